Background: an optimization exercise with open tools, aiming at small area. Do not read the settings as production practice.
Function was checked by simulation only, so behaviour that the tests miss may differ from the original.
Order is by start time. A run may have started before the one above it ended, and the first run may already hold edits.
The series may have gaps, and a smaller design here may also do less where the tests do not look.
No driver is modelled on the clock port, so clocking that relies on it looks cheaper here than on a real chip.
Power and IR drop assume default switching activity.

==> flow/config.mk <==
export PLATFORM = sky130hd
export DESIGN_NAME = sstv
export DESIGN_NICKNAME = sstv
export VERILOG_FILES = /design/flow/design.v
export SDC_FILE = /design/flow/constraint.sdc
export NUM_CORES = 4
export LEC_CHECK = 0
export CAP_MARGIN = 20
export CORE_MARGIN = 2
export CORE_UTILIZATION = 40
export SLEW_MARGIN = 20
==> flow/constraint.sdc <==
create_clock -name core_clock -period 10.0 [get_ports {clk}]
set_input_delay 2.0000 -clock core_clock [delete_from_list [all_inputs] [get_ports {clk}]]
set_output_delay 2.0000 -clock core_clock [all_outputs]
set_load 0.01 [all_outputs]
==> flow/design.v <==
module sstv_pixel (
    input   reset,
    input   [11:0]  freq,
    output  reg [1:0] color
);
    localparam PIXEL_BLACK     = 2'b00;
    localparam PIXEL_DARKGRAY  = 2'b01;
    localparam PIXEL_LIGHTGRAY = 2'b10;
    localparam PIXEL_WHITE     = 2'b11;
    localparam FREQ_BLACK_LOWER = 12'd1500;
    localparam FREQ_BLACK_UPPER = 12'd1700;
    localparam FREQ_GRAY_MIDDLE = 12'd1900;
    localparam FREQ_WHITE_LOWER = 12'd2100;
    localparam FREQ_WHITE_UPPER = 12'd2300;
    always @(*)
        if (reset)
            color = 0;
        else begin
            if ((freq > FREQ_WHITE_LOWER) &&
                (freq <= FREQ_WHITE_UPPER))
                    color = PIXEL_WHITE;
            else
            if ((freq > FREQ_GRAY_MIDDLE) &&
                (freq <= FREQ_WHITE_LOWER))
                    color = PIXEL_LIGHTGRAY;
            else
            if ((freq > FREQ_BLACK_UPPER) &&
                (freq <= FREQ_GRAY_MIDDLE))
                    color = PIXEL_DARKGRAY;
            else
                color = PIXEL_BLACK;
        end
endmodule
module sstv_cal #(
    parameter simulate = 0
)   (
    input   clk,
    input   reset,
    input   frame_active,
    input   [11:0] freq,
    output  reg cal_active,
    output  reg cal_ok
);
    reg [31:0] cal_counter;
    reg [3:0] cal_state;
    reg [3:0] next_cal_state;
    localparam  CLK_TICKS_10MS  = simulate ? 32'd1_000  : 32'd1_000_000;
    localparam  CLK_TICKS_300MS = simulate ? 32'd30_000 : 32'd30_000_000;
    localparam  FREQ_1900HZ = 12'd1900;
    localparam  FREQ_1200HZ = 12'd1200;
    localparam SSTV_CAL_IDLE        = 4'b0001;
    localparam SSTV_CAL_LEADER_A    = 4'b0010;
    localparam SSTV_CAL_BREAK       = 4'b0100;
    localparam SSTV_CAL_LEADER_B    = 4'b1000;
    always @(posedge clk)
        if (reset)
            cal_state <= SSTV_CAL_IDLE;
        else
            cal_state <= next_cal_state;
    always @(*) begin
        next_cal_state = SSTV_CAL_IDLE;
        case(cal_state)
            SSTV_CAL_IDLE: begin
                if ((FREQ_1900HZ == freq) &&
                    !frame_active)
                    next_cal_state = SSTV_CAL_LEADER_A;
                else
                    next_cal_state = SSTV_CAL_IDLE;
            end
            SSTV_CAL_LEADER_A: begin
                if (FREQ_1900HZ == freq)
                    next_cal_state = SSTV_CAL_LEADER_A;
                else if (FREQ_1200HZ == freq)
                    if (cal_counter >= CLK_TICKS_300MS)
                        next_cal_state = SSTV_CAL_BREAK;
                    else
                        next_cal_state = SSTV_CAL_IDLE;
                else
                    next_cal_state = SSTV_CAL_IDLE;
            end
            SSTV_CAL_BREAK: begin
                if (FREQ_1200HZ == freq)
                    next_cal_state = SSTV_CAL_BREAK;
                else if (FREQ_1900HZ == freq)
                    if (cal_counter >= CLK_TICKS_10MS)
                        next_cal_state = SSTV_CAL_LEADER_B;
                    else
                        next_cal_state = SSTV_CAL_IDLE;
                else
                    next_cal_state = SSTV_CAL_IDLE;
            end
            SSTV_CAL_LEADER_B: begin
                if (FREQ_1900HZ == freq)
                    next_cal_state = SSTV_CAL_LEADER_B;
                else
                    next_cal_state = SSTV_CAL_IDLE;
            end
            default:
                next_cal_state = SSTV_CAL_IDLE;
        endcase
    end
    always @(posedge clk)
        if (reset) begin
            cal_active   <= 0;
            cal_ok       <= 0;
        end
        else
            case (cal_state)
                SSTV_CAL_IDLE: begin
                    cal_active  <= 0;
                    cal_counter <= 32'd1;
                end
                SSTV_CAL_LEADER_A: begin
                    cal_active  <= 1;
                    cal_ok      <= 0;
                    if (FREQ_1900HZ == freq)
                        cal_counter <= cal_counter + 32'd1;
                    else
                        cal_counter <= 32'd1;
                end
                SSTV_CAL_BREAK: begin
                    if (FREQ_1200HZ == freq)
                        cal_counter <= cal_counter + 32'd1;
                    else
                        cal_counter <= 32'd1;
                end
                SSTV_CAL_LEADER_B: begin
                    if (FREQ_1900HZ == freq)
                        cal_counter <= cal_counter + 32'd1;
                    else begin
                        if (cal_counter >= CLK_TICKS_300MS)
                            cal_ok <= 1;
                        else
                            cal_ok <= 0;
                    end
                end
            endcase
endmodule
module sstv_vis #(
    parameter simulate = 0
)   (
    input   clk,
    input   reset,
    input   [11:0]  freq,
    input   cal_ok,
    output  reg [6:0] vis_code,
    output  reg valid
);
    reg [8:0] data_recv;
    reg [4:0]   vis_state;
    reg [4:0]   next_vis_state;
    reg [3:0]   bit_num;
    reg [31:0]  delay_counter;
    localparam  CLK_TICKS_30MS  =   simulate ? 32'd3_000 : 32'd3_000_000;
    localparam  FREQ_1100HZ = 12'd1100;
    localparam  FREQ_1200HZ = 12'd1200;
    localparam  FREQ_1300HZ = 12'd1300;
    localparam  SSTV_VIS_LENGTH      = 4'd8;
    localparam  SSTV_VIS_IDLE    =   'b00001;
    localparam  SSTV_VIS_BEGIN   =   'b00010;
    localparam  SSTV_VIS_RECV    =   'b00100;
    localparam  SSTV_VIS_END     =   'b01000;
    localparam  SSTV_VIS_PARITY  =   'b10000;
    always @(posedge clk)
        if (reset)
            vis_state <= SSTV_VIS_IDLE;
        else
            vis_state <= next_vis_state;
    always @(*) begin
        next_vis_state = SSTV_VIS_IDLE;
        case (vis_state)
            SSTV_VIS_IDLE:
                if (cal_ok && (freq == FREQ_1200HZ))
                    next_vis_state = SSTV_VIS_BEGIN;
                else
                    next_vis_state = SSTV_VIS_IDLE;
            SSTV_VIS_BEGIN:
                    if (CLK_TICKS_30MS == delay_counter)
                        next_vis_state = SSTV_VIS_RECV;
                    else if (((CLK_TICKS_30MS / 2) == delay_counter) &&
                            (FREQ_1200HZ != freq))
                        next_vis_state = SSTV_VIS_IDLE;
                    else
                        next_vis_state = SSTV_VIS_BEGIN;
            SSTV_VIS_RECV:
                if ((CLK_TICKS_30MS / 2) == delay_counter)
                    if ((FREQ_1100HZ != freq) &&
                        (FREQ_1300HZ != freq))
                        next_vis_state = SSTV_VIS_IDLE;
                    else
                        next_vis_state = SSTV_VIS_RECV;
                else if ((bit_num == SSTV_VIS_LENGTH) &&
                        (CLK_TICKS_30MS == delay_counter))
                    next_vis_state = SSTV_VIS_END;
                else
                    next_vis_state = SSTV_VIS_RECV;
            SSTV_VIS_END:
                if (CLK_TICKS_30MS == delay_counter)
                    next_vis_state = SSTV_VIS_PARITY;
                else if (((CLK_TICKS_30MS / 2) == delay_counter) &&
                         (FREQ_1200HZ != freq))
                    next_vis_state = SSTV_VIS_IDLE;
                else
                    next_vis_state = SSTV_VIS_END;
            SSTV_VIS_PARITY:
                if (0 == cal_ok)
                    next_vis_state = SSTV_VIS_IDLE;
                else
                    next_vis_state = SSTV_VIS_PARITY;
            default:
                next_vis_state = SSTV_VIS_IDLE;
        endcase
    end
    always @(posedge clk)
        if (reset) begin
            data_recv       <= 10'b0;
            vis_code        <= 7'b0;
            valid           <= 1'b0;
            delay_counter   <= 32'b1;
            bit_num         <= 4'd0;
        end
        else
            case (vis_state)
                SSTV_VIS_IDLE: begin
                    data_recv   <= 10'b0;
                    bit_num     <= 4'd0;
                    if (FREQ_1200HZ == freq)
                        delay_counter <= delay_counter + 32'b1;
                    else
                        delay_counter <= 32'b1;
                end
                SSTV_VIS_BEGIN: begin
                    valid    <= 1'b0;
                    if (CLK_TICKS_30MS == delay_counter)
                        delay_counter <= 32'b1;
                    else
                        delay_counter <= delay_counter + 32'b1;
                end
                SSTV_VIS_RECV:
                    if (CLK_TICKS_30MS == delay_counter) begin
                        delay_counter <= 32'b1;
                        data_recv <= data_recv >> 9'b1;
                    end
                    else begin
                        delay_counter <= delay_counter + 32'b1;
                        if ((CLK_TICKS_30MS / 2) == delay_counter) begin
                            bit_num <= bit_num + 4'd1;
                            if (FREQ_1300HZ == freq)
                                data_recv[8] <= 1'b0;
                            else
                                data_recv[8] <= 1'b1;
                        end
                    end
                SSTV_VIS_END:
                    if (CLK_TICKS_30MS == delay_counter)
                        delay_counter <= 32'b1;
                    else
                        delay_counter <= delay_counter + 32'b1;
                SSTV_VIS_PARITY:
                    if (^data_recv[7:0] == data_recv[8]) begin
                        vis_code <= data_recv[7:0];
                        valid    <= 1'b1;
                    end
            endcase
endmodule
module sstv #(
    parameter simulate = 1
)   (
    input clk,
    input reset,
    input [11:0] freq,
    output  reg vid_write,
    output  reg [14:0]  vid_addr,
    output  reg [1:0]   vid_pixel,
    output  [6:0]   vis_code,
    output  vis_valid
);
    wire cal_active;
    wire cal_ok;
    reg [8:0]   sstv_state;
    reg [8:0]   next_sstv_state;
    reg [31:0]  delay_counter;
    reg [6:0]   sstv_row;
    reg [7:0]   sstv_col;
    wire [1:0]  pixel_data;
    localparam  CLK_TICKS_30MS  =   simulate ? 32'd3_000 : 32'd3_000_000;
    localparam  CLK_TICKS_5MS   =   simulate ? 32'd500   : 32'd500_000;
    localparam  CLK_TICKS_350US =   simulate ? 32'd35    : 32'd35_000;
    localparam  HORIZ_MAX = 8'd160;
    localparam  VERT_MAX  = 7'd120;
    localparam  FREQ_HSYNC  = 12'd1200;
    localparam  FREQ_BLACK  = 12'd1500;
    localparam  FREQ_WHITE  = 12'd2300;
    localparam  SSTV_IDLE   = 'b00000001;
    localparam  SSTV_CAL    = 'b00000010;
    localparam  SSTV_VIS    = 'b00000100;
    localparam  SSTV_FRAME  = 'b00001000;
    always @(posedge clk)
        if (reset)
            sstv_state <= SSTV_IDLE;
        else
            sstv_state <= next_sstv_state;
    always @(*)
        if(reset)
            next_sstv_state = SSTV_IDLE;
        else
            case (sstv_state)
                SSTV_IDLE: begin
                    if (cal_active)
                        next_sstv_state = SSTV_CAL;
                    else
                        next_sstv_state = SSTV_IDLE;
                end
                SSTV_CAL: begin
                    if (!cal_active && cal_ok)
                        next_sstv_state = SSTV_VIS;
                    else if (cal_active)
                        next_sstv_state = SSTV_CAL;
                    else
                        next_sstv_state = SSTV_IDLE;
                end
                SSTV_VIS: begin
                    if (vis_valid)
                        next_sstv_state = SSTV_FRAME;
                    else if (!cal_ok && !vis_valid)
                        next_sstv_state = SSTV_IDLE;
                    else
                        next_sstv_state = SSTV_VIS;
                end
                SSTV_FRAME: begin
                    if (!cal_active && !cal_ok)
                        next_sstv_state = SSTV_IDLE;
                    else
                    if (sstv_row == VERT_MAX)
                        next_sstv_state = SSTV_IDLE;
                    else
                        next_sstv_state = SSTV_FRAME;
                end
                default:
                        next_sstv_state = SSTV_IDLE;
            endcase
    always @(posedge clk)
        if(reset) begin
            sstv_row   <= 0;
            sstv_col   <= 0;
            vid_write  <= 0;
            vid_addr   <= 0;
        end
        else
            case (sstv_state)
                SSTV_IDLE: begin
                    sstv_row    <= 0;
                    sstv_col    <= 0;
                    vid_write   <= 0;
                    vid_addr    <= 0;
                    delay_counter <= 1;
                end
                SSTV_CAL: begin
                end
                SSTV_VIS: begin
                end
                SSTV_FRAME: begin
                    vid_addr <= (sstv_row * 8'd160) + sstv_col;
                    if (FREQ_HSYNC == freq) begin
                        sstv_col    <= 0;
                        delay_counter <= 1;
                    end
                    else
                    if ((freq >= FREQ_BLACK) &&
                        (freq <= FREQ_WHITE)) begin
                            if (delay_counter == (CLK_TICKS_350US / 2)) begin
                                delay_counter <= delay_counter + 1;
                                vid_pixel <= pixel_data;
                                vid_write <= 1;
                            end
                            else
                            if (delay_counter < CLK_TICKS_350US) begin
                                delay_counter <= delay_counter + 1'b1;
                                vid_write <= 0;
                            end
                            else begin
                                delay_counter <= 1;
                                vid_write <= 0;
                                if (sstv_col == 8'd159) begin
                                    sstv_col <= 0;
                                    sstv_row <= sstv_row + 1'b1;
                                end
                                else
                                    sstv_col <= sstv_col + 1'b1;
                            end
                        end
                end
            endcase
    sstv_cal #(
        .simulate(simulate)
    ) CAL (
        .clk(clk),
        .reset(reset),
        .frame_active(sstv_state == SSTV_FRAME),
        .freq(freq),
        .cal_active(cal_active),
        .cal_ok(cal_ok)
    );
    sstv_vis #(
        .simulate(simulate)
    ) VIS (
        .clk(clk),
        .reset(reset),
        .freq(freq),
        .cal_ok(cal_ok),
        .vis_code(vis_code),
        .valid(vis_valid)
    );
    sstv_pixel PIX (
        .reset(reset),
        .freq(freq),
        .color(pixel_data)
    );
endmodule
==> flow/run.sh <==
#!/bin/bash
# synth_recipe.tcl (not shown) runs the flow's synth.tcl, then flattens the netlist and writes it again
# the make line also repeats each setting of config.mk as NAME=value (left out here)
make -C /OpenROAD-flow-scripts/flow DESIGN_CONFIG=/design/flow/config.mk WORK_HOME=/design/flow/orfs CLKGATE_MAP_FILE= SYNTH_SCRIPT=/design/flow/synth_recipe.tcl finish
==> flow_metrics.tcl, run 1 <==
set metrics [dict create \
    crit_path_end_kind "flop" \
    fin_crit_ns 4.67 \
    synth-seq-cells 165 \
    clockBufferDepth 2 \
    dp.cells 1238 \
    cts_tree "built" \
    track_usage 0.161 \
    async_reset_ff_frac 0 \
    yosysMostFrequentCell "nor2_1" \
    hold_violations 0 \
    relSlewSlack 0.270 \
    synthTopCellsByArea "dfxtp_1 (23%), edfxtp_1 (23%), nor2_1 (6.6%), xor2_1 (4.9%), ha_1 (3.5%)" \
    hold_buffers 0 \
    fillCellCount 2043 \
    status "timing/DRC/antenna clean" \
    synth_top_area_cell "dfxtp_1" \
    yosysSeqAreaShare 0.461 \
    p_per_area_mw_per_mm2 141 \
    period_share 0.467 \
    syn_area_per_cell_um2 9.33 \
    post-cts-setup-buffers 0 \
    ir_worst_vdd_uv 117 \
    io-pin-count 40 \
    fp-row-count 53 \
    cts_buffers 17 \
    numPortBuffers 39 \
    seqPwrFrac 0.511 \
    cp_data_required_time_ns 10.09 \
    grt_pass1_wl_um 29400 \
    drtPass1Iterations 5 \
    cts_root_buffer "clkbuf_16" \
    cts_resized 0 \
    die-area_mm2 0.0227 \
    start_util 0.408 \
    gp_congestion 0.864 \
    path_max_fanout 32 \
    crit_slowest_cell "or4_1" \
    multi_input_area_mm2 0.00453 \
    grt_pass1_vias 6121 \
    p_leak_uw 0.00343 \
    internal_power_uw 1080 \
    syn_to_final_growth_pct 15.7 \
    clkTransAtPathRegs_ns 0.07 \
    clock_power_share 0.463 \
    power_frac_comb 0.026 \
    clock-sinks 165 \
    hpwlAfterDp_um 12100 \
    antenna_found_initial 0 \
    tightest_slew_ns 1.09 \
    worstSetupPathType "in -> reg" \
    num_vias 6678 \
    die_x_um 151 \
    stdcell_count 1270 \
    post_drt_wl_per_cell_um 13.9 \
    fmax_mhz 214 \
    synth_ff_type "dfxtp_1" \
    rsz0062_at_grt "false" \
    insertion_delay_ns 0.44 \
    nets 1022 \
    synth_cells 922 \
    setup_tns_ns 0 \
    initialDrtViolationCount 407 \
    ant_nets 0 \
    yosys-top-cells-count "nor2_1 (152), dfxtp_1 (99), edfxtp_1 (66), nand2_1 (65), a21oi_1 (50)" \
    grt_max_degree 59 \
    setup_viol 0 \
    synth_edf_count 66 \
    core_area_mm2 0.0211 \
    antenna_cells 0 \
    htree_levels 4 \
    seq_area_mm2 0.00396 \
    p_switching_uw 327 \
    drc_errors 0 \
    critPathMaxStageDelay_ns 0.91 \
    yosys_warnings 4 \
    netlist_area_mm2 0.00860 \
    ys_types 72 \
    die_h_um 151 \
    cp-start-kind "input port" \
    hp-class "reg -> reg" \
    grt-ovfl-total 0 \
    switching_share 0.233 \
    drt_wl_total_um 17600 \
    viasPerCell 5.26 \
    final-max-slew-violation-count 0 \
    yosysTopAreaCellShare 0.230 \
    clock_skew_ns 0.0107 \
    crit_chain "clkdlybuf4s50_1 > or4b_4 > or4_1 > a311oi_4 > buf_4" \
    cap_violations 0 \
    layout-drive-gt1-share 0.0633 \
    crit_arrival_ns 4.76 \
]
## registers in the layout (all words and copies together), names as in the netlist
register and flops:
sstv_state 4, delay_counter 32, VIS.bit_num 4, sstv_col 8
VIS.delay_counter 32, sstv_row 7, vid_addr 15, VIS.valid 1
CAL.cal_state 4, vid_write 1, vid_pixel 2, CAL.cal_ok 1
VIS.data_recv 9, VIS.vis_state 5, VIS.vis_code 7, CAL.cal_counter 32
CAL.cal_active 1
## cells in the final DEF, fill, tap and decap left out, types with 9 or more instances in the layout
cell type,instances
a21o_1,9
a21oi_1,49
a22oi_1,14
and3_1,22
clkbuf_16,17
clkdlybuf4s50_1,38
conb_1,26
dfxtp_1,99
edfxtp_1,66
ha_1,24
inv_1,25
mux2i_1,12
nand2_1,65
nand2b_1,11
nand3_1,45
nand3b_1,11
nand4_1,31
nor2_1,151
nor3_1,28
nor4_1,19
o21ai_0,14
xnor2_1,34
xor2_1,48
## stage by stage
step / total power (uW) / setup WS (ns) / area (um^2) / utilization / hold WS, ns
floorplan: 754 / 3.59 / 8700 / - / 0.461
global placement: 769 / 4.95 / 9370 / 0.444 / 0.470
detailed placement: 769 / 4.92 / 9370 / 0.444 / 0.479
CTS: 1420 / 5.38 / 9950 / 0.472 / 0.487
global route: 1450 / 5.26 / 9950 / 0.472 / 0.512
finish: 1400 / 5.33 / 9950 / 0.472 / 0.485
## cell type report
type | count | share of cell area
Clock buffer | 17 | 0.0428
Clock inverter | 15 | 0.0156
Inverter | 25 | 0.00943
Multi-Input combinational cell | 727 | 0.455
Sequential cell | 165 | 0.398
Tap cell | 275 | 0.0346
Timing Repair Buffer | 46 | 0.0440
## power by group through the flow
stage / combinational [uW] / clock (uW) / sequential, uW
floorplan: 22.3 / 0 / 731
global placement: 36.2 / 0 / 733
detailed placement: 36.0 / 0 / 733
CTS: 36.2 / 669 / 718
global route: 40.2 / 692 / 719
finish: 36.4 / 650 / 718
## kinds of logic after synthesis
family | synth area share
buffers and inverters | 0.0268
and+or+nand+nor | 0.260
other | 0.000436
DFF | 0.461
AOI/OAI and AO/OA | 0.109
xor gates and xnor gates | 0.0861
muxes | 0.0166
adders and majority gates | 0.0407
## worst max-delay path: cells and delay by family
kind                   cells  cell delay (ns)
and+or+nand+nor            2             1.47
buffers and inverters      2             0.96
AOI/OAI and AO/OA          1             0.31
## path summary, 6_finish.rpt
path                    start                 to  slack (ns)  cells past startpoint
max                  freq[11]  delay_counter[19]        5.33                      5
min          VIS.data_recv[8]   VIS.data_recv[7]        0.48                      2
max reg2reg       sstv_row[1]       vid_addr[14]        6.78                     10
min reg2reg  VIS.data_recv[8]   VIS.data_recv[7]        0.48                      2
## layer usage
layer,part of all wire,track usage,vias to the layer above
met3,0.036,0.0403,16
met4,0.013,0.0435,0
met2,0.45,0.256,86
li1,-,-,3441
met5,0,0,-
met1,0.50,0.218,3135
==> run 2, diff against run 1 <==
==> flow/design.v (replaced) <==
module sstv_pixel (
    input   [11:0]  freq,
    output  [1:0] color
);
    wire gt1700 = (freq > 12'd1700);
    wire gt1900 = (freq > 12'd1900);
    wire gt2100 = (freq > 12'd2100);
    assign color[1] = gt1900;
    assign color[0] = gt2100 || (gt1700 && !gt1900);
endmodule
module sstv_cal (
    input   clk,
    input   reset,
    input   frame_active,
    input   [11:0] freq,
    output  reg cal_active,
    output  reg cal_ok
);
    localparam [1:0] ST_IDLE  = 2'd0;
    localparam [1:0] ST_LEAD_A = 2'd1;
    localparam [1:0] ST_BREAK = 2'd2;
    localparam [1:0] ST_LEAD_B = 2'd3;
    localparam [15-1:0] SEED     = 15'd1;
    localparam [15-1:0] C_LEADER = 15'd22506;   
    localparam [15-1:0] C_BREAK  = 15'd10815;   
    reg [1:0]     state;
    reg [1:0]     next_state;
    reg [15-1:0]    cnt;
    reg           cnt_past;
    wire f1900 = (freq == 12'd1900);
    wire f1200 = (freq == 12'd1200);
    wire in_break = (state == ST_BREAK);
    wire tone = in_break ? f1200 : ((state != ST_IDLE) && f1900);
    wire at_thr = in_break ? (cnt == C_BREAK) : (cnt == C_LEADER);
    wire cnt_ge = cnt_past || at_thr;
    always @(*) begin
        case (state)
            ST_IDLE:   next_state = (f1900 && !frame_active) ? ST_LEAD_A : ST_IDLE;
            ST_LEAD_A: next_state = f1900 ? ST_LEAD_A :
                                    ((f1200 && cnt_ge) ? ST_BREAK : ST_IDLE);
            ST_BREAK:  next_state = f1200 ? ST_BREAK :
                                    ((f1900 && cnt_ge) ? ST_LEAD_B : ST_IDLE);
            default:   next_state = f1900 ? ST_LEAD_B : ST_IDLE;
        endcase
    end
    always @(posedge clk) begin
        state    <= reset ? ST_IDLE : next_state;
        cnt      <= tone ? {cnt[15-2:0], cnt[14] ^ cnt[13]} : SEED;
        cnt_past <= tone && cnt_ge;
    end
    always @(posedge clk)
        if (reset) begin
            cal_active <= 1'b0;
            cal_ok     <= 1'b0;
        end else begin
            cal_active <= (state != ST_IDLE);
            if (state == ST_LEAD_A)
                cal_ok <= 1'b0;
            else if ((state == ST_LEAD_B) && !f1900)
                cal_ok <= cnt_ge;
        end
endmodule
module sstv_vis (
    input   clk,
    input   reset,
    input   [11:0]  freq,
    input   cal_ok,
    output  reg [6:0] vis_code,
    output  reg valid
);
    localparam [1:0] ST_IDLE = 2'd0;
    localparam [1:0] ST_SYNC = 2'd1;
    localparam [1:0] ST_RECV = 2'd2;
    localparam [1:0] ST_PAR  = 2'd3;
    localparam [12-1:0] SEED   = 12'd1;
    localparam [12-1:0] V_HALF = 12'd2884;   
    localparam [12-1:0] V_FULL = 12'd2502;   
    reg [1:0]  state;
    reg [1:0]  next_state;
    reg [12-1:0] cnt;
    reg [8:0]  sr;
    wire f1100 = (freq == 12'd1100);
    wire f1200 = (freq == 12'd1200);
    wire f1300 = (freq == 12'd1300);
    wire at_half = (cnt == V_HALF);
    wire at_full = (cnt == V_FULL);
    wire all_bits = sr[0];
    always @(*) begin
        case (state)
            ST_IDLE: next_state = (cal_ok && f1200) ? ST_SYNC : ST_IDLE;
            ST_SYNC: next_state = at_full ? (all_bits ? ST_PAR : ST_RECV) :
                                  ((at_half && !f1200) ? ST_IDLE : ST_SYNC);
            ST_RECV: next_state = at_half ? ((f1100 || f1300) ? ST_RECV : ST_IDLE) :
                                  ((all_bits && at_full) ? ST_SYNC : ST_RECV);
            default: next_state = cal_ok ? ST_PAR : ST_IDLE;
        endcase
    end
    wire cnt_step = (state == ST_IDLE) ? f1200 :
                    ((state != ST_PAR) && !at_full);
    always @(posedge clk) begin
        state <= reset ? ST_IDLE : next_state;
        cnt   <= cnt_step ? {cnt[12-2:0], cnt[11] ^ cnt[10]} : SEED;
        if (state == ST_IDLE)
            sr <= 9'h100;
        else if ((state == ST_RECV) && at_half)
            sr <= {f1100, sr[8:1]};
    end
    always @(posedge clk)
        if (reset) begin
            vis_code <= 7'd0;
            valid    <= 1'b0;
        end else if (state == ST_SYNC) begin
            valid    <= 1'b0;
        end else if ((state == ST_PAR) && !(^sr[8:1])) begin
            vis_code <= sr[7:1];
            valid    <= 1'b1;
        end
endmodule
module sstv #(
    parameter simulate = 1
)   (
    input clk,
    input reset,
    input [11:0] freq,
    output  reg vid_write,
    output  [14:0]  vid_addr,
    output  reg [1:0]   vid_pixel,
    output  [6:0]   vis_code,
    output  vis_valid
);
    wire cal_active;
    wire cal_ok;
    localparam [1:0] SSTV_IDLE  = 2'd0;
    localparam [1:0] SSTV_CAL   = 2'd1;
    localparam [1:0] SSTV_VIS   = 2'd2;
    localparam [1:0] SSTV_FRAME = 2'd3;
    reg [1:0]   sstv_state;
    reg [1:0]   next_sstv_state;
    reg [5:0]   delay_counter;
    reg [6:0]   sstv_row;    
    reg [7:0]   col_r;       
    reg         col_clr;
    wire [1:0]  pixel_data;
    wire f_hsync  = (freq == 12'd1200);
    wire f_pixel  = (freq >= 12'd1500) && (freq <= 12'd2300);
    wire frame    = (sstv_state == SSTV_FRAME);
    wire [7:0] col = col_clr ? 8'd0 : col_r;
    wire row_end  = &sstv_row[6:3];                           
    wire col_end  = col_r[7] && (&col_r[4:0]) && !col_clr;    
    wire dly_mid  = delay_counter[4] && !delay_counter[3] && !delay_counter[2] &&
                    !delay_counter[1] && delay_counter[0];    
    wire dly_end  = delay_counter[5] && delay_counter[1] && delay_counter[0];   
    always @(*)
        case (sstv_state)
            SSTV_IDLE:  next_sstv_state = cal_active ? SSTV_CAL : SSTV_IDLE;
            SSTV_CAL:   next_sstv_state = cal_active ? SSTV_CAL :
                                          (cal_ok ? SSTV_VIS : SSTV_IDLE);
            SSTV_VIS:   next_sstv_state = vis_valid ? SSTV_FRAME :
                                          (cal_ok ? SSTV_VIS : SSTV_IDLE);
            default:    next_sstv_state = ((!cal_active && !cal_ok) || row_end) ?
                                          SSTV_IDLE : SSTV_FRAME;
        endcase
    always @(posedge clk)
        sstv_state <= reset ? SSTV_IDLE : next_sstv_state;
    wire pix_step = frame && f_pixel;
    wire advance  = pix_step && dly_end;
    always @(posedge clk) begin
        if (reset || (sstv_state == SSTV_IDLE)) begin
            sstv_row  <= 7'd0;
            col_r     <= 8'd0;
            col_clr   <= 1'b0;
            vid_write <= 1'b0;
        end else if (frame) begin
            if (f_hsync) begin
                col_clr <= 1'b1;
                col_r   <= col;
            end else begin
                col_clr <= 1'b0;
                if (advance) begin
                    col_r    <= col_end ? 8'd0 : col + 8'd1;
                    sstv_row <= sstv_row + {6'd0, col_end};
                end else
                    col_r    <= col;
            end
            if (f_pixel)
                vid_write <= dly_mid;
        end
        if ((sstv_state == SSTV_IDLE) || (frame && f_hsync) || advance)
            delay_counter <= 6'd1;
        else if (pix_step)
            delay_counter <= delay_counter + 6'd1;
        if (pix_step && dly_mid)
            vid_pixel <= pixel_data;
    end
    assign vid_addr = {sstv_row, 7'd0} + {2'd0, sstv_row, 5'd0} + {7'd0, col_r};
    sstv_cal CAL (
        .clk(clk),
        .reset(reset),
        .frame_active(frame),
        .freq(freq),
        .cal_active(cal_active),
        .cal_ok(cal_ok)
    );
    sstv_vis VIS (
        .clk(clk),
        .reset(reset),
        .freq(freq),
        .cal_ok(cal_ok),
        .vis_code(vis_code),
        .valid(vis_valid)
    );
    sstv_pixel PIX (
        .freq(freq),
        .color(pixel_data)
    );
endmodule
==> run 2 against run 1 <==
  * Non-clock buffer count shrank 4
  * Die area is 51% lower
  * Clock power shrank 54%
  * Final area is 51% lower
  * Register-to-register slack gained 0.80 ns
  * Critical path type is now reg -> out
==> flow_metrics.tcl, run 2 <==
set metrics [dict create \
    syn_area_per_cell_um2 9.03 \
    crit_slowest_cell "clkdlybuf4s50_1" \
    grt_max_degree 28 \
    yosysTopAreaCellShare 0.368 \
    hold_violations 0 \
    post_drt_wl_per_cell_um 13.7 \
    clock_skew_ns 0.00932 \
    drtPass1Iterations 4 \
    synth_top_area_cell "dfxtp_1" \
    cp-start-kind "flop" \
    seq_area_mm2 0.00158 \
    p_per_area_mw_per_mm2 131 \
    rsz0062_at_grt "false" \
    ys_types 67 \
    crit_path_end_kind "output pin" \
    yosysMostFrequentCell "dfxtp_1" \
    num_vias 3328 \
    syn_to_final_growth_pct 17.4 \
    final-max-slew-violation-count 0 \
    largest_reg_flops 15 \
    crit_chain "fa_1 > fa_1 > a21o_1 > a21oi_1 > o21ai_0 > nor2b_1 > a21oi_1 > clkdlybuf4s50_1" \
    status "timing/DRC/antenna clean" \
    setup_viol 0 \
    fmax_mhz 192 \
    nets 522 \
    mostFrequentLayoutCell "dfxtp_1" \
    netlist_area_mm2 0.00414 \
    grt-ovfl-total 0 \
    die-area_mm2 0.0112 \
    final_cell_mix "dfxtp_1 (76), nor2_1 (40), clkdlybuf4s50_1 (39)" \
    top_regs "CAL.cnt: 15 flops, VIS.cnt: 12 flops, VIS.sr: 9 flops" \
    io-pin-count 40 \
    hold_buffers 0 \
    clockBufferDepth 2 \
    setup_tns_ns 0 \
    ant_nets 0 \
    path_buf_inv 1 \
    multi_input_area_mm2 0.00239 \
    relSlewSlack 0.460 \
    timing.hold.ws_ns 0.453 \
    track_usage 0.163 \
    drc_errors 0 \
    htree_levels 3 \
    grt_pass1_vias 3108 \
    cap_violations 0 \
    viasPerCell 5.29 \
    drt_wl_total_um 8640 \
    start_util 0.406 \
    clock-sinks 78 \
    worstSetupPathType "reg -> out" \
    synthTopCellsByArea "dfxtp_1 (37%), ha_1 (5.4%), mux2i_1 (4.4%), and2_1 (4.2%), nor2_1 (3.6%)" \
    critical-path-top-delay-family "adder cells" \
    numPortBuffers 39 \
    fp-row-count 37 \
    layout-drive-gt1-share 0.0649 \
    top_register "CAL.cnt" \
    gp_congestion 0.803 \
    hp-class "reg -> reg" \
    die_x_um 106 \
    antenna_cells 0 \
    yosys_warnings 3 \
    initialDrtViolationCount 155 \
    cp_data_required_time_ns 8.00 \
    cts_root_buffer "clkbuf_8" \
    yosys-top-cells-count "dfxtp_1 (76), nor2_1 (40), nand2_1 (31), and2_1 (28), nand2b_1 (23)" \
    cts_buffers 9 \
    core_area_mm2 0.0102 \
    synth_edf_count 2 \
    yosysSeqAreaShare 0.382 \
    cts_tree "built" \
    total_power_uw 637 \
    preCtsSetupSlack_ns 5.17 \
    async_reset_ff_frac 0 \
    synth_ff_type "dfxtp_1" \
    path_max_fanout 7 \
    critPathMaxStageDelay_ns 0.54 \
    post-cts-setup-buffers 0 \
    grt_pass1_wl_um 14700 \
    synth_cells 458 \
    p_leak_uw 0.00181 \
    hpwlAfterDp_um 6210 \
    insertion_delay_ns 0.36 \
    die_h_um 106 \
    clkTransAtPathRegs_ns 0.08 \
    fillCellCount 1004 \
    tightest_slew_ns 0.804 \
    synth-seq-cells 78 \
    period_share 0.522 \
    fin_crit_ns 5.22 \
    antenna_found_initial 0 \
    cts_resized 0 \
    ir_worst_vdd_uv 67.5 \
    crit_arrival_ns 3.22 \
    setup_slack_ns 4.78 \
]
-- run 2: cell types whose count changed in the layout (fill, tap and decap cells not counted), sizes merged, moves of 21 or more --
| cell | previous run | this run |
|---|---|---|
| a21oi | 50 | 21 |
| and2 | 2 | 28 |
| conb | 26 | 0 |
| dfxtp | 99 | 76 |
| edfxtp | 66 | 2 |
| inv | 36 | 14 |
| nand2 | 65 | 31 |
| nand3 | 45 | 12 |
| nor2 | 152 | 40 |
| nor3 | 28 | 7 |
| xor2 | 48 | 4 |
-- run 2: final cells by class --
class | instances | share of cell area
Multi-Input combinational cell | 344 | 0.492
Sequential cell | 78 | 0.326
Timing Repair Buffer | 42 | 0.0850
Tap cell | 136 | 0.0350
Clock buffer | 10 | 0.0283
Clock inverter | 6 | 0.0240
Inverter | 13 | 0.0100
-- run 2: where the power goes --
part           internal, uW  switching (uW)  leakage [uW]
sequential              313            1.35      0.000630
combinational          12.0            14.5       0.00105
clock                   174             122      0.000127
-- run 2: per-stage QoR --
step	instances	utilization	cell area, um^2
global placement	613	0.452	4600
global route	629	0.477	4860
CTS	629	0.477	4860
finish	629	0.477	4860
detailed placement	613	0.452	4600
floorplan	458	-	4140
-- run 2: final timing paths --
path              slack [ns]   startpoint  cells past startpoint      endpoint
setup reg to reg        7.58  VIS.cnt[10]                      7     VIS.sr[4]
hold / removal          0.45   VIS.cnt[0]                      1    VIS.cnt[1]
setup / recovery        4.78  sstv_row[2]                      8  vid_addr[12]
hold reg to reg         0.45   VIS.cnt[0]                      1    VIS.cnt[1]
-- run 2: kinds of logic (layout without fill, tap and decap cells) --
family,count (synthesis),after routing,synth area share
flip-flops,78,78,0.382
XOR/XNOR,18,18,0.0381
adder cells (fa/ha/maj),20,20,0.0641
multiplexers,21,21,0.0526
buffers and inverters,36,71,0.0402
AND/OR/NAND/NOR,205,205,0.293
AO/OA/AOI/OAI,80,80,0.129
-- run 2: routing by layer --
metal  vias up  GRT usage  share of wire  routed length, um
met2        50      0.256           0.45               3910
li1       1702          -              -                  -
met1      1566      0.218           0.51               4370
met5         -          0              0                  0
met3        10     0.0346          0.030                256
met4         0     0.0648          0.013                110
==> run 3, diff against run 2 <==
--- a/flow/design.v
+++ b/flow/design.v
@@ -79,6 +79,7 @@
     reg [1:0]  next_state;
     reg [12-1:0] cnt;
     reg [8:0]  sr;
+    reg        par;      
     wire f1100 = (freq == 12'd1100);
     wire f1200 = (freq == 12'd1200);
     wire f1300 = (freq == 12'd1300);
@@ -104,6 +105,7 @@
             sr <= 9'h100;
         else if ((state == ST_RECV) && at_half)
             sr <= {f1100, sr[8:1]};
+        par <= (state != ST_IDLE) && (par ^ ((state == ST_RECV) && at_half && f1100));
     end
     always @(posedge clk)
         if (reset) begin
@@ -111,7 +113,7 @@
             valid    <= 1'b0;
         end else if (state == ST_SYNC) begin
             valid    <= 1'b0;
-        end else if ((state == ST_PAR) && !(^sr[8:1])) begin
+        end else if ((state == ST_PAR) && !par) begin
             vis_code <= sr[7:1];
             valid    <= 1'b1;
         end
==> flow/flow/run.sh (new file) <==
#!/bin/bash
# Own layout flow: the standard flow (standard.sh) with
#  - no full/half-adder extraction before ABC (ADDER_MAP_FILE empty), and
#    ABC's combinational mapping run with an area script (flow/area.abc,
#    via flow/own_synth.tcl); registers are untouched,
#  - port buffers of the smallest buffer (buf_1) instead of clkdlybuf4s50_1,
#  - clock tree without dummy loads.
# standard.sh's full output goes to own_flow.log in this folder; ORFS's
# per-step logs stay under orfs/logs.
set -euo pipefail
W=$(pwd)
export OWN_WORK=$W
export OWN_ABC_SCRIPT=$W/flow/area.abc
bash "$W/standard.sh" \
  SYNTH_SCRIPT="$W/flow/own_synth.tcl" \
  ADDER_MAP_FILE= \
  "BUFFER_PORTS_ARGS=-buffer_cell sky130_fd_sc_hd__buf_1" \
  "CTS_ARGS=-sink_clustering_enable -repair_clock_nets -dont_use_dummy_load -buf_list {sky130_fd_sc_hd__clkbuf_4 sky130_fd_sc_hd__clkbuf_8}" \
  finish > "$W/own_flow.log" 2>&1
==> flow/flow/area.abc (new file) <==
strash
&get -n
&fraig -x
&put
scorr
dc2
strash
dch -f
amap
strash
dch -f
amap
strash
dch -f
amap
==> flow/flow/own_synth.tcl (new file) <==
# The standard synthesis (synth_recipe.tcl), with ABC's combinational mapping
# run with an area-oriented script (flow/area.abc) instead of ORFS's speed script.
# Registers are untouched: abc runs without -dff.
proc abc {args} {
  set i [lsearch $args -script]
  if {$i >= 0} { lset args [expr {$i + 1}] $::env(OWN_ABC_SCRIPT) }
  yosys abc {*}$args
}
source $::env(OWN_WORK)/synth_recipe.tcl
==> flow/standard.sh (new file) <==
#!/bin/bash
# synth_recipe.tcl (not shown) runs the flow's synth.tcl, then flattens the netlist and writes it again
# the make line also repeats each setting of config.mk as NAME=value (left out here)
make -C /OpenROAD-flow-scripts/flow DESIGN_CONFIG=/design/flow/config.mk WORK_HOME=/design/flow/orfs CLKGATE_MAP_FILE= SYNTH_SCRIPT=/design/flow/synth_recipe.tcl "${@:-finish}"
removed: flow/run.sh
==> run 3 against run 2 <==
  * Wire length is 20% lower
  * Synthesized area shrank 19%
  * Sequential power is essentially flat
  * Via count down 9.8%
  * Clock skew up 0.0097 ns
  * Critical endpoint is now vid_addr[13]
  * Highest routed layer unchanged
==> flow_metrics.tcl, run 3 <==
set metrics [dict create \
    cap_violations 0 \
    hpwlAfterDp_um 5210 \
    htree_levels 3 \
    clkTransAtPathRegs_ns 0.08 \
    fmax_mhz 203 \
    yosys-top-cells-count "nor2_1 (106), dfxtp_1 (77), clkinv_1 (54), nand2_1 (39), a21oi_1 (28)" \
    cts_root_buffer "clkbuf_8" \
    top_regs "CAL.cnt: 15 flops, VIS.cnt: 12 flops, VIS.sr: 9 flops" \
    synth_ff_type "dfxtp_1" \
    largest_reg_flops 15 \
    syn_to_final_growth_pct 11.1 \
    relSlewSlack 0.373 \
    synthTopCellsByArea "dfxtp_1 (46%), nor2_1 (12%), clkinv_1 (6.0%), nand2_1 (4.4%), a21oi_1 (4.2%)" \
    cp-start-kind "flop" \
    hold_violations 0 \
    clockBufferDepth 2 \
    grt_pass1_vias 2754 \
    cts_resized 0 \
    fp-row-count 33 \
    yosysSeqAreaShare 0.477 \
    drt_wl_total_um 6910 \
    hold_buffers 0 \
    yosysTopAreaCellShare 0.459 \
    layout-drive-gt1-share 0.0205 \
    drtPass1Iterations 4 \
    synth-seq-cells 79 \
    ir_worst_vdd_uv 57.5 \
    antenna_found_initial 0 \
    post-cts-setup-buffers 0 \
    drc_errors 0 \
    crit_path_end_kind "output pin" \
    rsz0062_at_grt "false" \
    clock_skew_ns 0.0190 \
    die-area_mm2 0.00914 \
    die_h_um 95.6 \
    antenna_cells 0 \
    worstSetupPathType "reg -> out" \
    nets 504 \
    fin_crit_ns 4.94 \
    status "timing/DRC/antenna clean" \
    async_reset_ff_frac 0 \
    synth_cells 444 \
    netlist_area_mm2 0.00336 \
    final_cell_mix "nor2_1 (106), dfxtp_1 (77), clkinv_1 (54)" \
    mostFrequentLayoutCell "nor2_1" \
    die_x_um 95.6 \
    ant_nets 0 \
    synth_top_area_cell "dfxtp_1" \
    insertion_delay_ns 0.34 \
    grt-ovfl-total 0 \
    final_core_util 0.456 \
    synth_edf_count 2 \
    yosys_warnings 3 \
    hp-class "reg -> reg" \
    syn_area_per_cell_um2 7.56 \
    viasPerCell 5.06 \
    p_leak_uw 0.00114 \
    grt_pass1_wl_um 11800 \
    cts_buffers 9 \
    numPortBuffers 39 \
    period_share 0.494 \
    num_vias 3003 \
    setup_tns_ns 0 \
    track_usage 0.163 \
    p_per_area_mw_per_mm2 135 \
    grt_max_degree 18 \
    setup_viol 0 \
    initialDrtViolationCount 112 \
    clock-sinks 79 \
    yosysMostFrequentCell "nor2_1" \
    top_register "CAL.cnt" \
    io-pin-count 40 \
    ys_types 36 \
    post_drt_wl_per_cell_um 11.7 \
    crit_arrival_ns 2.94 \
    core_area_mm2 0.00818 \
    tightest_slew_ns 0.933 \
    cp_data_required_time_ns 8.00 \
    gp_congestion 0.823 \
    cts_tree "built" \
    start_util 0.410 \
    final-max-slew-violation-count 0 \
    path_max_fanout 5 \
]
-- run 3: changes by cell type after synthesis, moves of 18 or more --
cell,previous run,this run
and2_1,28,0
clkinv_1,0,54
ha_1,18,0
mux2i_1,18,0
nand2b_1,23,1
nor2_1,40,106
-- run 3: path summary, 6_finish.rpt --
path | from | endpoint | slack, ns | cells after the start
worst max-delay path | sstv_row[0] | vid_addr[13] | 5.06 | 15
worst min-delay path | VIS.cnt[11] | VIS.cnt[0] | 0.42 | 1
worst min register to register | VIS.cnt[11] | VIS.cnt[0] | 0.42 | 1
worst max register to register | sstv_state[1] | sstv_row[4] | 6.64 | 18
-- run 3: area by class of cell --
cell class,instances,area (um^2)
Clock buffer,9,124
Fill cell,845,4450
Inverter,54,203
Multi-Input combinational cell,306,1510
Sequential cell,79,1600
Tap cell,105,131
Timing Repair Buffer,40,154
-- run 3: cells by family after synthesis --
| logic type | after synthesis | synth area share |
|---|---|---|
| and+or+nand+nor | 211 | 0.277 |
| DFF | 79 | 0.477 |
| buffers and inverters | 59 | 0.0716 |
| AOI/OAI and AO/OA | 95 | 0.175 |
-- run 3: critical path, stage by stage (launching register included) --
cell      delay, ns
dfxtp_1        0.39
clkinv_1       0.15
o22ai_1        0.27
o22ai_1        0.12
o21ai_0        0.27
o21ai_0        0.16
nand2_1        0.10
o21ai_0        0.10
nand2_1        0.10
o21ai_0        0.10
nand2_1        0.10
o21ai_0        0.13
a21oi_1        0.22
nor2_1         0.08
a21oi_1        0.12
buf_1          0.17
-- run 3: metal layers --
| layer | vias up | global-route usage | part of all wire |
|---|---|---|---|
| li1 | 1608 | - | - |
| met2 | 54 | 0.268 | 0.45 |
| met5 | - | 0 | 0 |
| met4 | 0 | 0.0726 | 0.013 |
| met1 | 1330 | 0.210 | 0.50 |
| met3 | 11 | 0.0253 | 0.043 |
-- run 3: per-stage QoR --
stage	hold slack, ns	cells	total power [uW]	cell area (um^2)	setup slack [ns]
2_1_floorplan	0.403	444	328	3360	5.36
5_1_grt	0.443	593	523	3730	4.63
4_1_cts	0.420	593	510	3730	5.02
3_3_place_gp	0.413	584	334	3600	4.99
6_report	0.418	593	504	3730	5.06
3_5_place_dp	0.418	584	334	3600	4.82
-- run 3: where the power goes --
group / internal, uW / leakage [uW] / switching [uW]
Clock: 80.3 / 0.0000647 / 97.3
Sequential: 316 / 0.000638 / 0.00188
Combinational: 3.55 / 0.000442 / 7.36
Total: 400 / 0.00114 / 105
==> run 4, diff against run 3 <==
--- a/flow/design.v
+++ b/flow/design.v
@@ -20,9 +20,9 @@
     localparam [1:0] ST_LEAD_A = 2'd1;
     localparam [1:0] ST_BREAK = 2'd2;
     localparam [1:0] ST_LEAD_B = 2'd3;
-    localparam [15-1:0] SEED     = 15'd1;
-    localparam [15-1:0] C_LEADER = 15'd22506;   
-    localparam [15-1:0] C_BREAK  = 15'd10815;   
+    localparam [15-1:0] SEED     = 15'd23726;   
+    localparam [15-1:0] C_LEADER = 15'd32703;   
+    localparam [15-1:0] C_BREAK  = 15'd24511;   
     reg [1:0]     state;
     reg [1:0]     next_state;
     reg [15-1:0]    cnt;
@@ -72,9 +72,9 @@
     localparam [1:0] ST_SYNC = 2'd1;
     localparam [1:0] ST_RECV = 2'd2;
     localparam [1:0] ST_PAR  = 2'd3;
-    localparam [12-1:0] SEED   = 12'd1;
-    localparam [12-1:0] V_HALF = 12'd2884;   
-    localparam [12-1:0] V_FULL = 12'd2502;   
+    localparam [12-1:0] SEED   = 12'd3505;   
+    localparam [12-1:0] V_HALF = 12'd4081;   
+    localparam [12-1:0] V_FULL = 12'd3839;   
     reg [1:0]  state;
     reg [1:0]  next_state;
     reg [12-1:0] cnt;
==> flow/flow/run.sh (replaced) <==
#!/bin/bash
# Own layout flow: the standard flow (standard.sh) with
#  - no full/half-adder extraction before ABC (ADDER_MAP_FILE empty), and
#    ABC's combinational mapping run with an area script (with &deepsyn) (flow/area.abc,
#    via flow/own_synth.tcl); registers are untouched,
#  - port buffers of the smallest buffer (buf_1) instead of clkdlybuf4s50_1,
#  - clock tree of clkbuf_4 cells without dummy loads; flow/post_cts.tcl
#    upsizes any clock buffer whose flip-flop clock pins see a large slew.
# standard.sh's full output goes to own_flow.log in this folder; ORFS's
# per-step logs stay under orfs/logs.
set -euo pipefail
W=$(pwd)
export OWN_WORK=$W
export OWN_ABC_SCRIPT=$W/flow/area.abc
bash "$W/standard.sh" \
  SYNTH_SCRIPT="$W/flow/own_synth.tcl" \
  ADDER_MAP_FILE= \
  "BUFFER_PORTS_ARGS=-buffer_cell sky130_fd_sc_hd__buf_1" \
  "CTS_ARGS=-sink_clustering_enable -repair_clock_nets -dont_use_dummy_load -buf_list sky130_fd_sc_hd__clkbuf_4" \
  POST_CTS_TCL="$W/flow/post_cts.tcl" \
  finish > "$W/own_flow.log" 2>&1
==> flow/flow/area.abc (replaced) <==
strash
&get -n
&fraig -x
&put
scorr
dc2
&get -n
&deepsyn -T 60
&put
strash
dch -f
amap
strash
dch -f
amap
strash
dch -f
amap
==> flow/flow/post_cts.tcl (new file) <==
estimate_parasitics -placement
set changed 1
set rounds 0
while {$changed && $rounds < 4} {
  set changed 0
  incr rounds
  set seen {}
  foreach pin [get_pins -hierarchical */CLK] {
    set s [get_property $pin slew_max]
    if {$s <= 0.100} { continue }
    set net [get_nets -of_objects $pin]
    foreach drv [get_pins -of_objects $net -filter "direction == output"] {
      set inst [get_cells -of_objects $drv]
      set name [get_full_name $inst]
      if {[lsearch $seen $name] >= 0} { continue }
      lappend seen $name
      set ref [get_property $inst ref_name]
      set up ""
      if {$ref eq "sky130_fd_sc_hd__clkbuf_2"} { set up sky130_fd_sc_hd__clkbuf_4 }
      if {$ref eq "sky130_fd_sc_hd__clkbuf_4"} { set up sky130_fd_sc_hd__clkbuf_8 }
      if {$ref eq "sky130_fd_sc_hd__clkbuf_8"} { set up sky130_fd_sc_hd__clkbuf_16 }
      if {$up ne ""} {
        puts "post_cts: $name $ref -> $up (clock pin slew [format %.3f $s] ns)"
        replace_cell $inst $up
        set changed 1
      }
    }
  }
  estimate_parasitics -placement
}
detailed_placement
check_placement -verbose
==> run 4 against run 3 <==
  * Synthesized cell count decreased by 11%
  * Clock skew increased by 0.0069 ns
  * Final cell count decreased by 9.3%
  * Highest routed layer unchanged
==> flow_metrics.tcl, run 4 <==
set metrics [dict create \
    cp-start-kind "flop" \
    rsz0062_at_grt "false" \
    synth_ff_type "dfxtp_1" \
    clock-sinks 79 \
    p_leak_uw 0.00109 \
    grt_pass1_vias 2491 \
    crit_path_end_kind "output pin" \
    worstSetupPathType "reg -> out" \
    cts_tree "built" \
    period_share 0.528 \
    drt_wl_total_um 6260 \
    final_area_mm2 0.00354 \
    hold_violations 0 \
    ant_nets 0 \
    grt_pass1_wl_um 10800 \
    setup_viol 0 \
    hp-class "reg -> reg" \
    cp_data_required_time_ns 8.00 \
    worst_hold_path.num_cells 2 \
    viasPerCell 4.98 \
    tightest_slew_ns 0.859 \
    num_vias 2677 \
    io-pin-count 40 \
    die_h_um 93.5 \
    synth-seq-cells 79 \
    numPortBuffers 39 \
    drc_errors 0 \
    track_usage 0.153 \
    grt-ovfl-total 0 \
    fp-row-count 32 \
    gp_congestion 0.917 \
    drtPass1Iterations 4 \
    r2r_cells 19 \
    largest_reg_flops 15 \
    top_regs "CAL.cnt: 15 flops, VIS.cnt: 12 flops, VIS.sr: 9 flops" \
    setup_tns_ns 0 \
    yosysSeqAreaShare 0.500 \
    fin_crit_ns 5.28 \
    syn_to_final_growth_pct 10.5 \
    antenna_found_initial 0 \
    ir_worst_vdd_uv 71.2 \
    p_per_area_mw_per_mm2 137 \
    path_max_fanout 8 \
    yosysMostFrequentCell "dfxtp_1" \
    initialDrtViolationCount 112 \
    place_area_mm2 0.00344 \
    synth_edf_count 2 \
    ys_types 37 \
    hpwlAfterDp_um 4760 \
    async_reset_ff_frac 0 \
    total_power_uw 483 \
    yosysTopAreaCellShare 0.481 \
    final-max-slew-violation-count 0 \
    yosys_warnings 3 \
    cap_violations 0 \
    mostFrequentLayoutCell "dfxtp_1" \
    yosys-top-cells-count "dfxtp_1 (77), clkinv_1 (57), nor2_1 (56), nand2_1 (31), o21ai_0 (22)" \
    die-area_mm2 0.00875 \
    insertion_delay_ns 0.42 \
    top_register "CAL.cnt" \
    timing.hold.ws_ns 0.427 \
    final_cell_mix "dfxtp_1 (77), clkinv_1 (57), nor2_1 (56)" \
    layout-drive-gt1-share 0.0206 \
    synth_cells 393 \
    relSlewSlack 0.421 \
    die_x_um 93.5 \
    start_util 0.415 \
    status "timing/DRC/antenna clean" \
    fmax_mhz 190 \
    netlist_area_mm2 0.00321 \
    synth_top_area_cell "dfxtp_1" \
    crit_arrival_ns 3.28 \
    fillCellCount 766 \
    synthTopCellsByArea "dfxtp_1 (48%), clkinv_1 (6.7%), nor2_1 (6.6%), o22ai_1 (4.1%), nand2_1 (3.6%)" \
    syn_area_per_cell_um2 8.16 \
    grt_max_degree 16 \
    clock_skew_ns 0.0258 \
    nets 452 \
    core_area_mm2 0.00773 \
    antenna_cells 0 \
    clkTransAtPathRegs_ns 0.10 \
    post_drt_wl_per_cell_um 11.6 \
]
-- run 4: cell types whose count changed in the layout (fill, tap and decap cells not counted), moves of 4 or more --
cell      change
nor2_1       -50
or2_0        +14
a21oi_1      -13
nand2_1       -8
o21ai_0       +6
a211oi_1      +5
nor3_1        -5
clkbuf_4      +4
clkbuf_8      -4
nor4_1        -4
-- run 4: cell families after synthesis --
kind of cell    Yosys count  synth area share
flops                    79             0.500
compound gates           94             0.186
simple gates            158             0.236
buf+inv                  62            0.0785
-- run 4: per-stage QoR --
step | std cells | setup WS, ns | util
2_1_floorplan | 393 | 5.01 | -
3_3_place_gp | 529 | 4.57 | 0.445
3_5_place_dp | 529 | 4.40 | 0.445
5_1_grt | 538 | 4.16 | 0.458
6_report | 538 | 4.72 | 0.458
-- run 4: worst paths after layout --
check,endpoint,start,slack [ns]
hold reg to reg,VIS.cnt[1],VIS.cnt[0],0.43
setup / recovery,vid_addr[12],sstv_row[1],4.72
setup reg to reg,sstv_row[6],sstv_state[0],6.40
hold / removal,VIS.cnt[1],VIS.cnt[0],0.43
-- run 4: power by group --
| group | switching (uW) | total (uW) | leakage, uW | internal, uW |
|---|---|---|---|---|
| registers | 0.250 | 316 | 0.000639 | 316 |
| clock network | 93.0 | 156 | 0.0000544 | 62.9 |
| logic | 7.81 | 11.4 | 0.000392 | 3.59 |
-- run 4: layout make-up --
class	count	area [um^2]	area share
Clock buffer	9	98.8	0.0279
Inverter	57	214	0.0604
Multi-Input combinational cell	252	1350	0.382
Sequential cell	79	1600	0.452
Tap cell	102	128	0.0360
Timing Repair Buffer	39	146	0.0413
-- run 4: worst max-delay path, cell delays in order, from the launching register on --
cell and delay [ns]:
dfxtp_1 0.48, nor2_1 0.10, a21oi_1 0.17, nand2_1 0.11, a21oi_1 0.21, a21oi_1 0.09, o21ai_0 0.20, or2_0 0.16
o21ai_0 0.11, nand2_1 0.11, o21ai_0 0.15, o311ai_0 0.52, clkinv_1 0.14, o22ai_1 0.14, buf_1 0.17
-- run 4: metal layers --
| layer | vias up | wire length (um) | GRT usage |
|---|---|---|---|
| met4 | 0 | 147 | 0.0895 |
| li1 | 1451 | - | - |
| met3 | 15 | 282 | 0.0363 |
| met5 | - | 0 | 0 |
| met2 | 41 | 2750 | 0.236 |
| met1 | 1170 | 3080 | 0.195 |
==> run 5, diff against run 4 <==
--- a/flow/config.mk
+++ b/flow/config.mk
@@ -7,5 +7,5 @@
 export LEC_CHECK = 0
 export CAP_MARGIN = 20
 export CORE_MARGIN = 2
-export CORE_UTILIZATION = 40
+export CORE_UTILIZATION = 60
 export SLEW_MARGIN = 20
==> run 5 against run 4 <==
  * Sequential share of layout area down 0.096 points
  * Wire length down 5.7%
  * Power decreased by 0.99%
  * Final cell count decreased by 2.0%
  * Non-clock buffer count grew 1
  * Count of clock-buffer cells in the layout did not move
  * Hold slack better by 0.0011 ns
  * Final area up 0.21%
  * Critical path type is now in -> reg
  * Critical endpoint is now sstv_row[6]
  * Largest cell class unchanged
  * Largest power group unchanged
==> flow_metrics.tcl, run 5 <==
set metrics [dict create \
    status "timing/DRC/antenna clean" \
    die-area_mm2 0.00601 \
    critPathMaxStageDelay_ns 0.27 \
    cap_violations 0 \
    period_share 0.540 \
    grt_pass1_vias 2592 \
    antenna_cells 0 \
    fmax_mhz 185 \
    grt_max_degree 17 \
    synth-seq-cells 79 \
    die_h_um 77.6 \
    synthTopCellsByArea "dfxtp_1 (47%), nor2_1 (9.3%), clkinv_1 (7.1%), o22ai_1 (3.7%), nand2_1 (3.5%)" \
    top_regs "CAL.cnt: 15 flops, VIS.cnt: 12 flops, VIS.sr: 9 flops" \
    gp_congestion 0.894 \
    synth_ff_type "dfxtp_1" \
    final_core_util 0.686 \
    tightest_slew_ns 0.799 \
    yosysTopAreaCellShare 0.475 \
    post_drt_wl_per_cell_um 11.2 \
    setup_slack_ns 4.60 \
    antenna_found_initial 0 \
    yosys_warnings 3 \
    relSlewSlack 0.462 \
    rrSetupSlack_ns 6.65 \
    io-pin-count 40 \
    synth-xor-area-share 0 \
    p_per_area_mw_per_mm2 135 \
    mostFrequentLayoutCell "nor2_1" \
    synthAdderAreaFrac 0 \
    setup_tns_ns 0 \
    stdcell_count 527 \
    syn_area_per_cell_um2 7.86 \
    setup_viol 0 \
    ys_types 36 \
    final-max-slew-violation-count 0 \
    clkTransAtPathRegs_ns 0.09 \
    nets 473 \
    async_reset_ff_frac 0 \
    drt_wl_total_um 5910 \
    path_max_fanout 5 \
    rsz0062_at_grt "false" \
    syn_to_final_growth_pct 9.33 \
    insertion_delay_ns 0.40 \
    clock-sinks 79 \
    num_vias 2774 \
    final_cell_mix "nor2_1 (80), dfxtp_1 (77), clkinv_1 (61)" \
    numPortBuffers 39 \
    track_usage 0.215 \
    ant_nets 0 \
    yosysMostFrequentCell "nor2_1" \
    drtPass1Iterations 5 \
    synthSimpleGateAreaFrac 0.269 \
    initialDrtViolationCount 128 \
    yosys-top-cells-count "nor2_1 (80), dfxtp_1 (77), clkinv_1 (61), nand2_1 (30), nor3_1 (22)" \
    synth_compound_area_frac 0.156 \
    layout-drive-gt1-share 0.0219 \
    synth_top_area_cell "dfxtp_1" \
    reg2reg_to "sstv_row[6]" \
    worstSetupPathType "in -> reg" \
    crit_arrival_ns 5.70 \
    cp_data_required_time_ns 10.29 \
    holdCritStartpoint "CAL.cnt[2]" \
    top_register "CAL.cnt" \
    grt_pass1_wl_um 10600 \
    synthMuxAreaShare 0 \
    yosysSeqAreaShare 0.493 \
    drc_errors 0 \
    worst_hold_path.num_cells 1 \
    regToRegStartpoint "sstv_state[0]" \
    hp-class "reg -> reg" \
    dp.cells 518 \
    netlist_area_mm2 0.00325 \
    hpwlAfterDp_um 4530 \
    preCtsSetupSlack_ns 4.25 \
    largest_reg_flops 15 \
    grt-ovfl-total 0 \
    die_x_um 77.6 \
    min_to "CAL.cnt[3]" \
    path_buf_inv 7 \
    cts_tree "built" \
    fp-row-count 26 \
    synth_edf_count 2 \
    start_util 0.627 \
    critical-path-top-delay-family "simple AND/OR/NAND/NOR gates" \
    core_area_mm2 0.00517 \
    synth_top_family_by_area "simple AND/OR/NAND/NOR gates" \
    ir_worst_vdd_uv 94.4 \
    cpMostUsedCell "nand2_1" \
    fin_crit_ns 5.40 \
    crit_path_end_kind "flop" \
    cp-start-kind "input port" \
    hold_violations 0 \
    crit_slowest_cell "and3_1" \
    p_leak_uw 0.00114 \
    synth_cells 413 \
    viasPerCell 5.26 \
    r2r_cells 21 \
    clock_skew_ns 0.0222 \
]
[run 5: changes by cell type in the layout (fill, tap and decap cells not counted), moves of 2 or more]
cell / delta
nor2_1: +24
nor3_1: +6
o21ai_0: -5
clkinv_1: +4
o21a_1: -3
a211oi_1: -2
a221oi_1: +2
a31oi_1: -2
o22ai_1: -2
[run 5: logic make-up after synthesis]
family	Yosys count
and+or+nand+nor	188
buffers and inverters	66
AOI/OAI and AO/OA	80
DFF	79
[run 5: how the worst max path moves through the flow]
stage,from,endpoint,slack [ns],depth (start not counted)
2_1_floorplan,freq[2],sstv_row[6],4.84,25
3_3_place_gp,freq[2],sstv_row[6],4.44,26
3_5_place_dp,freq[2],sstv_row[6],4.25,26
5_1_grt,freq[2],sstv_row[6],4.10,26
6_report,freq[2],sstv_row[6],4.60,26
[run 5: power breakdown]
| part | leakage (uW) | internal (uW) | switching (uW) |
|---|---|---|---|
| sequential | 0.000639 | 316 | 0.0144 |
| combinational | 0.000446 | 3.25 | 7.14 |
| clock | 0.0000544 | 62.9 | 89.6 |
| total | 0.00114 | 382 | 96.8 |
[run 5: routing by layer]
metal | GRT usage | wire length [um] | vias up
met5 | 0 | 0 | -
met4 | 0.0911 | 80 | 0
met3 | 0.0453 | 222 | 8
met2 | 0.352 | 2680 | 55
met1 | 0.277 | 2920 | 1220
li1 | - | - | 1491
[run 5: per-stage QoR]
stage / hold slack [ns] / area [um^2] / total power [uW]
after floorplan: 0.409 / 3250 / 328
after global placement: 0.425 / 3450 / 333
after detailed placement: 0.430 / 3450 / 333
after global routing: 0.431 / 3550 / 500
final: 0.429 / 3550 / 479
[run 5: final cells by class]
class,count,area (um^2)
multi-input cells,268,1380
fillers,452,1620
inverters,61,229
repair buffers,40,154
clock buffers,9,98.8
flip-flops and latches,79,1600
well taps,70,87.6
==> run 6, diff against run 5 <==
--- a/flow/config.mk
+++ b/flow/config.mk
@@ -7,5 +7,5 @@
 export LEC_CHECK = 0
 export CAP_MARGIN = 20
 export CORE_MARGIN = 2
-export CORE_UTILIZATION = 60
+export CORE_UTILIZATION = 75
 export SLEW_MARGIN = 20
==> run 6 against run 5 <==
  * Core utilization is 17 points higher
  * Global-route usage increased by 6.6 points
  * Final area down 1.1%
  * Via count grew 5.3%
  * Setup slack lost 0.038 ns
  * Synthesized cell count unchanged
  * Hold slack better by 0.0075 ns
  * First-iteration DRC count is 33% higher
  * Sequential share of layout area up 0.48 points
  * Critical path type unchanged
  * Largest cell class unchanged
==> flow_metrics.tcl, run 6 <==
set metrics [dict create \
    p_leak_uw 0.00113 \
    ir_worst_vdd_uv 125 \
    yosys_warnings 3 \
    setup_viol 0 \
    mostFrequentLayoutCell "nor2_1" \
    drc_errors 0 \
    grt_pass1_wl_um 11100 \
    total_power_uw 470 \
    path_max_fanout 5 \
    top_regs "CAL.cnt: 15 flops, VIS.cnt: 12 flops, VIS.sr: 9 flops" \
    synthTopCellsByArea "dfxtp_1 (47%), nor2_1 (9.3%), clkinv_1 (7.1%), o22ai_1 (3.7%), nand2_1 (3.5%)" \
    rsz0062_at_grt "false" \
    relSlewSlack 0.442 \
    clkTransAtPathRegs_ns 0.09 \
    largest_reg_flops 15 \
    synth_cells 413 \
    core_area_mm2 0.00409 \
    antenna_cells 0 \
    insertion_delay_ns 0.40 \
    cp-start-kind "input port" \
    synth_top_area_cell "dfxtp_1" \
    die_x_um 69.8 \
    die-area_mm2 0.00487 \
    synth_edf_count 2 \
    hpwlAfterDp_um 4870 \
    regToRegStartpoint "sstv_state[0]" \
    antenna_found_initial 0 \
    io-pin-count 40 \
    holdCritStartpoint "CAL.cnt[11]" \
    crit_arrival_ns 5.75 \
    gp_congestion 0.830 \
    wl_met2_um 3070 \
    final-max-slew-violation-count 0 \
    netlist_area_mm2 0.00325 \
    met1_length_um 2860 \
    ys_types 36 \
    async_reset_ff_frac 0 \
    post_drt_wl_per_cell_um 12.7 \
    cp_data_required_time_ns 10.31 \
    start_util 0.794 \
    fillCellCount 254 \
    layout-drive-gt1-share 0.0219 \
    yosysSeqAreaShare 0.493 \
    hold_violations 0 \
    startpoint "freq[2]" \
    drtPass1Iterations 4 \
    syn_area_per_cell_um2 7.86 \
    status "timing/DRC/antenna clean" \
    fp-row-count 23 \
    crit_path_end_kind "flop" \
    multi_input_area_mm2 0.00138 \
    nets 473 \
    yosys-top-cells-count "nor2_1 (80), dfxtp_1 (77), clkinv_1 (61), nand2_1 (30), nor3_1 (22)" \
    die_h_um 69.8 \
    yosysMostFrequentCell "nor2_1" \
    clock-sinks 79 \
    track_usage 0.281 \
    wl_met3_um 400 \
    initialDrtViolationCount 170 \
    clock_skew_ns 0.0172 \
    drt_wl_total_um 6440 \
    fmax_mhz 184 \
    setup_tns_ns 0 \
    hp-class "reg -> reg" \
    grt_max_degree 17 \
    synth_ff_type "dfxtp_1" \
    yosysTopAreaCellShare 0.475 \
    numPortBuffers 39 \
    worstSetupPathType "in -> reg" \
    final_cell_mix "nor2_1 (80), dfxtp_1 (77), clkinv_1 (61)" \
    dp.cells 498 \
    top_layer "met4" \
    ant_nets 0 \
    seq_area_mm2 0.00160 \
    cap_violations 0 \
    stdcell_count 507 \
    num_vias 2922 \
    top_register "CAL.cnt" \
    cts_tree "built" \
    grt-ovfl-total 0 \
    fin_crit_ns 5.44 \
    synth-seq-cells 79 \
    viasPerCell 5.76 \
    syn_to_final_growth_pct 8.17 \
    grt_pass1_vias 2641 \
    p_per_area_mw_per_mm2 134 \
    tightest_slew_ns 0.834 \
    period_share 0.544 \
]
==> run 6: changes by cell type in the layout (fill, tap and decap cells not counted) <==
cell	before	now
clkbuf_8	5	3
clkbuf_4	4	6
==> run 6: layer usage <==
metal  vias to the layer above  track usage
met1                      1309        0.350
met3                        13       0.0581
met5                         -            0
met4                         0        0.109
li1                       1494            -
met2                       106        0.478
==> run 6: power by group <==
part           internal, uW  total [uW]  switching (uW)
Sequential              316         316          0.0142
Clock                  54.5         144            89.4
Combinational          3.24        10.9            7.68
==> run 6: critical path, cell delays in order <==
cell and delay, ns:
buf_1 0.10, clkinv_1 0.10, nor2_1 0.14, clkinv_1 0.10
o21ai_0 0.25, clkinv_1 0.11, o32ai_1 0.22, o21ai_0 0.15
clkinv_1 0.08, nand2_1 0.08, clkinv_1 0.08, nand2_1 0.09
clkinv_1 0.09, nand2_1 0.07, nor2_1 0.16, and2_0 0.22
and2_0 0.20, and3_1 0.25, nand2_1 0.11, nor2_1 0.16
nand2_1 0.11, nor2_1 0.17, nand2_1 0.11, nor2_1 0.18
nand2_1 0.12, a221oi_1 0.29
==> run 6: final timing paths <==
check                                    to  slack [ns]  depth (start not counted)
worst min-delay path            CAL.cnt[12]        0.44                          1
worst min register to register  CAL.cnt[12]        0.44                          1
worst max-delay path            sstv_row[6]        4.56                         26
worst max register to register  sstv_row[6]        6.56                         21
==> run 6: metrics by stage <==
step                utilization  hold WS, ns  cell area, um^2  setup WS (ns)
global placement          0.838        0.425             3420           4.48
floorplan                     -        0.409             3250           4.84
global route              0.859        0.465             3510           4.05
detailed placement        0.838        0.434             3420           4.19
finish                    0.859        0.436             3510           4.56
==> run 6: logic make-up (layout without fill, tap and decap cells) <==
kind of cell           Yosys count  after routing  share of synthesized area
and+or+nand+nor                188            188                      0.269
DFF                             79             79                      0.493
AOI/OAI and AO/OA               80             80                      0.156
buffers and inverters           66            110                     0.0821
==> run 6: cell type report <==
class	count	share of cell area
Sequential cell	79	0.456
Multi-Input combinational cell	268	0.392
Inverter	61	0.0652
Timing Repair Buffer	40	0.0438
Clock buffer	9	0.0246
Tap cell	50	0.0178
==> run 7, diff against run 6 <==
--- a/flow/flow/post_cts.tcl
+++ b/flow/flow/post_cts.tcl
@@ -7,7 +7,7 @@
   set seen {}
   foreach pin [get_pins -hierarchical */CLK] {
     set s [get_property $pin slew_max]
-    if {$s <= 0.100} { continue }
+    if {$s <= 0.112} { continue }
     set net [get_nets -of_objects $pin]
     foreach drv [get_pins -of_objects $net -filter "direction == output"] {
       set inst [get_cells -of_objects $drv]
--- a/flow/config.mk
+++ b/flow/config.mk
@@ -7,5 +7,5 @@
 export LEC_CHECK = 0
 export CAP_MARGIN = 20
 export CORE_MARGIN = 2
-export CORE_UTILIZATION = 75
+export CORE_UTILIZATION = 40
 export SLEW_MARGIN = 20
==> run 7 against run 6 <==
  * Count of clock-buffer cells in the layout unchanged
  * Largest power group unchanged
  * Highest routed layer unchanged
  * Still clean
  * Power up 0.64%
  * Critical path depth down 12
  * Die area up 80%
  * Clock skew up 0.017 ns
  * Combinational power up 5%
  * Synthesized area down 1.2%
==> flow_metrics.tcl, run 7 <==
set metrics [dict create \
    status "timing/DRC/antenna clean" \
    syn_to_final_growth_pct 10.1 \
    num_vias 2680 \
    grt_max_degree 16 \
    total_power_uw 473 \
    hp-class "reg -> reg" \
    grt_pass1_wl_um 10800 \
    synth_ff_type "dfxtp_1" \
    timing.hold.ws_ns 0.402 \
    initialDrtViolationCount 98 \
    synth_edf_count 2 \
    r2r_cells 19 \
    critical-path-top-delay-family "compound AO/OA/AOI/OAI gates" \
    place_area_mm2 0.00344 \
    crit_chain "nor2_1 > a21oi_1 > nand2_1 > a21oi_1 > a21oi_1 > o21ai_0 > or2_0 > o21ai_0 > nand2_1 > o21ai_0 > o311ai_0 > clkinv_1 > o22ai_1 > buf_1" \
    crit_slowest_cell "o311ai_0" \
    worstSetupPathType "reg -> out" \
    grt-ovfl-total 0 \
    synth-seq-cells 79 \
    final_cell_mix "dfxtp_1 (77), clkinv_1 (57), nor2_1 (56)" \
    top_register "CAL.cnt" \
    p_per_area_mw_per_mm2 134 \
    largest_reg_flops 15 \
    layout-drive-gt1-share 0.0206 \
    nets 452 \
    antenna_cells 0 \
    drc_errors 0 \
    netlist_area_mm2 0.00321 \
    cap_violations 0 \
    die_x_um 93.5 \
    relSlewSlack 0.420 \
    fin_crit_ns 5.25 \
    fp-row-count 32 \
    viasPerCell 4.98 \
    crit_path_end_kind "output pin" \
    p_leak_uw 0.00108 \
    cp-start-kind "flop" \
    antenna_found_initial 0 \
    stdcell_count 538 \
    top_regs "CAL.cnt: 15 flops, VIS.cnt: 12 flops, VIS.sr: 9 flops" \
    track_usage 0.153 \
    final_area_mm2 0.00353 \
    synth_cells 393 \
    hold_violations 0 \
    cp_data_required_time_ns 8.00 \
    core_area_mm2 0.00773 \
    ant_nets 0 \
    worst_hold_path.num_cells 2 \
    yosys-top-cells-count "dfxtp_1 (77), clkinv_1 (57), nor2_1 (56), nand2_1 (31), o21ai_0 (22)" \
    hpwlAfterDp_um 4760 \
    numPortBuffers 39 \
    clock-sinks 79 \
    setup_viol 0 \
    ys_types 37 \
    clock_skew_ns 0.0344 \
    post_drt_wl_per_cell_um 11.6 \
    insertion_delay_ns 0.41 \
    period_share 0.525 \
    critPathMaxStageDelay_ns 0.52 \
    mostFrequentLayoutCell "dfxtp_1" \
    path_max_fanout 8 \
    drtPass1Iterations 4 \
    die_h_um 93.5 \
    grt_pass1_vias 2491 \
    path_buf_inv 2 \
    drt_wl_total_um 6240 \
    clkTransAtPathRegs_ns 0.11 \
    async_reset_ff_frac 0 \
    synthTopCellsByArea "dfxtp_1 (48%), clkinv_1 (6.7%), nor2_1 (6.6%), o22ai_1 (4.1%), nand2_1 (3.6%)" \
    yosysMostFrequentCell "dfxtp_1" \
    fmax_mhz 190 \
    synth_top_area_cell "dfxtp_1" \
    critical_path_depth 14 \
    yosysSeqAreaShare 0.500 \
    start_util 0.415 \
    final-max-slew-violation-count 0 \
    gp_congestion 0.917 \
    die-area_mm2 0.00875 \
    rsz0062_at_grt "false" \
    syn_area_per_cell_um2 8.16 \
    yosys_warnings 3 \
    cts_tree "built" \
    dp.cells 529 \
    yosysTopAreaCellShare 0.481 \
    tightest_slew_ns 0.861 \
    setup_tns_ns 0 \
    crit_arrival_ns 3.25 \
    ir_worst_vdd_uv 67.3 \
    io-pin-count 40 \
]
-- run 7: kinds of logic (layout without fill, tap and decap cells) --
group | after synthesis | in the layout | synth area share
buf+inv | 62 | 105 | 0.0785
simple gates | 158 | 158 | 0.236
compound gates | 94 | 94 | 0.186
flops | 79 | 79 | 0.500
-- run 7: where the power goes --
part / total [uW] / internal (uW) / switching (uW) / leakage (uW)
registers: 316 / 316 / 0.250 / 0.000639
logic: 11.4 / 3.59 / 7.81 / 0.000392
clock network: 146 / 54.5 / 91.3 / 0.0000492
total: 473 / 374 / 99.3 / 0.00108
-- run 7: final cells by class --
type,count,area [um^2]
clock buffers,9,86.3
multi-input cells,252,1350
well taps,102,128
repair buffers,39,146
inverters,57,214
flip-flops and latches,79,1600
fillers,769,4200
-- run 7: per-layer routing --
metal / track usage / vias up / wire length (um)
li1: - / 1454 / -
met1: 0.195 / 1164 / 3060
met2: 0.236 / 47 / 2740
met3: 0.0363 / 15 / 296
met4: 0.0895 / 0 / 147
met5: 0 / - / 0
-- run 7: through the flow --
| step | utilization | setup slack, ns |
|---|---|---|
| 6_report | 0.457 | 4.75 |
| 3_3_place_gp | 0.445 | 4.57 |
| 5_1_grt | 0.457 | 4.15 |
| 2_1_floorplan | - | 5.01 |
| 3_5_place_dp | 0.445 | 4.40 |
-- run 7: path summary, 6_finish.rpt --
path | start | endpoint | slack, ns
worst max-delay path | sstv_row[1] | vid_addr[12] | 4.75
worst min-delay path | VIS.cnt[1] | VIS.cnt[2] | 0.40
worst max register to register | sstv_state[0] | sstv_row[6] | 6.39
worst min register to register | VIS.cnt[1] | VIS.cnt[2] | 0.40
-- run 7: worst min-delay path, cell delays in order (launching register included) --
cell      delay (ns)
dfxtp_1         0.30
clkinv_1        0.05
nor2_1          0.04
==> run 8, diff against run 7 <==
--- a/flow/design.v
+++ b/flow/design.v
@@ -141,11 +141,11 @@
     reg [5:0]   delay_counter;
     reg [6:0]   sstv_row;    
     reg [7:0]   col_r;       
-    reg         col_clr;
     wire [1:0]  pixel_data;
     wire f_hsync  = (freq == 12'd1200);
     wire f_pixel  = (freq >= 12'd1500) && (freq <= 12'd2300);
     wire frame    = (sstv_state == SSTV_FRAME);
+    wire col_clr  = (delay_counter == 6'd0);
     wire [7:0] col = col_clr ? 8'd0 : col_r;
     wire row_end  = &sstv_row[6:3];                           
     wire col_end  = col_r[7] && (&col_r[4:0]) && !col_clr;    
@@ -170,14 +170,11 @@
         if (reset || (sstv_state == SSTV_IDLE)) begin
             sstv_row  <= 7'd0;
             col_r     <= 8'd0;
-            col_clr   <= 1'b0;
             vid_write <= 1'b0;
         end else if (frame) begin
             if (f_hsync) begin
-                col_clr <= 1'b1;
                 col_r   <= col;
             end else begin
-                col_clr <= 1'b0;
                 if (advance) begin
                     col_r    <= col_end ? 8'd0 : col + 8'd1;
                     sstv_row <= sstv_row + {6'd0, col_end};
@@ -187,10 +184,12 @@
             if (f_pixel)
                 vid_write <= dly_mid;
         end
-        if ((sstv_state == SSTV_IDLE) || (frame && f_hsync) || advance)
+        if (frame && f_hsync)
+            delay_counter <= 6'd0;
+        else if ((sstv_state == SSTV_IDLE) || advance)
             delay_counter <= 6'd1;
         else if (pix_step)
-            delay_counter <= delay_counter + 6'd1;
+            delay_counter <= {delay_counter[5:1], delay_counter[0] | col_clr} + 6'd1;
         if (pix_step && dly_mid)
             vid_pixel <= pixel_data;
     end
==> run 8 against run 7 <==
  * Wire length down 2.8%
  * Die area down 0.15%
  * Power down 1.4%
  * Sequential share of layout area down 0.50 points
  * First-iteration DRC count down 7.1%
  * Clock power about the same
  * Hold slack better by 0.031 ns
==> flow_metrics.tcl, run 8 <==
set metrics [dict create \
    r2r_cells 19 \
    clock_skew_ns 0.0257 \
    antenna_cells 0 \
    track_usage 0.148 \
    final_core_util 0.456 \
    crit_chain "clkinv_1 > nor2_1 > clkinv_1 > nand2_1 > nand2_1 > nor2_1 > a31oi_1 > o21ai_0 > nand2_1 > o21ai_0 > nor2_1 > a21oi_1 > nand2_1 > and3_1 > o22ai_1 > and2_0 > nor2_1 > nand2_1 > nand2_1 > nor2_1 > a21oi_1 > buf_1" \
    yosysMostFrequentCell "dfxtp_1" \
    tightest_slew_ns 1.03 \
    mostFrequentLayoutCell "dfxtp_1" \
    hold_violations 0 \
    layout-drive-gt1-share 0.0202 \
    ys_types 35 \
    yosys_warnings 3 \
    viasPerCell 4.94 \
    antenna_found_initial 0 \
    start_util 0.414 \
    fmax_mhz 191 \
    crit_slowest_cell "dfxtp_1" \
    clkTransAtPathRegs_ns 0.10 \
    crit_end "vid_addr[13]" \
    crit_path_end_kind "output pin" \
    hp-class "reg -> reg" \
    cp-start-kind "flop" \
    regToRegStartpoint "sstv_state[1]" \
    rrSetupSlack_ns 6.50 \
    drc_errors 0 \
    synth-seq-cells 78 \
    cts_tree "built" \
    io-pin-count 40 \
    top_register "CAL.cnt" \
    gp_congestion 0.841 \
    p_per_area_mw_per_mm2 133 \
    cpMostUsedCell "nand2_1" \
    num_vias 2708 \
    yosysTopAreaCellShare 0.475 \
    rsz0062_at_grt "false" \
    final-max-slew-violation-count 0 \
    largest_reg_flops 15 \
    grt_max_degree 17 \
    die-area_mm2 0.00873 \
    grt_pass1_vias 2415 \
    synthTopCellsByArea "dfxtp_1 (48%), nor2_1 (8.6%), clkinv_1 (7.0%), o21ai_0 (4.2%), nand2_1 (3.8%)" \
    path_max_fanout 3 \
    netlist_area_mm2 0.00320 \
    relSlewSlack 0.311 \
    die_h_um 93.5 \
    syn_area_per_cell_um2 7.94 \
    drtPass1Iterations 4 \
    synth_top_area_cell "dfxtp_1" \
    top_regs "CAL.cnt: 15 flops, VIS.cnt: 12 flops, VIS.sr: 9 flops" \
    period_share 0.524 \
    nets 462 \
    ir_worst_vdd_uv 62.1 \
    yosysSeqAreaShare 0.494 \
    synth_edf_count 2 \
    setup_viol 0 \
    setup_tns_ns 0 \
    reg2reg_to "sstv_row[6]" \
    ant_nets 0 \
    critPathMaxStageDelay_ns 0.36 \
    fin_crit_ns 5.24 \
    grt_pass1_wl_um 10400 \
    cp_data_required_time_ns 8.00 \
    clock-sinks 78 \
    syn_to_final_growth_pct 10.1 \
    fp-row-count 32 \
    synth_cells 403 \
    post_drt_wl_per_cell_um 11.1 \
    worstSetupPathType "reg -> out" \
    initialDrtViolationCount 91 \
    insertion_delay_ns 0.42 \
    p_leak_uw 0.00113 \
    async_reset_ff_frac 0 \
    die_x_um 93.5 \
    grt-ovfl-total 0 \
    numPortBuffers 39 \
    core_area_mm2 0.00773 \
    yosys-top-cells-count "dfxtp_1 (76), nor2_1 (73), clkinv_1 (60), nand2_1 (32), o21ai_0 (27)" \
    drt_wl_total_um 6070 \
    startpoint "col_r[5]" \
    synth_ff_type "dfxtp_1" \
    final_cell_mix "dfxtp_1 (76), nor2_1 (73), clkinv_1 (60)" \
    cap_violations 0 \
    hpwlAfterDp_um 4600 \
    crit_arrival_ns 3.24 \
    status "timing/DRC/antenna clean" \
]
## run 8: layout make-up
class / count / area (um^2)
clock buffers: 9 / 86.3
fillers: 841 / 4200
inverters: 60 / 225
multi-input cells: 260 / 1360
flip-flops and latches: 78 / 1580
well taps: 102 / 128
repair buffers: 39 / 146
## run 8: per-layer routing
layer  global-route usage  vias to the layer above  part of all wire
li1                     -                     1453                 -
met1                0.198                     1194              0.51
met2                0.228                       56              0.43
met3               0.0419                        5             0.046
met4               0.0515                        0             0.010
met5                    0                        -                 0
## run 8: critical path, delay by kind of cell, from the launching register on
| kind | cells | cell delay, ns |
|---|---|---|
| flip-flops | 1 | 0.36 |
| AND/OR/NAND/NOR | 13 | 1.46 |
| AO/OA/AOI/OAI | 6 | 0.68 |
| buffers and inverters | 3 | 0.32 |
## run 8: kinds of logic after synthesis
kind of cell    after synthesis  share of synthesized area
compound gates               92                      0.182
buf+inv                      65                     0.0821
flops                        78                      0.494
simple gates                168                      0.242
## run 8: report_power, final
part           internal [uW]  leakage [uW]  switching, uW
combinational           3.35      0.000449           7.16
clock                   54.5     0.0000492           90.0
sequential               312      0.000631          0.136
## run 8: per-stage QoR
step	instance area, um^2	std cells	setup WS (ns)	hold slack (ns)	power (uW)
2_1_floorplan	3200	403	5.02	0.404	324
3_3_place_gp	3440	539	4.57	0.424	329
3_5_place_dp	3440	539	4.42	0.411	330
5_1_grt	3520	548	4.26	0.460	488
6_report	3520	548	4.76	0.433	467
## run 8: worst min path at each step
stage / from / endpoint / slack (ns) / cells past startpoint
detailed placement: VIS.cnt[0] / VIS.cnt[1] / 0.41 / 2
finish: VIS.cnt[0] / VIS.cnt[1] / 0.43 / 2
global placement: VIS.cnt[0] / VIS.cnt[1] / 0.42 / 2
global route: CAL.cnt[8] / CAL.cnt[9] / 0.46 / 2
floorplan: CAL.cnt[8] / CAL.cnt[9] / 0.40 / 2
==> run 9, diff against run 8 <==
--- a/flow/config.mk
+++ b/flow/config.mk
@@ -7,5 +7,5 @@
 export LEC_CHECK = 0
 export CAP_MARGIN = 20
 export CORE_MARGIN = 2
-export CORE_UTILIZATION = 40
+export CORE_UTILIZATION = 30
 export SLEW_MARGIN = 20
==> run 9 against run 8 <==
  * Non-clock buffer count rose by 1
  * Power fell by 0.35%
  * Largest power group unchanged
  * Final cell count increased by 6.4%
  * Die area rose by 32%
  * Register-to-register slack gained 0.13 ns
  * Setup slack got worse by 0.064 ns
  * Final area increased by 1.2%
  * Critical endpoint unchanged
  * Still clean on timing, DRC and antenna
==> flow_metrics.tcl, run 9 <==
set metrics [dict create \
    status "timing/DRC/antenna clean" \
    fin_crit_ns 5.31 \
    path_buf_inv 3 \
    yosysSeqAreaShare 0.494 \
    timing.hold.ws_ns 0.408 \
    num_vias 2755 \
    drt_wl_total_um 6610 \
    critPathMaxStageDelay_ns 0.36 \
    synth_top_area_cell "dfxtp_1" \
    hold_violations 0 \
    async_reset_ff_frac 0 \
    final-max-slew-violation-count 0 \
    clock_skew_ns 0.0254 \
    drtPass1Iterations 5 \
    die_h_um 107 \
    critical-path-top-delay-family "simple AND/OR/NAND/NOR gates" \
    drc_errors 0 \
    tightest_slew_ns 1.01 \
    synth_edf_count 2 \
    period_share 0.531 \
    die_x_um 107 \
    reg2reg_to "sstv_row[6]" \
    setup_tns_ns 0 \
    yosysMostFrequentCell "dfxtp_1" \
    die-area_mm2 0.0115 \
    crit_slowest_cell "dfxtp_1" \
    ir_worst_vdd_uv 44.9 \
    netlist_area_mm2 0.00320 \
    post_drt_wl_per_cell_um 11.3 \
    final_cell_mix "dfxtp_1 (76), nor2_1 (73), clkinv_1 (60)" \
    fmax_mhz 188 \
    syn_to_final_growth_pct 11.5 \
    stdcell_count 583 \
    p_leak_uw 0.00113 \
    track_usage 0.118 \
    syn_area_per_cell_um2 7.94 \
    final_core_util 0.346 \
    p_per_area_mw_per_mm2 130 \
    seq_area_mm2 0.00158 \
    setup_viol 0 \
    viasPerCell 4.73 \
    rsz0062_at_grt "false" \
    relSlewSlack 0.328 \
    cts_tree "built" \
    numPortBuffers 39 \
    crit_arrival_ns 3.31 \
    regToRegStartpoint "sstv_state[0]" \
    worst_hold_path.num_cells 2 \
    fillCellCount 1098 \
    insertion_delay_ns 0.41 \
    initialDrtViolationCount 104 \
    path_max_fanout 3 \
    clock-sinks 78 \
    gp_congestion 0.856 \
    synth-seq-cells 78 \
    rrSetupSlack_ns 6.63 \
    fp-row-count 37 \
    cp-start-kind "flop" \
    grt_max_degree 17 \
    start_util 0.310 \
    clkTransAtPathRegs_ns 0.10 \
    total_power_uw 465 \
    cap_violations 0 \
    hp-class "reg -> reg" \
    r2r_cells 19 \
    core_area_mm2 0.0103 \
    yosys-top-cells-count "dfxtp_1 (76), nor2_1 (73), clkinv_1 (60), nand2_1 (32), o21ai_0 (27)" \
    top_regs "CAL.cnt: 15 flops, VIS.cnt: 12 flops, VIS.sr: 9 flops" \
    layout-drive-gt1-share 0.0224 \
    cpMostUsedCell "nand2_1" \
    ys_types 35 \
    synth_cells 403 \
    multi_input_area_mm2 0.00136 \
    synthTopCellsByArea "dfxtp_1 (48%), nor2_1 (8.6%), clkinv_1 (7.0%), o21ai_0 (4.2%), nand2_1 (3.8%)" \
    io-pin-count 40 \
    worstSetupPathType "reg -> out" \
    yosys_warnings 3 \
    largest_reg_flops 15 \
    synth_ff_type "dfxtp_1" \
    ant_nets 0 \
    cp_data_required_time_ns 8.00 \
    antenna_cells 0 \
    grt_pass1_vias 2491 \
    mostFrequentLayoutCell "dfxtp_1" \
    yosysTopAreaCellShare 0.475 \
    holdCritStartpoint "CAL.cnt[8]" \
    hpwlAfterDp_um 5000 \
    top_register "CAL.cnt" \
    crit_chain "clkinv_1 > nor2_1 > clkinv_1 > nand2_1 > nand2_1 > nor2_1 > a31oi_1 > o21ai_0 > nand2_1 > o21ai_0 > nor2_1 > a21oi_1 > nand2_1 > and3_1 > o22ai_1 > and2_0 > nor2_1 > nand2_1 > nand2_1 > a21oi_1 > buf_1" \
    dp.cells 574 \
    crit_path_end_kind "output pin" \
    grt_pass1_wl_um 10900 \
    antenna_found_initial 0 \
    grt-ovfl-total 0 \
    min_to "CAL.cnt[9]" \
    nets 463 \
]
==> run 9: changes by cell type in the layout (fill, tap and decap cells not counted), sizes merged <==
cell and change:
buf +1
==> run 9: cells by family after synthesis <==
group / count (synthesis) / synth area share
simple gates: 168 / 0.242
compound gates: 92 / 0.182
flops: 78 / 0.494
buf+inv: 65 / 0.0821
==> run 9: metal layers <==
| layer | routed length (um) | vias to the layer above | global-route usage |
|---|---|---|---|
| li1 | - | 1461 | - |
| met1 | 3190 | 1208 | 0.144 |
| met2 | 2920 | 66 | 0.193 |
| met3 | 363 | 20 | 0.0333 |
| met4 | 135 | 0 | 0.0529 |
| met5 | 0 | - | 0 |
==> run 9: through the flow <==
stage                     area (um^2)  setup slack (ns)
after floorplan                  3200              5.02
after global placement           3490              4.62
after detailed placement         3490              4.49
after global routing             3570              4.28
final                            3570              4.69
==> run 9: worst reg2reg max path, stage by stage, from the launching register on <==
cell	delay, ns
dfxtp_1	0.38
clkinv_1	0.14
nor2_1	0.22
o21ai_0	0.20
clkinv_1	0.09
o21ai_0	0.13
nor2_1	0.24
and2_0	0.22
and3_1	0.23
and3_1	0.21
nand2_1	0.10
nor2_1	0.16
nand2_1	0.10
nor2_1	0.16
nand2_1	0.10
nor2_1	0.15
nand2_1	0.10
nor2_1	0.17
nor2_1	0.06
a211oi_1	0.15
==> run 9: worst max-delay path by stage <==
stage | slack, ns | to | from | cells after the start
6_report | 4.69 | vid_addr[13] | col_r[5] | 21
5_1_grt | 4.28 | vid_addr[13] | sstv_row[0] | 22
3_5_place_dp | 4.49 | sstv_row[6] | freq[8] | 20
3_3_place_gp | 4.62 | sstv_row[6] | freq[8] | 20
2_1_floorplan | 5.02 | sstv_row[6] | freq[8] | 19
==> run 9: power by group <==
| group | internal, uW | switching (uW) | leakage [uW] |
|---|---|---|---|
| sequential | 312 | 0.129 | 0.000631 |
| clock | 50.4 | 92.0 | 0.0000466 |
| combinational | 3.35 | 7.71 | 0.000453 |
==> run 9: area by class of cell <==
type | count | share of cell area
flip-flops and latches | 78 | 0.443
multi-input cells | 260 | 0.380
repair buffers | 40 | 0.0431
well taps | 136 | 0.0477
clock buffers | 9 | 0.0224
inverters | 60 | 0.0631
==> run 10, diff against run 9 <==
--- a/flow/config.mk
+++ b/flow/config.mk
@@ -7,5 +7,5 @@
 export LEC_CHECK = 0
 export CAP_MARGIN = 20
 export CORE_MARGIN = 2
-export CORE_UTILIZATION = 30
+export CORE_UTILIZATION = 50
 export SLEW_MARGIN = 20
==> run 10 against run 9 <==
  * Wire length down 11%
  * Critical path depth down 1
  * Still clean on timing, DRC and antenna
  * Synthesized area unchanged
  * Core utilization up 21 points
  * Clock skew down 0.0088 ns
  * Fmax up 1.5%
  * Count of clock-buffer cells in the layout unchanged
  * Die area down 39%
  * Register-to-register slack worse by 0.11 ns
  * Clock power about the same
  * Via count down 1.6%
==> flow_metrics.tcl, run 10 <==
set metrics [dict create \
    drt_wl_total_um 5890 \
    start_util 0.510 \
    mostFrequentLayoutCell "dfxtp_1" \
    fin_crit_ns 5.23 \
    gp_congestion 0.856 \
    startpoint "freq[8]" \
    synthTopCellsByArea "dfxtp_1 (48%), nor2_1 (8.6%), clkinv_1 (7.0%), o21ai_0 (4.2%), nand2_1 (3.8%)" \
    synth_top_family_by_area "simple AND/OR/NAND/NOR gates" \
    yosysTopAreaCellShare 0.475 \
    netlist_area_mm2 0.00320 \
    synthMuxAreaShare 0 \
    drc_errors 0 \
    die_x_um 84.0 \
    ant_nets 0 \
    top_register "CAL.cnt" \
    grt-ovfl-total 0 \
    track_usage 0.179 \
    relSlewSlack 0.448 \
    syn_area_per_cell_um2 7.94 \
    drtPass1Iterations 4 \
    cap_violations 0 \
    crit_arrival_ns 5.54 \
    insertion_delay_ns 0.40 \
    layout-drive-gt1-share 0.0224 \
    rrSetupSlack_ns 6.52 \
    synth-xor-area-share 0 \
    fillCellCount 630 \
    io-pin-count 40 \
    die-area_mm2 0.00706 \
    status "timing/DRC/antenna clean" \
    hold_violations 0 \
    core_area_mm2 0.00628 \
    regToRegStartpoint "sstv_state[1]" \
    p_leak_uw 0.00113 \
    num_vias 2712 \
    grt_pass1_vias 2479 \
    synth-seq-cells 78 \
    synthSimpleGateAreaFrac 0.242 \
    fmax_mhz 191 \
    nets 462 \
    path_max_fanout 6 \
    synth_compound_area_frac 0.182 \
    ys_types 35 \
    synth_edf_count 2 \
    critPathMaxStageDelay_ns 0.53 \
    tightest_slew_ns 0.820 \
    setup_tns_ns 0 \
    antenna_found_initial 0 \
    synthAdderAreaFrac 0 \
    fp-row-count 29 \
    crit_end "sstv_row[6]" \
    reg2reg_to "sstv_row[6]" \
    initialDrtViolationCount 47 \
    antenna_cells 0 \
    worstSetupPathType "in -> reg" \
    crit_slowest_cell "or4_1" \
    yosys_warnings 3 \
    clock-sinks 78 \
    clkTransAtPathRegs_ns 0.08 \
    hp-class "reg -> reg" \
    grt_max_degree 17 \
    p_per_area_mw_per_mm2 133 \
    yosys-top-cells-count "dfxtp_1 (76), nor2_1 (73), clkinv_1 (60), nand2_1 (32), o21ai_0 (27)" \
    rsz0062_at_grt "false" \
    cts_tree "built" \
    async_reset_ff_frac 0 \
    clock_skew_ns 0.0166 \
    synth_top_area_cell "dfxtp_1" \
    synth_ff_type "dfxtp_1" \
    cp-start-kind "input port" \
    crit_path_end_kind "flop" \
    ir_worst_vdd_uv 86.6 \
    timing.hold.ws_ns 0.415 \
    largest_reg_flops 15 \
    final_cell_mix "dfxtp_1 (76), nor2_1 (73), clkinv_1 (60)" \
    yosysSeqAreaShare 0.494 \
    setup_viol 0 \
    final-max-slew-violation-count 0 \
    r2r_cells 19 \
    numPortBuffers 39 \
    viasPerCell 5.19 \
    synth_cells 403 \
    cp_data_required_time_ns 10.31 \
    yosysMostFrequentCell "dfxtp_1" \
    crit_chain "buf_1 > or4_1 > a31oi_1 > o21ai_0 > clkinv_1 > o21ai_0 > nor2_1 > and2_0 > and3_1 > and3_1 > nand2_1 > nor2_1 > nand2_1 > nor2_1 > nand2_1 > nor2_1 > nand2_1 > nor2_1 > nor2_1 > a211oi_1" \
    top_regs "CAL.cnt: 15 flops, VIS.cnt: 12 flops, VIS.sr: 9 flops" \
    post_drt_wl_per_cell_um 11.3 \
    grt_pass1_wl_um 10400 \
    period_share 0.523 \
    syn_to_final_growth_pct 9.30 \
    hpwlAfterDp_um 4520 \
    cpMostUsedCell "nor2_1" \
    die_h_um 84.0 \
]
-- run 10: cell counts after synthesis --
No cell type changed its count.
-- run 10: worst min-delay path by stage --
| stage | from | to | slack, ns | cells past startpoint |
|---|---|---|---|---|
| after detailed placement | VIS.cnt[0] | VIS.cnt[1] | 0.42 | 2 |
| after floorplan | CAL.cnt[8] | CAL.cnt[9] | 0.40 | 2 |
| final | VIS.cnt[0] | VIS.cnt[1] | 0.41 | 2 |
| after global routing | VIS.cnt[0] | VIS.cnt[1] | 0.42 | 2 |
| after global placement | VIS.cnt[0] | VIS.cnt[1] | 0.41 | 2 |
-- run 10: area by class of cell --
cell class	instances	area, um^2	area share
inverters	60	225	0.0644
well taps	77	96.3	0.0275
repair buffers	39	146	0.0418
multi-input cells	260	1360	0.389
flip-flops and latches	78	1580	0.452
clock buffers	9	86.3	0.0247
-- run 10: worst max-delay path: cells and delay by family --
family | cells | cell delay [ns]
compound gates | 4 | 0.73
buf+inv | 2 | 0.24
simple gates | 14 | 2.57
-- run 10: cell families (layout without fill, tap and decap cells) --
logic type,after synthesis,in the layout
AND/OR/NAND/NOR,168,168
buffers and inverters,65,108
AO/OA/AOI/OAI,92,92
flip-flops,78,78
-- run 10: through the flow --
stage | utilization | area [um^2] | total power, uW | setup slack [ns] | std cells
2_1_floorplan | - | 3200 | 324 | 5.02 | 403
3_3_place_gp | 0.543 | 3410 | 330 | 4.56 | 514
3_5_place_dp | 0.543 | 3410 | 329 | 4.41 | 514
5_1_grt | 0.557 | 3500 | 487 | 4.24 | 523
6_report | 0.557 | 3500 | 466 | 4.77 | 523
-- run 10: per-layer routing --
layer | vias to the layer above | routed length, um | GRT usage
met4 | 0 | 133 | 0.0865
li1 | 1465 | - | -
met3 | 15 | 210 | 0.0346
met2 | 59 | 2500 | 0.277
met1 | 1173 | 3040 | 0.239
met5 | - | 0 | 0
-- run 10: where the power goes --
part,total (uW),switching [uW],internal [uW]
Clock,143,88.7,54.5
Sequential,312,0.152,312
Combinational,10.5,7.18,3.36
Total,466,96.0,370

## separate check: timing with driven ports
The results above use ideal ports. As a check the final layouts listed here were re-extracted and re-timed, cells and wires unchanged. Step 1 sets driving cells, clkbuf_16 on the clock port and buf_2 on the other inputs (assumed; they add their load-dependent delay and slew). Step 2 also shifts input and output timing later by t, the mid clock arrival at the registers, as if the neighbouring blocks saw the same clock. a / b / c = ideal ports / drivers / drivers and shift; a / b = the first two.
run | shift t [ns] | setup slack, ns | worst data-port slew with drivers (ns)
run 1 | 0.476 | 5.329 / 5.354 / 4.877 | 0.03
run 2 | 0.385 | 4.780 / 4.746 / 5.131 | 0.03
run 3 | 0.367 | 5.065 / 5.036 / 4.792 | 0.04
run 4 | 0.430 | 4.724 / 4.697 / 4.347 | 0.04
run 5 | 0.416 | 4.597 / 4.599 / 4.182 | 0.03
run 6 | 0.420 | 4.558 / 4.564 / 4.143 | 0.03
run 7 | 0.423 | 4.746 / 4.719 / 4.329 | 0.04
run 8 | 0.429 | 4.757 / 4.730 / 4.389 | 0.03
run 9 | 0.427 | 4.693 / 4.665 / 4.488 | 0.05
run 10 | 0.418 | 4.770 / 4.758 / 4.361 | 0.03
After both steps setup and hold are still met in every run listed. The setup slack of run 1, which loses most, moves by +0.025 ns with the drivers and by -0.452 ns with both steps.
